Source: an optimization exercise on an open RTL-to-GDS flow (aim: small area, a short achievable clock period and few clock cycles). Production flows keep margins and buffers that such runs may drop.
Function was checked by simulation only, so behaviour that the tests miss may differ from the original.
Order is by start time. A run may have started before the one above it ended, and the first run may already hold edits.
Some runs may be left out. An edit can pass the tests and still lose a function that they never use.
No activity file was given, so power comes from the tool's default toggle rates.

[flow/config.mk]
export PLATFORM = sky130hd
export DESIGN_NAME = akarin_riscv
export DESIGN_NICKNAME = akarin_riscv
export VERILOG_FILES = /design/flow/design.v
export SDC_FILE = /design/flow/constraint.sdc
export NUM_CORES = 4
export LEC_CHECK = 0
export CAP_MARGIN = 20
export CORE_MARGIN = 2
export CORE_UTILIZATION = 40
export PLACE_DENSITY = 0.6
export SLEW_MARGIN = 20
[flow/constraint.sdc]
create_clock -name core_clock -period 9.0 [get_ports {clk}]
set_input_delay 1.8000 -clock core_clock [delete_from_list [all_inputs] [get_ports {clk}]]
set_output_delay 1.8000 -clock core_clock [all_outputs]
set_load 0.01 [all_outputs]
[flow/design.v]
module RegFile(
    input  logic        clk,
    input  logic [4:0]  ra1_i, ra2_i,
    output logic [31:0] rd1_o, rd2_o,
    input  logic        we_i,
    input  logic [4:0]  wa_i,
    input  logic [31:0] wd_i
);
    logic [31:0] rf [1:31];
    genvar k;
    generate
        for (k = 1; k < 32; k++) begin : g_row
            always_ff @(posedge clk) begin
                if (we_i && wa_i == k) rf[k] <= wd_i;
            end
        end
    endgenerate
    always_comb begin
        rd1_o = 32'h0;
        rd2_o = 32'h0;
        for (int i = 1; i < 32; i++) begin
            rd1_o = rd1_o | ({32{ra1_i == i}} & rf[i]);
            rd2_o = rd2_o | ({32{ra2_i == i}} & rf[i]);
        end
    end
endmodule
module ALU(
    input  logic [31:0] a_i, b_i,
    input  logic [2:0]  f3_i,
    input  logic        sub_i,
    input  logic        sra_i,
    output logic [31:0] res_o
);
    logic [32:0] sum;
    logic        lt, ltu;
    logic [31:0] shin, shr, shl;
    logic        left;
    assign sum = {1'b0, a_i} + {1'b0, b_i ^ {32{sub_i}}} + {32'h0, sub_i};
    assign ltu = ~sum[32];
    assign lt  = (a_i[31] ^ b_i[31]) ? a_i[31] : sum[31];
    assign left = ~f3_i[2];
    always_comb begin
        for (int i = 0; i < 32; i++) shin[i] = left ? a_i[31 - i] : a_i[i];
    end
    logic [32:0] shr33;
    assign shr33 = $signed({sra_i & a_i[31] & ~left, shin}) >>> b_i[4:0];
    assign shr   = shr33[31:0];
    always_comb begin
        for (int i = 0; i < 32; i++) shl[i] = shr[31 - i];
    end
    always_comb begin
        case (f3_i)
            3'b000: res_o = sum[31:0];
            3'b001: res_o = shl;
            3'b010: res_o = {31'h0, lt};
            3'b011: res_o = {31'h0, ltu};
            3'b100: res_o = a_i ^ b_i;
            3'b101: res_o = shr;
            3'b110: res_o = a_i | b_i;
            default: res_o = a_i & b_i;
        endcase
    end
endmodule
module akarin_riscv(
   input  logic        clk, rst,
   output logic [31:2] ibus_addr,
   output logic [31:0] ibus_dataD,
   input  logic [31:0] ibus_dataQ,
   output logic        ibus_read, ibus_write,
   input  logic        ibus_ready,
   output logic [3:0]  ibus_byteSel,
   output logic        wb_valid,
   output logic [31:2] wb_pc,
   output logic [4:0]  wb_rd,
   output logic [31:0] wb_data
 );
   logic [31:2] fa;
   logic        outst;
   assign ibus_read    = ibus_ready | ~outst;
   assign ibus_addr    = fa;
   assign ibus_write   = 1'b0;
   assign ibus_dataD   = 32'h0;
   assign ibus_byteSel = 4'b1111;
   always_ff @(posedge clk) begin
      if (!rst) begin
         fa    <= 30'h0;
         outst <= 1'b0;
      end else begin
         outst <= 1'b1;
         if (ibus_read) fa <= fa + 30'h1;
      end
   end
   logic [31:0] q;
   logic        isOp, isImm, okOp, okImm, f7ok;
   assign q     = ibus_dataQ;
   assign isOp  = q[6:0] == 7'b0110011;
   assign isImm = q[6:0] == 7'b0010011;
   assign f7ok  = q[31:25] == 7'h00 || q[31:25] == 7'h20;
   assign okOp  = isOp  && (f7ok || (q[14:12] != 3'b000 && q[14:12] != 3'b101));
   assign okImm = isImm && (f7ok || q[14:12] != 3'b101);
   logic        v1, w1, imm1;    
   logic [4:0]  rd1, rs1_1;
   logic [2:0]  f3_1;
   logic [11:0] hi1;             
   always_ff @(posedge clk) begin
      v1    <= rst & ibus_ready;
      w1    <= rst & ibus_ready & (okOp | okImm) & (q[11:7] != 5'h0);
      imm1  <= ~q[5];
      rd1   <= q[11:7];
      rs1_1 <= q[19:15];
      f3_1  <= q[14:12];
      hi1   <= q[31:20];
   end
   logic [31:0] rfa, rfb;
   logic        v2, w2, fwa2, fwb2, sub2, sra2;
   logic [4:0]  rd2;
   logic [2:0]  f3_2;
   logic [31:0] a2, b2, res;
   RegFile rfu (
      .clk,
      .ra1_i (rs1_1),
      .ra2_i (hi1[4:0]),
      .rd1_o (rfa),
      .rd2_o (rfb),
      .we_i  (w2),
      .wa_i  (rd2),
      .wd_i  (res)
   );
   always_ff @(posedge clk) begin
      v2   <= rst & v1;
      w2   <= rst & w1;
      rd2  <= rd1;
      f3_2 <= f3_1;
      sub2 <= (f3_1 == 3'b000) ? (~imm1 & hi1[10]) : (f3_1[2:1] == 2'b01);
      sra2 <= hi1[10];
      fwa2 <= w2 && rd2 == rs1_1;
      fwb2 <= ~imm1 && w2 && rd2 == hi1[4:0];
      a2   <= rfa;
      b2   <= imm1 ? {{20{hi1[11]}}, hi1} : rfb;
   end
   logic [31:0] opa, opb;
   assign opa = fwa2 ? wb_data : a2;
   assign opb = fwb2 ? wb_data : b2;
   ALU exu (
      .a_i   (opa),
      .b_i   (opb),
      .f3_i  (f3_2),
      .sub_i (sub2),
      .sra_i (sra2),
      .res_o (res)
   );
   always_ff @(posedge clk) begin
      wb_valid <= rst & w2;
      wb_rd    <= rd2;
      wb_data  <= res;
   end
   assign wb_pc = fa - 30'd2 - {29'h0, v1} - {29'h0, v2};
 endmodule
[flow/run.sh]
#!/bin/bash
# synth_recipe.tcl (not shown) runs the flow's synth.tcl, then flattens the netlist and writes it again
# the make line also repeats each setting of config.mk as NAME=value (left out here)
make -C /OpenROAD-flow-scripts/flow DESIGN_CONFIG=/design/flow/config.mk WORK_HOME=/design/flow/orfs CLKGATE_MAP_FILE= SYNTH_SCRIPT=/design/flow/synth_recipe.tcl finish
==> summary.txt, run 1 <==
Setup path
  • Slowest-stage cell, CP: clkdlybuf4s50_1
  • Startpoint types: flip-flop
  • CP most frequent cell: inv_1
  • WP data required: 7.20 ns
  • CP max stage delay: 0.55 ns
  • Critical Path Sink Type: output port
  • Crit path from: fa[2]
  • Worst EP arrival: 4.60 ns
  • Reg2Reg Launch Point: fwb2
  • CP Class: reg2out
  • Crit path max fanout: 4
  • Critical path cell sequence: inv_1, fa_1, inv_1, ha_1, inv_1, ha_1, nand2b_1, nor4_1, nand2_1, or3_1, nor4_2, nand2_1, nor4_1, xor2_1, clkdlybuf4s50_1

Timing
  • Setup ws final: 2.60 ns
  • Final hold violation count: 0
  • RSZ-0062 raised after global routing: no
  • Total negative slack: 0 ns
  • F_max: 156 MHz
  • Final Cycle Share: 0.711
  • Final Critical Period: 6.40 ns
  • WHS: 0.328 ns
  • Pin slew with the least headroom to its limit: 1.27 ns
  • Final setup viols: 0
  • Skew final: 0.0434 ns
  • Slew HR: 0.151
  • Slew Viols, Final: 0

Floorplan
  • Initial Utilization: 0.403
  • Placeable core region: 0.133 mm²
  • FP Rows: 134
  • Die W: 371 µm
  • DIE HEIGHT: 371 µm
  • Die area: 0.138 mm²
  • Io pins: 171

Clock tree
  • CTS tree: done
  • Clock-pin slew on the worst setup and hold paths: 0.07 ns
  • Maximum buffer depth of the clock tree: 3
  • Hold-fix buffers, CTS: 0
  • Max H-tree Level: 3
  • CTS Buf Count: 113
  • Setup bufs post-CTS: 0
  • Resized Gates After CTS: 0
  • Clock latency (worst-skew pair): 0.77 ns
  • CTS root buffer: clkbuf_16
  • Clk sinks: 1,167

Global routing
  • Number of global-route vias before repair: 42,300
  • Largest net degree at the start of global routing: 44
  • Total track usage: 0.370
  • Initial antenna violation count: 15
  • Gr ovfl total: 0
  • First-pass GRT wire length: 350,000 µm

Cells and area
  • Fin cells: 6,078
  • Most frequent cells in the layout: 992 x edfxtp_1, 465 x a22oi_1, 238 x a221oi_1
  • Ratio of cells with drive above 1 in the final layout: 0.127
  • Filler instances: 11,800
  • Total area of sequential cells: 0.0333 mm²
  • Commonest non-fill, non-tap cell in the layout: edfxtp_1
  • Area Growth Syn to Fin: 15.0%
  • Post-route cell area: 0.0619 mm²
  • Multi-input gate area: 0.0198 mm²
  • Layout Nets: 4,334

Synth
  • Number of synthesized flops with an enable pin: 992
  • Mapped Area: 0.0538 mm²
  • Seq/Total Area, Yosys: 0.618
  • Seq cells post-synth: 1,167
  • Mean Syn Cell Area: 13.1 µm²
  • Mapped Cells: 4,106
  • Ys flop type: edfxtp_1
  • YS warnings: 4
  • FFs w/ async S/R, synth: 0
  • Synth cell types: 87

Drt
  • Post-Route WL: 262,000 µm
  • 1st-iter DRT viols: 10,800
  • Drt drc: 0
  • First-pass DRT Iterations: 10
  • Via/cell ratio: 7.57
  • Detail Route Antenna Nets: 0
  • Average wire per standard cell: 43.1 µm
  • Total number of vias: 46,000

Power
  • PD cells: 216 mW/mm²
  • Seq pwr share: 0.474
  • Int Power: 9.63 mW
  • Leakage power figure: 20.4 nW
  • Sw power: 3.75 mW
  • Max VDD drop: 0.161 mV
  • Switching portion of total power: 0.280
  • Comb power frac: 0.154
  • Clock share of power: 0.371

Placement
  • Gpl congestion: 1.01
  • Placed Instances: 5,851
  • Placed Area: 0.0580 mm²
  • DP Wirelength: 146,000 µm
  • Pre-CTS setup slack: 3.03 ns
  • Number of port buffers: 133

Status
  • Status: complete, no violations

Hold path
  • Hold Crit Start: rd1[1]
  • Hold Path Class: reg2reg

Job
  • MaxCap Viol Count: 0
-- layer usage --
| layer | vias up | GRT usage | wire [µm] |
|---|---|---|---|
| met5 | - | 0.00699 | 176 |
| li1 | 16900 | - | - |
| met2 | 5126 | 0.513 | 105000 |
| met4 | 20 | 0.213 | 19400 |
| met3 | 1436 | 0.167 | 44900 |
| met1 | 22500 | 0.475 | 92700 |
-- per-stage QoR --
step           power, mW  utilization
2_1_floorplan       7.55            -
3_3_place_gp        8.44        0.434
3_5_place_dp        8.43        0.434
4_1_cts             13.3        0.463
5_1_grt             13.7        0.464
6_report            13.4        0.464
-- power groups by stage --
stage               combinational [mW]  sequential, mW  clock, mW
detailed placement                1.98            6.46          0
global placement                  1.98            6.46          0
floorplan                         1.17            6.38          0
CTS                               1.98            6.34       4.98
global route                      2.17            6.35       5.17
finish                            2.06            6.35       4.97
-- logic make-up (layout without fill, tap and decap cells) --
| group | count (synthesis) | in the layout | share of synthesized area |
|---|---|---|---|
| AO/OA/AOI/OAI | 1297 | 1297 | 0.186 |
| XOR/XNOR | 116 | 116 | 0.0189 |
| adder cells (fa/ha/maj) | 100 | 100 | 0.0235 |
| buffers and inverters | 423 | 580 | 0.0330 |
| flip-flops | 1167 | 1167 | 0.618 |
| multiplexers | 185 | 185 | 0.0440 |
| other | 2 | 49 | 0.000139 |
| AND/OR/NAND/NOR | 816 | 816 | 0.0762 |
-- worst max-delay path: cells and delay by family, from the launching register on --
family                     cells  cell delay (ns)
DFF                            1             0.33
and+or+nand+nor                7             2.01
adders and majority gates      3             0.56
xor gates and xnor gates       1             0.18
buffers and inverters          4             0.78
-- state kept, by name, indices dropped and copies added, names as in the netlist, 3 cells and up --
name / flops
wb_rd: 5
wb_data: 32
rs1_1: 5
hi1: 12
f3_1: 3
rfu.rf: 992
fa: 30
rd1: 5
f3_2: 3
b2: 32
rd2: 5
a2: 32
-- synth_stat cells, drive strengths merged, types with 8 or more instances --
cell,instances,area share
or4,29,0.0040
and3,14,0.0016
xor2,34,0.0055
o22ai,15,0.0017
a211oi,18,0.0025
dfxtp,175,0.065
a22o,235,0.038
nor2b,11,0.0013
clkbuf,245,0.017
a221oi,238,0.039
o221ai,8,0.0013
o21ai,59,0.0055
buf,82,0.0092
nor3,53,0.0049
a222oi,32,0.0059
mux2,33,0.0070
edfxtp,992,0.55
o211ai,15,0.0023
and2,37,0.0043
a21o,11,0.0015
nand3,146,0.014
a22oi,465,0.065
a21oi,134,0.013
a31oi,14,0.0017
mux2i,116,0.022
nand2,120,0.0084
xnor2,82,0.013
nand2b,16,0.0019
inv,94,0.0066
or3,17,0.0020
ha,98,0.023
mux4,36,0.015
nor2,217,0.015
nand4,121,0.014
nor4,11,0.0014
-- final timing paths --
path	to	cells after the start	slack, ns
worst max-delay path	wb_pc[31]	15	2.60
worst min-delay path	rd2[1]	0	0.33
worst max register to register	rfu.rf[11][0]	15	3.26
worst min register to register	rd2[1]	0	0.33
-- cell type report --
class                   instances  area share
inverters                      96     0.00586
clock buffers                 139      0.0496
multi-input cells            2551       0.320
well taps                    1768      0.0357
flip-flops and latches       1167       0.538
clock inverters                75      0.0124
repair buffers                270      0.0381
diodes                         12    0.000485
Testbench counts, summed over its fixed seeds: cycles 42,063.
==> run 2: changes to the inputs <==
--- a/flow/design.v
+++ b/flow/design.v
@@ -98,19 +98,6 @@
    assign f7ok  = q[31:25] == 7'h00 || q[31:25] == 7'h20;
    assign okOp  = isOp  && (f7ok || (q[14:12] != 3'b000 && q[14:12] != 3'b101));
    assign okImm = isImm && (f7ok || q[14:12] != 3'b101);
-   logic        v1, w1, imm1;    
-   logic [4:0]  rd1, rs1_1;
-   logic [2:0]  f3_1;
-   logic [11:0] hi1;             
-   always_ff @(posedge clk) begin
-      v1    <= rst & ibus_ready;
-      w1    <= rst & ibus_ready & (okOp | okImm) & (q[11:7] != 5'h0);
-      imm1  <= ~q[5];
-      rd1   <= q[11:7];
-      rs1_1 <= q[19:15];
-      f3_1  <= q[14:12];
-      hi1   <= q[31:20];
-   end
    logic [31:0] rfa, rfb;
    logic        v2, w2, fwa2, fwb2, sub2, sra2;
    logic [4:0]  rd2;
@@ -118,8 +105,8 @@
    logic [31:0] a2, b2, res;
    RegFile rfu (
       .clk,
-      .ra1_i (rs1_1),
-      .ra2_i (hi1[4:0]),
+      .ra1_i (q[19:15]),
+      .ra2_i (q[24:20]),
       .rd1_o (rfa),
       .rd2_o (rfb),
       .we_i  (w2),
@@ -127,16 +114,16 @@
       .wd_i  (res)
    );
    always_ff @(posedge clk) begin
-      v2   <= rst & v1;
-      w2   <= rst & w1;
-      rd2  <= rd1;
-      f3_2 <= f3_1;
-      sub2 <= (f3_1 == 3'b000) ? (~imm1 & hi1[10]) : (f3_1[2:1] == 2'b01);
-      sra2 <= hi1[10];
-      fwa2 <= w2 && rd2 == rs1_1;
-      fwb2 <= ~imm1 && w2 && rd2 == hi1[4:0];
+      v2   <= rst & ibus_ready;
+      w2   <= rst & ibus_ready & (okOp | okImm) & (q[11:7] != 5'h0);
+      rd2  <= q[11:7];
+      f3_2 <= q[14:12];
+      sub2 <= (q[14:12] == 3'b000) ? (q[5] & q[30]) : (q[14:13] == 2'b01);
+      sra2 <= q[30];
+      fwa2 <= w2 && rd2 == q[19:15];
+      fwb2 <= q[5] && w2 && rd2 == q[24:20];
       a2   <= rfa;
-      b2   <= imm1 ? {{20{hi1[11]}}, hi1} : rfb;
+      b2   <= q[5] ? rfb : {{20{q[31]}}, q[31:20]};
    end
    logic [31:0] opa, opb;
    assign opa = fwa2 ? wb_data : a2;
@@ -154,5 +141,5 @@
       wb_rd    <= rd2;
       wb_data  <= res;
    end
-   assign wb_pc = fa - 30'd2 - {29'h0, v1} - {29'h0, v2};
+   assign wb_pc = fa - 30'd2 - {29'h0, v2};
  endmodule
==> run 2 against run 1 <==
Largest cell class unchanged. Still clean. Register-to-register slack better by 0.08 ns. Highest routed layer unchanged. Combinational power about the same. Critical endpoint unchanged. Die area down 0.76%.
==> summary.txt, run 2 <==
Status
  • Status: complete, no violations

Cells and area
  • Layout Nets: 4,283 (-1.2%)
  • Area Growth Syn to Fin: 14.9% (about the same)
  • Most frequent cells in the layout: 992 x edfxtp_1, 386 x a22oi_1, 279 x a221oi_1
  • Commonest non-fill, non-tap cell in the layout: edfxtp_1
  • Biggest register: rfu.rf
  • Filler instances: 11,700 (-1.3%)
  • Post-route cell area: 0.0614 mm² (-0.80%)
  • Max reg flops: 992 (unchanged)
  • Ratio of cells with drive above 1 in the final layout: 0.127 (about the same)

Drt
  • Detail Route Antenna Nets: 0 (unchanged)
  • 1st-iter DRT viols: 9,998 (-7.5%)
  • Drt drc: 0 (unchanged)
  • Average wire per standard cell: 42.7 µm (-0.98%)
  • Post-Route WL: 257,000 µm (-1.9%)
  • First-pass DRT Iterations: 11 (+1)
  • Via/cell ratio: 7.56 (-0.13%)
  • Total number of vias: 45,500 (-1.0%)

Clock tree
  • CTS root buffer: clkbuf_16
  • Hold-fix buffers, CTS: 0 (unchanged)
  • Clock-pin slew on the worst setup and hold paths: 0.06 ns (about the same)
  • Clk sinks: 1,139 (-2.4%)
  • Setup bufs post-CTS: 0 (unchanged)
  • CTS Buf Count: 115 (+1.8%)
  • Resized Gates After CTS: 0 (unchanged)
  • CTS tree: done
  • Clock latency (worst-skew pair): 0.76 ns (about the same)
  • Maximum buffer depth of the clock tree: 3 (unchanged)
  • Max H-tree Level: 3 (unchanged)

Timing
  • Final setup viols: 0 (unchanged)
  • Slew HR: 0.143 (-0.00842)
  • Final Cycle Share: 0.659 (-0.0516)
  • Pin slew with the least headroom to its limit: 1.28 ns (+0.0126 ns)
  • Total negative slack: 0 ns (unchanged)
  • Skew final: 0.0573 ns (+0.0139 ns)
  • Slew Viols, Final: 0 (unchanged)
  • Final Critical Period: 5.93 ns (-0.465 ns)
  • Final hold violation count: 0 (unchanged)
  • RSZ-0062 raised after global routing: no
  • WHS: 0.513 ns (+0.185 ns)
  • F_max: 169 MHz (+7.8%)
  • Setup ws final: 3.07 ns (+0.465 ns)

Synth
  • Most common cell in the synthesized netlist: edfxtp_1
  • FFs w/ async S/R, synth: 0 (unchanged)
  • Seq/Total Area, Yosys: 0.613 (-0.00568)
  • Number of synthesized flops with an enable pin: 992 (unchanged)
  • Mean Syn Cell Area: 13.2 µm² (+0.50%)
  • Synth area leader: edfxtp_1
  • Mapped Area: 0.0534 mm² (-0.77%)
  • Seq cells post-synth: 1,139 (-2.4%)
  • Post-synth top cells: 992 x edfxtp_1, 386 x a22oi_1, 279 x a221oi_1
  • Yosys top cell area share: 0.558 (+0.00430)
  • YS warnings: 4 (unchanged)
  • Synth cell types: 83 (-4.6%)
  • Mapped Cells: 4,054 (-1.3%)
  • Area contributors post-synth: edfxtp_1 56%, dfxtp_1 5.5%, a22oi_1 5.4%, a221oi_1 4.6%, a22o_1 4.5%
  • Ys flop type: edfxtp_1

Power
  • Sw power: 3.73 mW (-0.44%)
  • Seq pwr share: 0.471 (-0.003)
  • PD cells: 216 mW/mm² (-0.16%)
  • Max VDD drop: 0.192 mV (+19%)
  • Leakage power figure: 20.1 nW (-1.5%)
  • Comb power frac: 0.156 (+0.002)
  • Int Power: 9.52 mW (-1.2%)
  • Switching portion of total power: 0.282 (+0.00146)
  • Clock share of power: 0.374 (+0.003)

Setup path
  • Startpoint types: flip-flop
  • Crit path buf inv count: 1 (-3)
  • CP Class: reg2out
  • Critical Path Sink Type: output port
  • CP max stage delay: 0.65 ns (+0.10 ns)
  • Worst EP arrival: 4.13 ns (-0.47 ns)
  • Critical path cell sequence: or4_1, nor4_1, or3b_2, nor3_1, nand3b_1, xnor2_1, clkdlybuf4s50_1
  • Cell family contributing the most delay on the critical path: simple AND/OR/NAND/NOR gates
  • WP data required: 7.20 ns (about the same)
  • Crit path max fanout: 9 (+5)
  • Slowest-stage cell, CP: or4_1

Global routing
  • Total track usage: 0.365 (-0.00549)
  • Number of global-route vias before repair: 42,000 (-0.78%)
  • First-pass GRT wire length: 345,000 µm (-1.3%)
  • Initial antenna violation count: 10 (-5)
  • Largest net degree at the start of global routing: 62 (+41%)
  • Gr ovfl total: 0 (unchanged)

Placement
  • DP Wirelength: 146,000 µm (-0.42%)
  • Number of port buffers: 133 (unchanged)
  • Pre-CTS setup slack: 3.12 ns (+0.0891 ns)
  • Placed Area: 0.0575 mm² (-0.82%)
  • Gpl congestion: 0.983 (-2.9%)

Floorplan
  • Placeable core region: 0.133 mm² (-0.38%)
  • Initial Utilization: 0.402 (-0.00160)
  • Io pins: 171 (unchanged)
  • DIE HEIGHT: 369 µm (-0.38%)
  • Die W: 369 µm (-0.38%)
  • Die area: 0.136 mm² (-0.76%)
  • FP Rows: 134 (unchanged)

Hold path
  • Hold Path Class: reg2reg

Job
  • MaxCap Viol Count: 0 (unchanged)
[run 2: cell families (layout without fill, tap and decap cells)]
family,after synthesis,after routing,synth area share
AOI/OAI and AO/OA,1280,1280,0.189
DFF,1139,1139,0.613
and+or+nand+nor,815,815,0.0761
buffers and inverters,415,576,0.0329
muxes,187,187,0.0465
xor gates and xnor gates,116,116,0.0190
adders and majority gates,100,100,0.0236
other,2,42,0.000141
[run 2: path summary, 6_finish.rpt]
kind	startpoint	cells after the start	to	slack (ns)
worst max-delay path	fa[13]	7	wb_pc[31]	3.07
worst min-delay path	rd2[0]	0	wb_rd[0]	0.51
worst max register to register	fwb2	13	rfu.rf[16][21]	3.34
worst min register to register	rd2[0]	0	wb_rd[0]	0.51
[run 2: power groups by stage]
stage	clock, mW	sequential (mW)	combinational [mW]
floorplan	0	6.24	1.18
global placement	0	6.34	1.96
detailed placement	0	6.34	1.97
CTS	4.94	6.23	1.98
global route	5.15	6.24	2.16
finish	4.95	6.24	2.06
[run 2: final cells by class]
class                   count  area, µm²  area share
diodes                      5       12.5    0.000204
clock buffers             156       3170      0.0517
clock inverters            63        689      0.0112
inverters                  84        315     0.00513
multi-input cells        2535      19900       0.324
flip-flops and latches   1139      32700       0.533
well taps                1768       2210      0.0360
repair buffers            273       2380      0.0387
[run 2: through the flow]
stage               instances  power [mW]  utilization
finish                   6023        13.3        0.462
global route             6018        13.5        0.462
CTS                      6018        13.1        0.462
detailed placement       5799        8.31        0.433
global placement         5799        8.31        0.433
floorplan                4089        7.41            -
[run 2: routing by layer]
layer  share of wire  global-route usage  vias to the layer above  wire length (µm)
met2            0.40               0.516                     5266            103000
met1            0.34               0.454                    21900             86300
met5         0.00088             0.00605                        -               227
li1                -                   -                    16800                 -
met3            0.17               0.152                     1522             44700
met4           0.089               0.240                       12             22800
Testbench counts for the RTL of run 2, summed over its fixed seeds: cycles 42,055.
==> run 3: changes to the inputs <==
--- a/flow/config.mk
+++ b/flow/config.mk
@@ -8,5 +8,7 @@
 export CAP_MARGIN = 20
 export CORE_MARGIN = 2
 export CORE_UTILIZATION = 40
+export CTS_BUF_LIST = sky130_fd_sc_hd__clkbuf_8
 export PLACE_DENSITY = 0.6
+export SETUP_SLACK_MARGIN = 4.7
 export SLEW_MARGIN = 20
==> run 3 against run 2 <==
Synthesized cell count is the same. Hold slack gained 0.053 ns. Largest cell class unchanged. Critical path depth grew 1. Critical path type unchanged.
==> summary.txt, run 3 <==
Drt
  • Met3 WL: 49,800 µm (+12%)
  • Wl on met1: 88,300 µm (+2.4%)
  • Top layer in use: met5
  • First-pass DRT Iterations: 15 (+4)
  • Post-Route WL: 269,000 µm (+4.7%)
  • Total number of vias: 47,300 (+4.0%)
  • WL met2: 106,000 µm (+3.0%)
  • 1st-iter DRT viols: 12,300 (+23%)
  • Drt drc: 0 (unchanged)
  • Via/cell ratio: 7.56 (about the same)
  • Average wire per standard cell: 43.0 µm (+0.68%)
  • Detail Route Antenna Nets: 0 (unchanged)

Timing
  • Slew HR: 0.205 (+0.0620)
  • Pin slew with the least headroom to its limit: 1.19 ns (-0.0899 ns)
  • F_max: 200 MHz (+18%)
  • Final setup viols: 0 (unchanged)
  • Skew final: 0.0434 ns (-0.0140 ns)
  • RSZ-0062 raised after global routing: yes
  • Final hold violation count: 0 (unchanged)
  • Final Cycle Share: 0.557 (-0.102)
  • Slew Viols, Final: 0 (unchanged)
  • Total negative slack: 0 ns (unchanged)
  • Final Critical Period: 5.01 ns (-0.922 ns)

Job
  • MaxCap Viol Count: 0 (unchanged)

Floorplan
  • Die W: 369 µm (unchanged)
  • Initial Utilization: 0.402 (unchanged)
  • Io pins: 171 (unchanged)
  • DIE HEIGHT: 369 µm (unchanged)
  • Die area: 0.136 mm² (unchanged)
  • Placeable core region: 0.133 mm² (unchanged)
  • FP Rows: 134 (unchanged)

Synth
  • Synth area leader: edfxtp_1
  • FFs w/ async S/R, synth: 0 (unchanged)
  • Post-synth top cells: 992 x edfxtp_1, 386 x a22oi_1, 279 x a221oi_1
  • Mapped Area: 0.0534 mm² (unchanged)
  • Seq/Total Area, Yosys: 0.613 (unchanged)
  • Ys flop type: edfxtp_1
  • Number of synthesized flops with an enable pin: 992 (unchanged)
  • Mean Syn Cell Area: 13.2 µm² (unchanged)
  • YS warnings: 4 (unchanged)
  • Yosys top cell area share: 0.558 (unchanged)
  • Synth cell types: 83 (unchanged)
  • Seq cells post-synth: 1,139 (unchanged)
  • Area contributors post-synth: edfxtp_1 56%, dfxtp_1 5.5%, a22oi_1 5.4%, a221oi_1 4.6%, a22o_1 4.5%
  • Mapped Cells: 4,054 (unchanged)
  • Most common cell in the synthesized netlist: edfxtp_1

Cells and area
  • Area Growth Syn to Fin: 19.5%
  • Biggest register: rfu.rf
  • Commonest non-fill, non-tap cell in the layout: edfxtp_1
  • Final core occ: 0.480 (+0.0184)
  • Most frequent cells in the layout: 992 x edfxtp_1, 386 x a22oi_1, 278 x a221oi_1
  • Layout Nets: 4,460 (+4.1%)
  • Post-route cell area: 0.0639 mm² (+4.0%)
  • Filler instances: 11,600 (-0.51%)
  • Max reg flops: 992 (unchanged)
  • Ratio of cells with drive above 1 in the final layout: 0.198 (+0.0704)

Clock tree
  • Clk sinks: 1,139 (unchanged)
  • CTS Buf Count: 182 (+58%)
  • Hold-fix buffers, CTS: 0 (unchanged)
  • CTS root buffer: clkbuf_8
  • Max H-tree Level: 4 (+1)
  • Maximum buffer depth of the clock tree: 3 (unchanged)
  • Clock-pin slew on the worst setup and hold paths: 0.06 ns (about the same)
  • Clock latency (worst-skew pair): 0.91 ns (+0.15 ns)
  • CTS tree: done

Power
  • PD cells: 212 mW/mm² (-1.6%)
  • Leakage power figure: 21.4 nW (+6.4%)
  • Max VDD drop: 0.142 mV (-26%)

Global routing
  • Gr ovfl total: 0 (unchanged)
  • Number of global-route vias before repair: 43,500 (+3.6%)
  • Total track usage: 0.378 (+0.0131)
  • First-pass GRT wire length: 355,000 µm (+2.9%)
  • Initial antenna violation count: 18 (+8)
  • Largest net degree at the start of global routing: 48 (-23%)

Placement
  • DP Wirelength: 142,000 µm (-2.5%)
  • Number of port buffers: 133 (unchanged)
  • Placed Area: 0.0575 mm² (about the same)
  • Gpl congestion: 1.03 (+5.0%)

Setup path
  • Critical Path Sink Type: output port
  • CP most frequent cell: nor4_4
  • Slowest-stage cell, CP: or4_4
  • Startpoint types: flip-flop
  • Crit path max fanout: 4 (-5)
  • Worst EP arrival: 3.21 ns (-0.92 ns)
  • Critical path cell sequence: or4_4, nor4_4, or3b_4, buf_4, buf_6, nor4_4, xor2_1, buf_2
  • WP data required: 7.20 ns (about the same)
  • CP Class: reg2out
  • CP max stage delay: 0.55 ns (-0.10 ns)

Status
  • Status: complete, no violations

Hold path
  • Hold Path Class: reg2reg
run 3: cell count changes in the layout (fill, tap and decap cells not counted), sizes merged, moves of 2 or more:
| cell | delta |
|---|---|
| clkinv | +6 |
| dlygate4sd2 | +3 |
| o32a | +3 |
| diode | +7 |
| a21oi | +2 |
| clkdlybuf4s50 | -30 |
| buf | +122 |
| inv | +52 |
| clkbuf | +57 |
| bufinv | +9 |
| bufbuf | +3 |
run 3: power breakdown:
group / internal [mW] / switching, mW / leakage, nW / total (mW)
combinational: 0.871 / 1.56 / 8.94 / 2.43
clock: 2.69 / 2.18 / 2.22 / 4.86
sequential: 6.05 / 0.217 / 10.2 / 6.27
run 3: routing by layer:
layer  up-vias  track usage
met5         -       0.0167
met4        24        0.245
met3      1751        0.188
met2      5579        0.524
met1     22700        0.460
li1      17200            -
run 3: kinds of logic (layout without fill, tap and decap cells):
logic type	Yosys count	count (layout)	synth area share
AO/OA/AOI/OAI	1280	1289	0.189
flip-flops	1139	1139	0.613
buffers and inverters	415	799	0.0329
XOR/XNOR	116	116	0.0190
adder cells (fa/ha/maj)	100	100	0.0236
AND/OR/NAND/NOR	815	815	0.0761
multiplexers	187	187	0.0465
other	2	49	0.000141
run 3: worst max-delay path, delay by kind of cell, from the launching register on:
kind / cells / cell delay (ns)
AND/OR/NAND/NOR: 4 / 1.35
buffers and inverters: 3 / 0.43
flip-flops: 1 / 0.35
XOR/XNOR: 1 / 0.16
run 3: worst paths after layout:
kind | end | start | slack, ns | cells after the start
worst max-delay path | wb_pc[27] | fa[14] | 3.99 | 8
worst min register to register | fa[31] | fa[31] | 0.57 | 2
worst max register to register | rfu.rf[28][0] | a2[6] | 4.67 | 14
worst min-delay path | fa[31] | fa[31] | 0.57 | 2
run 3: layout make-up:
cell class	instances	area (µm²)	share of cell area
inverters	84	324	0.00508
flip-flops and latches	1139	32800	0.513
multi-input cells	2544	21000	0.329
diodes	12	30.0	0.000470
repair buffers	374	3550	0.0557
well taps	1768	2210	0.0346
clock inverters	130	1060	0.0166
clock buffers	211	2900	0.0455
run 3: repair_timing:
item	4_1_cts	5_1_grt
gates cloned	10	4
gates resized for setup	297	72
buffers inserted	58	46
endpoints found under the setup margin	1053	774
pin swaps	36	43
run 3: through the flow:
stage	setup WS [ns]	hold WS, ns	instances	power, mW
after floorplan	4.69	0.329	4089	7.42
after global placement	3.52	0.519	5791	8.32
after detailed placement	3.41	0.544	5791	8.32
after CTS	3.94	0.554	6200	13.3
after global routing	3.85	0.569	6253	13.8
final	3.99	0.566	6262	13.6
==> run 4: changes to the inputs <==
--- a/flow/design.v
+++ b/flow/design.v
@@ -98,11 +98,11 @@
    assign f7ok  = q[31:25] == 7'h00 || q[31:25] == 7'h20;
    assign okOp  = isOp  && (f7ok || (q[14:12] != 3'b000 && q[14:12] != 3'b101));
    assign okImm = isImm && (f7ok || q[14:12] != 3'b101);
-   logic [31:0] rfa, rfb;
-   logic        v2, w2, fwa2, fwb2, sub2, sra2;
+   logic [31:0] rfa, rfb, res;
+   logic        v2, w2, sub2, sra2, fwa, fwb;
    logic [4:0]  rd2;
    logic [2:0]  f3_2;
-   logic [31:0] a2, b2, res;
+   logic [31:0] a2, b2;
    RegFile rfu (
       .clk,
       .ra1_i (q[19:15]),
@@ -113,6 +113,8 @@
       .wa_i  (rd2),
       .wd_i  (res)
    );
+   assign fwa = w2 && rd2 == q[19:15];
+   assign fwb = q[5] && w2 && rd2 == q[24:20];
    always_ff @(posedge clk) begin
       v2   <= rst & ibus_ready;
       w2   <= rst & ibus_ready & (okOp | okImm) & (q[11:7] != 5'h0);
@@ -120,17 +122,12 @@
       f3_2 <= q[14:12];
       sub2 <= (q[14:12] == 3'b000) ? (q[5] & q[30]) : (q[14:13] == 2'b01);
       sra2 <= q[30];
-      fwa2 <= w2 && rd2 == q[19:15];
-      fwb2 <= q[5] && w2 && rd2 == q[24:20];
-      a2   <= rfa;
-      b2   <= q[5] ? rfb : {{20{q[31]}}, q[31:20]};
+      a2   <= fwa ? res : rfa;
+      b2   <= fwb ? res : q[5] ? rfb : {{20{q[31]}}, q[31:20]};
    end
-   logic [31:0] opa, opb;
-   assign opa = fwa2 ? wb_data : a2;
-   assign opb = fwb2 ? wb_data : b2;
    ALU exu (
-      .a_i   (opa),
-      .b_i   (opb),
+      .a_i   (a2),
+      .b_i   (b2),
       .f3_i  (f3_2),
       .sub_i (sub2),
       .sra_i (sra2),
@@ -140,6 +137,6 @@
       wb_valid <= rst & w2;
       wb_rd    <= rd2;
       wb_data  <= res;
+      wb_pc    <= fa - 30'd2;
    end
-   assign wb_pc = fa - 30'd2 - {29'h0, v2};
  endmodule
==> run 4 against run 3 <==
Die area grew 3.6%. Synthesized area increased by 3.6%. First-iteration DRC count is 4.7% lower. Via count up 5.4%. Highest routed layer unchanged. Sequential power increased by 2%. Critical endpoint is now b2[30]. Non-clock buffer count rose by 4. Critical path type is now in2reg. Routed wire length is 4.0% higher. Combinational power about the same.
==> summary.txt, run 4 <==
Job
  • MaxCap Viol Count: 0 (unchanged)

Clock tree
  • Max H-tree Level: 4 (unchanged)
  • Maximum buffer depth of the clock tree: 3 (unchanged)
  • CTS Buf Count: 190 (+4.4%)
  • Clk sinks: 1,166 (+2.4%)
  • Clock latency (worst-skew pair): 0.99 ns (+0.08 ns)
  • CTS root buffer: clkbuf_8
  • Clock-pin slew on the worst setup and hold paths: 0.07 ns (about the same)
  • CTS tree: done

Setup path
  • Startpoint types: primary input
  • WP data required: 9.88 ns (+2.68 ns)
  • Worst R2R Path Depth: 10 (-4)
  • Crit path max fanout: 23 (+19)
  • Worst EP arrival: 5.50 ns (+2.29 ns)
  • CP Class: in2reg
  • Critical Path Sink Type: flip-flop

Drt
  • Average wire per standard cell: 41.3 µm (-4.0%)
  • Detail Route Antenna Nets: 0 (unchanged)
  • First-pass DRT Iterations: 13 (-2)
  • 1st-iter DRT viols: 11,700 (-4.7%)
  • Total number of vias: 49,900 (+5.4%)
  • Via/cell ratio: 7.36 (-2.7%)
  • Drt drc: 0 (unchanged)
  • Post-Route WL: 280,000 µm (+4.0%)

Floorplan
  • DIE HEIGHT: 376 µm (+1.8%)
  • Io pins: 171 (unchanged)
  • Placeable core region: 0.137 mm² (+3.4%)
  • Initial Utilization: 0.403 (+0.000902)
  • Die area: 0.141 mm² (+3.6%)
  • Die W: 376 µm (+1.8%)
  • FP Rows: 136 (+1.5%)

Global routing
  • First-pass GRT wire length: 375,000 µm (+5.5%)
  • Gr ovfl total: 0 (unchanged)
  • Total track usage: 0.383 (+0.00536)
  • Initial antenna violation count: 15 (-3)
  • Largest net degree at the start of global routing: 50 (+4.2%)
  • Number of global-route vias before repair: 46,200 (+6.2%)

Synth
  • Yosys top cell area share: 0.538 (-0.0196)
  • Seq/Total Area, Yosys: 0.601 (-0.0118)
  • YS warnings: 4 (unchanged)
  • Synth area leader: edfxtp_1
  • Mapped Cells: 4,556 (+12%)
  • Mapped Area: 0.0554 mm² (+3.6%)
  • Area contributors post-synth: edfxtp_1 54%, a22oi_1 12%, dfxtp_1 6.3%, nand2_1 3.0%, mux4_2 2.4%
  • Ys flop type: edfxtp_1
  • Seq cells post-synth: 1,166 (+2.4%)
  • Post-synth top cells: 992 x edfxtp_1, 903 x a22oi_1, 440 x nand2_1
  • Synth cell types: 78 (-6.0%)
  • FFs w/ async S/R, synth: 0 (unchanged)
  • Mean Syn Cell Area: 12.2 µm² (-7.8%)
  • Number of synthesized flops with an enable pin: 992 (unchanged)
  • Most common cell in the synthesized netlist: edfxtp_1

Timing
  • Pin slew with the least headroom to its limit: 1.20 ns (+0.00473 ns)
  • Skew final: 0.0655 ns (+0.0221 ns)
  • Final hold violation count: 0 (unchanged)
  • WHS: 0.458 ns (-0.108 ns)
  • Total negative slack: 0 ns (unchanged)
  • Final setup viols: 0 (unchanged)
  • Setup ws final: 4.38 ns (+0.391 ns)
  • F_max: 217 MHz (+8.5%)
  • Slew HR: 0.201 (-0.00403)
  • Final Cycle Share: 0.513 (-0.0435)
  • RSZ-0062 raised after global routing: yes
  • Final Critical Period: 4.62 ns (-0.391 ns)
  • Slew Viols, Final: 0 (unchanged)

Status
  • Status: complete, no violations

Cells and area
  • Max reg flops: 992 (unchanged)
  • Multi-input gate area: 0.0213 mm² (+1.2%)
  • Ratio of cells with drive above 1 in the final layout: 0.162 (-0.0353)
  • Area Growth Syn to Fin: 16.7%
  • Layout Nets: 4,952 (+11%)
  • Biggest register: rfu.rf
  • Most frequent cells in the layout: 992 x edfxtp_1, 902 x a22oi_1, 438 x nand2_1
  • Total area of sequential cells: 0.0333 mm² (+1.6%)
  • Final core occ: 0.470 (-0.0102)
  • Commonest non-fill, non-tap cell in the layout: edfxtp_1
  • Filler instances: 12,300 (+5.6%)

Placement
  • DP Wirelength: 161,000 µm (+13%)
  • Gpl congestion: 0.997 (-3.4%)
  • Number of port buffers: 133 (unchanged)
  • Pre-CTS setup slack: 3.59 ns (+0.178 ns)

Hold path
  • WHS Path Cells: 0 (-2)
  • Hold Path Class: reg2reg

Power
  • Max VDD drop: 0.131 mV (-7.7%)
  • PD cells: 212 mW/mm² (about the same)
  • Leakage power figure: 22.7 nW (+6.0%)
run 4: layout make-up:
| class | count | area share |
|---|---|---|
| repair inverters | 15 | 0.00174 |
| diodes | 10 | 0.000387 |
| inverters | 101 | 0.00662 |
| clock buffers | 207 | 0.0441 |
| multi-input cells | 2966 | 0.329 |
| clock inverters | 144 | 0.0170 |
| well taps | 1794 | 0.0347 |
| repair buffers | 378 | 0.0512 |
| flip-flops and latches | 1166 | 0.515 |
run 4: worst paths after layout:
| kind | start | endpoint | slack [ns] |
|---|---|---|---|
| setup reg to reg | a2[11] | rfu.rf[12][25] | 4.72 |
| setup / recovery | ibus_dataQ[21] | b2[30] | 4.38 |
| hold / removal | fa[2] | wb_pc[2] | 0.46 |
| hold reg to reg | fa[2] | wb_pc[2] | 0.46 |
run 4: logic make-up (layout without fill, tap and decap cells):
group           Yosys count  count (layout)  share of synthesized area
simple gates           1161            1161                     0.0983
xor+xnor                 99              99                     0.0157
flops                  1166            1166                      0.601
other cells               2              47                   0.000136
mux                     148             148                     0.0422
fa+ha+maj                99              99                     0.0225
compound gates         1422            1422                      0.186
buf+inv                 459             845                     0.0344
run 4: routing by layer:
layer	global-route usage	routed length, µm
met2	0.541	113000
met3	0.199	50600
met4	0.254	25500
met1	0.452	91000
met5	0.0106	233
run 4: repair_timing:
item / in CTS / in global routing
endpoints found under the setup margin: 815 / 531
gates resized for setup: 59 / 37
cloned: 8 / 7
setup buffers: 29 / 18
hold buffers: 0 / 0
pin swaps: 10 / 8
run 4: power by group:
group	switching, mW	total, mW	internal (mW)
clock network	2.33	4.90	2.57
logic	1.62	2.43	0.812
registers	0.188	6.39	6.20
total	4.14	13.7	9.59
run 4: critical path, stage by stage:
cell             delay [ns]
clkdlybuf4s50_1        0.66
or2_2                  0.58
nor2_4                 0.62
buf_4                  0.71
a22oi_1                0.20
nand2_1                0.11
nor3_1                 0.05
a21oi_1                0.47
nand2_1                0.14
o21ai_0                0.09
run 4: per-stage QoR:
| stage | area, µm² | std cells | total power, mW |
|---|---|---|---|
| 4_1_cts | 64200 | 6744 | 13.6 |
| 5_1_grt | 64600 | 6773 | 14.1 |
| 3_3_place_gp | 59800 | 6356 | 8.68 |
| 2_1_floorplan | 55500 | 4591 | 7.69 |
| 6_report | 64600 | 6781 | 13.7 |
| 3_5_place_dp | 59800 | 6356 | 8.69 |
Testbench counts for the RTL of run 4, summed over its fixed seeds: cycles 42,055.
==> run 5: changes to the inputs <==
--- a/flow/design.v
+++ b/flow/design.v
@@ -31,35 +31,41 @@
     input  logic        sra_i,
     output logic [31:0] res_o
 );
-    logic [32:0] sum;
-    logic        lt, ltu;
+    logic [31:0] bx, p, g, sum;
+    logic [32:0] s33;
+    logic        lt, ltu, left;
     logic [31:0] shin, shr, shl;
-    logic        left;
-    assign sum = {1'b0, a_i} + {1'b0, b_i ^ {32{sub_i}}} + {32'h0, sub_i};
-    assign ltu = ~sum[32];
+    logic [32:0] shr33;
+    logic        selP, selG, selS, selL, selR, selLt, selLtu;
+    assign bx  = b_i ^ {32{sub_i}};
+    assign p   = a_i ^ bx;
+    assign g   = a_i & bx;
+    assign s33 = {1'b0, a_i} + {1'b0, bx} + {32'h0, sub_i};
+    assign sum = s33[31:0];
+    assign ltu = ~s33[32];
     assign lt  = (a_i[31] ^ b_i[31]) ? a_i[31] : sum[31];
     assign left = ~f3_i[2];
     always_comb begin
         for (int i = 0; i < 32; i++) shin[i] = left ? a_i[31 - i] : a_i[i];
     end
-    logic [32:0] shr33;
     assign shr33 = $signed({sra_i & a_i[31] & ~left, shin}) >>> b_i[4:0];
     assign shr   = shr33[31:0];
     always_comb begin
         for (int i = 0; i < 32; i++) shl[i] = shr[31 - i];
     end
-    always_comb begin
-        case (f3_i)
-            3'b000: res_o = sum[31:0];
-            3'b001: res_o = shl;
-            3'b010: res_o = {31'h0, lt};
-            3'b011: res_o = {31'h0, ltu};
-            3'b100: res_o = a_i ^ b_i;
-            3'b101: res_o = shr;
-            3'b110: res_o = a_i | b_i;
-            default: res_o = a_i & b_i;
-        endcase
-    end
+    assign selP   = f3_i == 3'b100 || f3_i == 3'b110;
+    assign selG   = f3_i == 3'b111 || f3_i == 3'b110;
+    assign selS   = f3_i == 3'b000;
+    assign selL   = f3_i == 3'b001;
+    assign selR   = f3_i == 3'b101;
+    assign selLt  = f3_i == 3'b010;
+    assign selLtu = f3_i == 3'b011;
+    assign res_o = ({32{selP}} & p)
+                 | ({32{selG}} & g)
+                 | ({32{selS}} & sum)
+                 | ({32{selL}} & shl)
+                 | ({32{selR}} & shr)
+                 | {31'h0, (selLt & lt) | (selLtu & ltu)};
 endmodule
 module akarin_riscv(
    input  logic        clk, rst,
==> flow/flow/run.sh (new file) <==
#!/bin/bash
# Standard ORFS flow (standard.sh, unchanged synthesis) with two
# resizer settings changed:
#  - ports are buffered with buf_2 instead of the default pick (a delay cell)
#  - the resizer may swap cells of different widths
set -euo pipefail
bash standard.sh MATCH_CELL_FOOTPRINT=0 "BUFFER_PORTS_ARGS=-buffer_cell sky130_fd_sc_hd__buf_2" finish > flow.log 2>&1
==> flow/standard.sh (new file) <==
#!/bin/bash
# synth_recipe.tcl (not shown) runs the flow's synth.tcl, then flattens the netlist and writes it again
# the make line also repeats each setting of config.mk as NAME=value (left out here)
make -C /OpenROAD-flow-scripts/flow DESIGN_CONFIG=/design/flow/config.mk WORK_HOME=/design/flow/orfs CLKGATE_MAP_FILE= SYNTH_SCRIPT=/design/flow/synth_recipe.tcl "${@:-finish}"
--- a/flow/config.mk
+++ b/flow/config.mk
@@ -8,7 +8,8 @@
 export CAP_MARGIN = 20
 export CORE_MARGIN = 2
 export CORE_UTILIZATION = 40
-export CTS_BUF_LIST = sky130_fd_sc_hd__clkbuf_8
+export CTS_CLUSTER_DIAMETER = 120
+export CTS_CLUSTER_SIZE = 24
 export PLACE_DENSITY = 0.6
-export SETUP_SLACK_MARGIN = 4.7
+export SETUP_SLACK_MARGIN = 5
 export SLEW_MARGIN = 20
removed: flow/run.sh
==> run 5 against run 4 <==
Still clean. Power fell by 13%. Sequential share of layout area rose by 3.4 points. Hold slack got worse by 0.015 ns. Critical path depth did not move. Global-route usage fell by 0.67 points. First-iteration DRC count rose by 0.62%. Via count fell by 4.2%. Die area fell by 1.2%. Synthesized cell count fell by 3.2%. Non-clock buffer count fell by 43. Critical endpoint is now b2[5].
==> summary.txt, run 5 <==
Status
  • Status: complete, no violations

Cells and area
  • Post-route cell area: 0.0606 mm² (-6.3%)
  • Area Growth Syn to Fin: 10.8%
  • Biggest register: rfu.rf
  • Layout Nets: 4,546 (-8.2%)
  • Max reg flops: 992 (unchanged)
  • Commonest non-fill, non-tap cell in the layout: edfxtp_1
  • Ratio of cells with drive above 1 in the final layout: 0.157 (-0.00515)
  • Most frequent cells in the layout: 992 x edfxtp_1, 834 x a22oi_1, 382 x nand2_1

Synth
  • YS warnings: 4 (unchanged)
  • Area contributors post-synth: edfxtp_1 54%, a22oi_1 11%, dfxtp_1 6.4%, nand2_1 2.7%, mux4_2 2.7%
  • Mapped Area: 0.0547 mm² (-1.2%)
  • Synth area leader: edfxtp_1
  • Number of synthesized flops with an enable pin: 992 (unchanged)
  • FFs w/ async S/R, synth: 0 (unchanged)
  • Ys flop type: edfxtp_1
  • Mean Syn Cell Area: 12.4 µm² (+2.0%)
  • Mapped Cells: 4,411 (-3.2%)
  • Seq/Total Area, Yosys: 0.608 (+0.00751)
  • Yosys top cell area share: 0.545 (+0.00672)
  • Synth cell types: 90 (+15%)
  • Post-synth top cells: 992 x edfxtp_1, 835 x a22oi_1, 391 x nand2_1
  • Seq cells post-synth: 1,166 (unchanged)
  • Most common cell in the synthesized netlist: edfxtp_1

Timing
  • Pin slew with the least headroom to its limit: 1.20 ns (+0.00575 ns)
  • F_max: 239 MHz (+10%)
  • Slew HR: 0.198 (-0.00295)
  • Final Cycle Share: 0.465 (-0.0483)
  • Slew Viols, Final: 0 (unchanged)
  • RSZ-0062 raised after global routing: yes
  • Final Critical Period: 4.18 ns (-0.435 ns)
  • Total negative slack: 0 ns (unchanged)
  • Final hold violation count: 0 (unchanged)
  • Skew final: 0.0597 ns (-0.00581 ns)
  • Final setup viols: 0 (unchanged)

Floorplan
  • Initial Utilization: 0.403 (+0.000472)
  • DIE HEIGHT: 374 µm (-0.61%)
  • Die area: 0.140 mm² (-1.2%)
  • Placeable core region: 0.136 mm² (-1.3%)
  • FP Rows: 135 (-0.74%)
  • Io pins: 171 (unchanged)
  • Die W: 374 µm (-0.61%)

Power
  • Leakage power figure: 20.7 nW (-8.7%)
  • PD cells: 197 mW/mm² (-7.2%)
  • Max VDD drop: 0.136 mV (+3.7%)

Drt
  • 1st-iter DRT viols: 11,800 (+0.62%)
  • Post-Route WL: 274,000 µm (-2.2%)
  • Drt drc: 0 (unchanged)
  • First-pass DRT Iterations: 12 (-1)
  • Total number of vias: 47,800 (-4.2%)
  • Via/cell ratio: 7.57 (+2.9%)
  • Average wire per standard cell: 43.4 µm (+5.1%)
  • Detail Route Antenna Nets: 0 (unchanged)

Hold path
  • Hold Path Class: reg2reg
  • Hold Crit Start: fa[2]

Global routing
  • Total track usage: 0.376 (-0.00669)
  • Number of global-route vias before repair: 44,400 (-3.9%)
  • Gr ovfl total: 0 (unchanged)
  • Initial antenna violation count: 22 (+7)
  • First-pass GRT wire length: 367,000 µm (-1.9%)
  • Largest net degree at the start of global routing: 60 (+20%)

Clock tree
  • CTS tree: done
  • CTS Buf Count: 56 (-71%)
  • Clock latency (worst-skew pair): 0.76 ns (-0.23 ns)
  • Hold-fix buffers, CTS: 0 (unchanged)
  • CTS root buffer: clkbuf_16
  • Clk sinks: 1,166 (unchanged)
  • Clock-pin slew on the worst setup and hold paths: 0.11 ns (+0.04 ns)
  • Maximum buffer depth of the clock tree: 3 (unchanged)
  • Max H-tree Level: 2 (-2)

Setup path
  • WP data required: 9.64 ns (-0.24 ns)
  • CP most frequent cell: buf_4
  • Reg2Reg Launch Point: a2[27]
  • CP max stage delay: 0.63 ns (-0.08 ns)
  • Crit path from: ibus_dataQ[22]
  • Worst EP arrival: 4.82 ns (-0.68 ns)
  • Cell family contributing the most delay on the critical path: buffers and inverters
  • Crit path buf inv count: 3 (+1)
  • Slowest-stage cell, CP: buf_4
  • CP Class: in2reg
  • Crit path max fanout: 24 (+4.3%)
  • Critical path cell sequence: buf_2, nor3b_4, buf_4, and2_2, buf_4, a22oi_1, nand2_1, nor4_1, a21oi_1, mux2_2
  • Critical Path Sink Type: flip-flop
  • Startpoint types: primary input

Job
  • MaxCap Viol Count: 0 (unchanged)

Placement
  • Gpl congestion: 1.02 (+2.3%)
  • Placed Area: 0.0580 mm² (-3.1%)
  • Number of port buffers: 133 (unchanged)
  • DP Wirelength: 155,000 µm (-3.7%)
==> run 5: kinds of logic (layout without fill, tap and decap cells) <==
| family | Yosys count | in the layout | share of synthesized area |
|---|---|---|---|
| AO/OA/AOI/OAI | 1350 | 1350 | 0.183 |
| XOR/XNOR | 99 | 99 | 0.0159 |
| adder cells (fa/ha/maj) | 37 | 37 | 0.00856 |
| buffers and inverters | 410 | 487 | 0.0317 |
| flip-flops | 1166 | 1166 | 0.608 |
| multiplexers | 151 | 151 | 0.0436 |
| other | 2 | 40 | 0.000137 |
| AND/OR/NAND/NOR | 1196 | 1196 | 0.108 |
==> run 5: report_power, final <==
part	internal (mW)	switching [mW]
Combinational	0.749	1.69
Sequential	6.29	0.173
Clock	1.21	1.82
==> run 5: final timing paths <==
path | cells past startpoint | slack, ns | end
max reg2reg | 7 | 5.04 | rfu.rf[19][9]
min reg2reg | 0 | 0.44 | wb_pc[2]
max | 10 | 4.82 | b2[5]
min | 0 | 0.44 | wb_pc[2]
==> run 5: layout make-up <==
class | count | area [µm²]
fill | 12300 | 75100
sequential | 1166 | 33300
multi-input combinational | 2870 | 20800
timing repair buffer | 335 | 2390
tap | 1781 | 2230
clock buffer | 98 | 1560
inverter | 37 | 169
clock inverter | 8 | 116
timing repair inverter | 9 | 67.6
antenna | 3 | 7.51
==> run 5: what timing repair did <==
item / 4_1_cts / 5_1_grt
resized for setup: 81 / 59
pin swaps: 3 / 11
setup endpoints to repair: 790 / 593
cloned: 6 / 3
setup buffers: 16 / 25
==> run 5: through the flow <==
| stage | std cells | hold WS, ns | power (mW) | setup WS [ns] | utilization |
|---|---|---|---|---|---|
| 5_1_grt | 6304 | 0.463 | 12.2 | 4.99 | 0.447 |
| 4_1_cts | 6275 | 0.443 | 11.8 | 5.00 | 0.443 |
| 3_3_place_gp | 6147 | 0.424 | 8.77 | 3.36 | 0.427 |
| 3_5_place_dp | 6147 | 0.424 | 8.77 | 3.37 | 0.427 |
| 6_report | 6307 | 0.443 | 11.9 | 4.82 | 0.447 |
| 2_1_floorplan | 4446 | 0.329 | 7.82 | 5.00 | - |
==> run 5: per-layer routing <==
metal,vias up,GRT usage,wire length [µm]
met4,18,0.244,23100
met3,1522,0.171,49100
met1,23100,0.473,93000
li1,17800,-,-
met2,5362,0.520,108000
met5,-,0,200
Testbench counts for the RTL of run 5, summed over its fixed seeds: cycles 42,055.
==> run 6: changes to the inputs <==
--- a/flow/design.v
+++ b/flow/design.v
@@ -104,6 +104,19 @@
    assign f7ok  = q[31:25] == 7'h00 || q[31:25] == 7'h20;
    assign okOp  = isOp  && (f7ok || (q[14:12] != 3'b000 && q[14:12] != 3'b101));
    assign okImm = isImm && (f7ok || q[14:12] != 3'b101);
+   logic        v1, w1, op1;     
+   logic [4:0]  rd1, rs1_1;
+   logic [2:0]  f3_1;
+   logic [11:0] hi1;             
+   always_ff @(posedge clk) begin
+      v1    <= rst & ibus_ready;
+      w1    <= rst & ibus_ready & (okOp | okImm) & (q[11:7] != 5'h0);
+      op1   <= q[5];
+      rd1   <= q[11:7];
+      rs1_1 <= q[19:15];
+      f3_1  <= q[14:12];
+      hi1   <= q[31:20];
+   end
    logic [31:0] rfa, rfb, res;
    logic        v2, w2, sub2, sra2, fwa, fwb;
    logic [4:0]  rd2;
@@ -111,25 +124,25 @@
    logic [31:0] a2, b2;
    RegFile rfu (
       .clk,
-      .ra1_i (q[19:15]),
-      .ra2_i (q[24:20]),
+      .ra1_i (rs1_1),
+      .ra2_i (hi1[4:0]),
       .rd1_o (rfa),
       .rd2_o (rfb),
       .we_i  (w2),
       .wa_i  (rd2),
       .wd_i  (res)
    );
-   assign fwa = w2 && rd2 == q[19:15];
-   assign fwb = q[5] && w2 && rd2 == q[24:20];
+   assign fwa = w2 && rd2 == rs1_1;
+   assign fwb = op1 && w2 && rd2 == hi1[4:0];
    always_ff @(posedge clk) begin
-      v2   <= rst & ibus_ready;
-      w2   <= rst & ibus_ready & (okOp | okImm) & (q[11:7] != 5'h0);
-      rd2  <= q[11:7];
-      f3_2 <= q[14:12];
-      sub2 <= (q[14:12] == 3'b000) ? (q[5] & q[30]) : (q[14:13] == 2'b01);
-      sra2 <= q[30];
+      v2   <= rst & v1;
+      w2   <= rst & w1;
+      rd2  <= rd1;
+      f3_2 <= f3_1;
+      sub2 <= (f3_1 == 3'b000) ? (op1 & hi1[10]) : (f3_1[2:1] == 2'b01);
+      sra2 <= hi1[10];
       a2   <= fwa ? res : rfa;
-      b2   <= fwb ? res : q[5] ? rfb : {{20{q[31]}}, q[31:20]};
+      b2   <= fwb ? res : op1 ? rfb : {{20{hi1[11]}}, hi1};
    end
    ALU exu (
       .a_i   (a2),
@@ -143,6 +156,6 @@
       wb_valid <= rst & w2;
       wb_rd    <= rd2;
       wb_data  <= res;
-      wb_pc    <= fa - 30'd2;
+      wb_pc    <= fa - 30'd2 - {29'h0, v1};
    end
  endmodule
==> flow/flow/run.sh (replaced) <==
#!/bin/bash
# Standard ORFS flow (standard.sh, unchanged synthesis) with some
# tool settings changed:
#  - ports are buffered with buf_2 instead of the default pick (a delay cell)
#  - the resizer may swap cells of different widths
#  - clock tree: larger sink clusters, no dummy loads
set -euo pipefail
bash standard.sh MATCH_CELL_FOOTPRINT=0 \
  "BUFFER_PORTS_ARGS=-buffer_cell sky130_fd_sc_hd__buf_2" \
  "CTS_ARGS=-sink_clustering_enable -repair_clock_nets -sink_clustering_size 20 -sink_clustering_max_diameter 100 -dont_use_dummy_load" \
  finish > flow.log 2>&1
--- a/flow/config.mk
+++ b/flow/config.mk
@@ -8,8 +8,6 @@
 export CAP_MARGIN = 20
 export CORE_MARGIN = 2
 export CORE_UTILIZATION = 40
-export CTS_CLUSTER_DIAMETER = 120
-export CTS_CLUSTER_SIZE = 24
 export PLACE_DENSITY = 0.6
 export SETUP_SLACK_MARGIN = 5
 export SLEW_MARGIN = 20
==> run 6 against run 5 <==
Final cell count fell by 2.4%. Combinational power barely moved. Hold slack worse by 0.11 ns. Sequential power grew 2%. Register-to-register slack lost 0.31 ns. Critical endpoint is now b2[2]. Highest routed layer unchanged.
==> summary.txt, run 6 <==
Synth
  • Synth area leader: edfxtp_1
  • YS warnings: 4 (unchanged)
  • Compound-Gate Fraction of Synth Area: 0.184 (+0.000983)
  • Largest family of logic cells by synthesized area: compound AO/OA/AOI/OAI gates
  • Synth Area in Simple Gates: 0.0928 (-0.0156)
  • Multiplexer share of the synthesized area: 0.0417 (-0.00193)
  • Mapped Area: 0.0541 mm² (-1.0%)
  • Seq cells post-synth: 1,194 (+2.4%)
  • Seq/Total Area, Yosys: 0.625 (+0.0167)
  • Post-synth top cells: 992 x edfxtp_1, 690 x a22oi_1, 398 x nand2_1
  • Mapped Cells: 4,251 (-3.6%)
  • Synth cell types: 89 (-1.1%)
  • FFs w/ async S/R, synth: 0 (unchanged)
  • Mean Syn Cell Area: 12.7 µm² (+2.7%)
  • Number of synthesized flops with an enable pin: 992 (unchanged)
  • Area contributors post-synth: edfxtp_1 55%, a22oi_1 9.6%, dfxtp_1 7.5%, nand2_1 2.8%, a221oi_1 2.2%
  • Ys flop type: edfxtp_1
  • Post-synthesis xor/xnor area fraction: 0.0170 (+0.00114)
  • Most common cell in the synthesized netlist: edfxtp_1
  • Synth Area in Adders: 0.00869 (+0.000135)
  • Yosys top cell area share: 0.550 (+0.00567)

Power
  • Leakage power figure: 20.5 nW (-1.1%)
  • PD cells: 204 mW/mm² (+3.3%)
  • Max VDD drop: 0.127 mV (-6.3%)

Timing
  • Final Critical Period: 4.27 ns (+0.0838 ns)
  • F_max: 234 MHz (-2.0%)
  • Slew HR: 0.136 (-0.0617)
  • Skew final: 0.129 ns (+0.0697 ns)
  • Final Cycle Share: 0.474 (+0.00931)
  • RSZ-0062 raised after global routing: no
  • Total negative slack: 0 ns (unchanged)
  • Pin slew with the least headroom to its limit: 1.29 ns (+0.0894 ns)
  • Final setup viols: 0 (unchanged)
  • Final hold violation count: 0 (unchanged)
  • Slew Viols, Final: 0 (unchanged)
  • WHS: 0.331 ns (-0.112 ns)

Global routing
  • Largest net degree at the start of global routing: 55 (-8.3%)
  • First-pass GRT wire length: 359,000 µm (-2.2%)
  • Gr ovfl total: 0 (unchanged)
  • Initial antenna violation count: 17 (-23%)
  • Total track usage: 0.379 (+0.00230)
  • Number of global-route vias before repair: 42,900 (-3.4%)

Cells and area
  • Area Growth Syn to Fin: 11.6%
  • Max reg flops: 992 (unchanged)
  • Commonest non-fill, non-tap cell in the layout: edfxtp_1
  • Layout Nets: 4,449 (-2.1%)
  • Most frequent cells in the layout: 992 x edfxtp_1, 690 x a22oi_1, 397 x nand2_1
  • Biggest register: rfu.rf
  • Ratio of cells with drive above 1 in the final layout: 0.160 (+0.00257)

Drt
  • Post-Route WL: 269,000 µm (-1.6%)
  • First-pass DRT Iterations: 10 (-2)
  • Drt drc: 0 (unchanged)
  • Total number of vias: 46,800 (-1.9%)
  • Via/cell ratio: 7.61 (+0.45%)
  • Detail Route Antenna Nets: 0 (unchanged)
  • Average wire per standard cell: 43.7 µm (+0.80%)
  • 1st-iter DRT viols: 10,700 (-8.9%)

Clock tree
  • Hold-fix buffers, CTS: 0 (unchanged)
  • Clk sinks: 1,194 (+2.4%)
  • Max H-tree Level: 3 (+1)
  • CTS tree: done
  • Clock-pin slew on the worst setup and hold paths: 0.08 ns (-0.03 ns)
  • Clock latency (worst-skew pair): 0.75 ns (about the same)
  • Maximum buffer depth of the clock tree: 3 (unchanged)
  • CTS root buffer: clkbuf_16
  • CTS Buf Count: 72 (+29%)

Status
  • Status: complete, no violations

Floorplan
  • Io pins: 171 (unchanged)
  • Die W: 372 µm (-0.51%)
  • FP Rows: 134 (-0.74%)
  • Die area: 0.138 mm² (-1.0%)
  • Placeable core region: 0.134 mm² (-1.4%)
  • DIE HEIGHT: 372 µm (-0.51%)
  • Initial Utilization: 0.405 (+0.00135)

Placement
  • Number of port buffers: 133 (unchanged)
  • Gpl congestion: 1.01 (-0.52%)
  • DP Wirelength: 149,000 µm (-3.6%)

Setup path
  • CP Class: reg2reg
  • Critical Path Sink Type: flip-flop
  • Startpoint types: flip-flop
  • Crit path max fanout: 17 (-29%)
  • Worst EP arrival: 4.72 ns (-0.10 ns)
  • WP data required: 9.46 ns (-0.18 ns)

Job
  • MaxCap Viol Count: 0 (unchanged)

Hold path
  • Hold Path Class: reg2reg
## run 6: cell types whose count changed after synthesis, moves of 20 or more
cell       previous run  this run
and3_1               97        17
a221oi_1             37       134
nand3_1             138       108
o21ai_1               4        29
nor3_1               82        60
dfxtp_1             174       202
a2111oi_0            24         1
nor2_1              170       199
o21ai_0              60        40
a22o_1               41       129
clkbuf_1            292       262
a22oi_1             835       690
and2_1               61        34
## run 6: layer usage
metal | GRT usage | wire length (µm) | share of wire
met5 | 0 | 358 | 0.0013
met4 | 0.258 | 25400 | 0.094
met3 | 0.168 | 47200 | 0.18
met2 | 0.530 | 108000 | 0.40
met1 | 0.468 | 88800 | 0.33
## run 6: logic make-up (layout without fill, tap and decap cells)
| kind of cell | Yosys count | in the layout |
|---|---|---|
| flip-flops | 1194 | 1194 |
| AND/OR/NAND/NOR | 1062 | 1062 |
| other | 2 | 51 |
| adder cells (fa/ha/maj) | 37 | 37 |
| XOR/XNOR | 105 | 105 |
| AO/OA/AOI/OAI | 1313 | 1313 |
| buffers and inverters | 381 | 470 |
| multiplexers | 157 | 157 |
## run 6: power by group
part           leakage (nW)  switching [mW]  internal, mW  total, mW
Combinational          8.87            1.69         0.758       2.44
Clock                 0.887            1.83          1.42       3.25
Sequential             10.7           0.174          6.43       6.60
Total                  20.5            3.69          8.61       12.3
## run 6: cell type report
| class | count | area [µm²] |
|---|---|---|
| inverters | 44 | 235 |
| repair buffers | 333 | 2340 |
| well taps | 1768 | 2210 |
| multi-input cells | 2711 | 19800 |
| diodes | 14 | 35.0 |
| repair inverters | 21 | 153 |
| flip-flops and latches | 1194 | 33800 |
| fillers | 12100 | 73400 |
| clock buffers | 72 | 1800 |
## run 6: what timing repair did
action	in CTS	in global routing
gates resized for setup	69	29
endpoints found under the setup margin	875	566
cloned	17	5
pin swaps	5	9
buffers inserted	20	18
## run 6: final timing paths
path               start  cells past startpoint  slack [ns]      to
setup / recovery  hi1[2]                      9        4.73   b2[2]
hold / removal    rd1[0]                      0        0.33  rd2[0]
setup reg to reg  hi1[2]                      9        4.73   b2[2]
hold reg to reg   rd1[0]                      0        0.33  rd2[0]
## run 6: per-stage QoR
stage	power (mW)	cells	setup WS, ns	instance area, µm²	util
after floorplan	7.90	4286	5.00	54300	-
after global placement	8.82	6010	3.77	57600	0.431
after detailed placement	8.81	6010	3.73	57700	0.431
after CTS	12.1	6119	4.98	60100	0.449
after global routing	12.5	6143	5.00	60400	0.451
final	12.3	6157	4.73	60400	0.452
## run 6: worst max-delay path: stages (launching register included)
cell and delay (ns):
dfxtp_1 0.77, nand3b_1 0.47, nor2_4 0.97, buf_4 0.60, a22oi_1 0.17, nand3_1 0.14
nor4_1 0.05, nand2_1 0.30, o211ai_1 0.14, o21ai_1 0.38
Testbench counts for the RTL of run 6, summed over its fixed seeds: cycles 42,063.
==> run 7: changes to the inputs <==
--- a/flow/design.v
+++ b/flow/design.v
@@ -2,7 +2,7 @@
     input  logic        clk,
     input  logic [4:0]  ra1_i, ra2_i,
     output logic [31:0] rd1_o, rd2_o,
-    input  logic        we_i,
+    input  logic        we_i, wen_i,
     input  logic [4:0]  wa_i,
     input  logic [31:0] wd_i
 );
@@ -10,8 +10,11 @@
     genvar k;
     generate
         for (k = 1; k < 32; k++) begin : g_row
+            logic wr, hold;
+            assign wr   = we_i && wa_i == k;
+            assign hold = wen_i || wa_i != k;
             always_ff @(posedge clk) begin
-                if (we_i && wa_i == k) rf[k] <= wd_i;
+                rf[k] <= (rf[k] & {32{hold}}) | (wd_i & {32{wr}});
             end
         end
     endgenerate
@@ -118,7 +121,7 @@
       hi1   <= q[31:20];
    end
    logic [31:0] rfa, rfb, res;
-   logic        v2, w2, sub2, sra2, fwa, fwb;
+   logic        w2, wn2, sub2, sra2, fwa, fwb;
    logic [4:0]  rd2;
    logic [2:0]  f3_2;
    logic [31:0] a2, b2;
@@ -129,14 +132,15 @@
       .rd1_o (rfa),
       .rd2_o (rfb),
       .we_i  (w2),
+      .wen_i (wn2),
       .wa_i  (rd2),
       .wd_i  (res)
    );
    assign fwa = w2 && rd2 == rs1_1;
    assign fwb = op1 && w2 && rd2 == hi1[4:0];
    always_ff @(posedge clk) begin
-      v2   <= rst & v1;
       w2   <= rst & w1;
+      wn2  <= ~(rst & w1);
       rd2  <= rd1;
       f3_2 <= f3_1;
       sub2 <= (f3_1 == 3'b000) ? (op1 & hi1[10]) : (f3_1[2:1] == 2'b01);
==> flow/flow/run.sh (replaced) <==
#!/bin/bash
# Standard ORFS flow (standard.sh, unchanged synthesis) with some
# tool settings changed:
#  - ports are buffered with buf_1 instead of the default pick (a delay cell)
#  - the resizer may swap cells of different widths
#  - clock tree: larger sink clusters, no dummy loads
set -euo pipefail
bash standard.sh MATCH_CELL_FOOTPRINT=0 \
  "BUFFER_PORTS_ARGS=-buffer_cell sky130_fd_sc_hd__buf_1" \
  "CTS_ARGS=-sink_clustering_enable -repair_clock_nets -sink_clustering_size 20 -sink_clustering_max_diameter 100 -dont_use_dummy_load" \
  finish > flow.log 2>&1
==> run 7 against run 6 <==
Largest cell class is now multi-input combinational cells. Core utilization shrank 1.5 points. Critical path type unchanged. Synthesized cell count increased by 45%. Global-route usage is 8.5 points higher. Largest power group unchanged. Combinational power is 61% lower. Setup slack gained 0.053 ns. Flip-flop and latch count is 1 higher. Register-to-register slack better by 0.05 ns. Final cell count rose by 27%.
==> summary.txt, run 7 <==
Status
  • Status: complete, no violations

Hold path
  • WHS Path Cells: 0 (unchanged)
  • Hold Path Class: reg2reg
  • Hold Path End: rd2[2]
  • Hold Crit Start: rd1[2]

Synth
  • Seq/Total Area, Yosys: 0.435 (-0.190)
  • Ys flop type: dfxtp_1
  • YS warnings: 4 (unchanged)
  • Post-synth top cells: 1,195 x dfxtp_1, 892 x nand2_1, 825 x a22oi_1
  • Synth area leader: dfxtp_1
  • FFs w/ async S/R, synth: 0 (unchanged)
  • Number of synthesized flops with an enable pin: 0 (-100%)
  • Most common cell in the synthesized netlist: dfxtp_1
  • Yosys top cell area share: 0.435 (-0.115)
  • Synth cell types: 90 (+1.1%)
  • Seq cells post-synth: 1,195 (+0.084%)
  • Area contributors post-synth: dfxtp_1 44%, a22oi_1 11%, a22o_1 10%, nand2_1 6.1%, o21ai_0 4.4%
  • Mapped Area: 0.0550 mm² (+1.6%)
  • Mapped Cells: 6,171 (+45%)
  • Mean Syn Cell Area: 8.91 µm² (-30%)

Timing
  • Skew final: 0.137 ns (+0.00744 ns)
  • Slew HR: 0.112 (-0.0236)
  • Final setup viols: 0 (unchanged)
  • F_max: 237 MHz (+1.3%)
  • WHS: 0.332 ns (+0.00168 ns)
  • Pin slew with the least headroom to its limit: 1.33 ns (+0.0352 ns)
  • Slew Viols, Final: 0 (unchanged)
  • Final Cycle Share: 0.468 (-0.00591)
  • Final Critical Period: 4.21 ns (-0.0532 ns)
  • Final hold violation count: 0 (unchanged)
  • RSZ-0062 raised after global routing: yes
  • Total negative slack: 0 ns (unchanged)

Drt
  • Average wire per standard cell: 43.9 µm (+0.41%)
  • Drt drc: 0 (unchanged)
  • Post-Route WL: 344,000 µm (+28%)
  • Total number of vias: 61,700 (+32%)
  • Detail Route Antenna Nets: 0 (unchanged)
  • 1st-iter DRT viols: 15,300 (+43%)
  • Via/cell ratio: 7.89 (+3.7%)
  • First-pass DRT Iterations: 16 (+6)

Setup path
  • Crit path max fanout: 23 (+6)
  • Flop2flop setup slack: 4.79 ns (+0.05 ns)
  • CP most frequent cell: nor2_1
  • Critical path cell sequence: or3b_2, nor2_4, buf_4, a22oi_1, nand2_1, nor4_1, a21oi_1, nor2_1, nor2_1
  • Reg2Reg Launch Point: hi1[2]
  • Slowest-stage cell, CP: buf_4
  • Worst EP arrival: 4.81 ns (+0.09 ns)
  • Cell family contributing the most delay on the critical path: simple AND/OR/NAND/NOR gates
  • Startpoint types: flip-flop
  • Reg2reg end: b2[12]
  • WP data required: 9.59 ns (+0.13 ns)
  • CP Class: reg2reg
  • Crit path buf inv count: 1 (unchanged)
  • Critical Path Sink Type: flip-flop
  • Worst R2R Path Depth: 9 (unchanged)
  • CP max stage delay: 0.78 ns (-0.19 ns)

Global routing
  • Initial antenna violation count: 35 (+18)
  • Largest net degree at the start of global routing: 64 (+16%)
  • Number of global-route vias before repair: 54,700 (+27%)
  • Gr ovfl total: 0 (unchanged)
  • First-pass GRT wire length: 457,000 µm (+27%)
  • Total track usage: 0.464 (+0.0854)

Job
  • MaxCap Viol Count: 0 (unchanged)

Placement
  • DP Wirelength: 183,000 µm (+22%)
  • Gpl congestion: 1.06 (+4.1%)
  • Number of port buffers: 133 (unchanged)
  • Placed Area: 0.0574 mm² (-0.53%)

Cells and area
  • Post-route cell area: 0.0599 mm² (-0.93%)
  • Most frequent cells in the layout: 1,189 x dfxtp_1, 858 x nand2_1, 824 x a22oi_1
  • Commonest non-fill, non-tap cell in the layout: dfxtp_1
  • Filler instances: 13,300 (+10%)
  • Biggest register: rfu.rf
  • Ratio of cells with drive above 1 in the final layout: 0.0934 (-0.0664)
  • Layout Nets: 6,071 (+36%)
  • Max reg flops: 992 (unchanged)
  • Area Growth Syn to Fin: 8.89%

Power
  • Switching portion of total power: 0.280 (-0.0203)
  • Leakage power figure: 22.1 nW (+7.7%)
  • Max VDD drop: 0.122 mV (-3.6%)
  • Comb power frac: 0.098 (-0.101)
  • Int Power: 7.01 mW (-19%)
  • PD cells: 163 mW/mm² (-20%)
  • Sw power: 2.72 mW (-26%)
  • Seq pwr share: 0.555 (+0.018)
  • Clock share of power: 0.347 (+0.082)
  • Total Power: 9.73 mW (-21%)

Floorplan
  • Initial Utilization: 0.401 (-0.00321)
  • DIE HEIGHT: 375 µm (+0.77%)
  • Io pins: 171 (unchanged)
  • FP Rows: 136 (+1.5%)
  • Die area: 0.140 mm² (+1.6%)
  • Placeable core region: 0.137 mm² (+2.4%)
  • Die W: 375 µm (+0.77%)

Clock tree
  • CTS Buf Count: 73 (+1.4%)
  • Max H-tree Level: 3 (unchanged)
  • Clk sinks: 1,195 (+0.084%)
  • Hold-fix buffers, CTS: 0 (unchanged)
  • CTS tree: done
  • Clock latency (worst-skew pair): 0.75 ns (about the same)
  • Clock-pin slew on the worst setup and hold paths: 0.08 ns (about the same)
  • Maximum buffer depth of the clock tree: 3 (unchanged)
  • CTS root buffer: clkbuf_16
run 7: cell types whose count changed after synthesis, sizes merged, moves of 47 or more:
cell,previous run,this run
edfxtp,992,0
a221oi,134,87
dfxtp,202,1195
a22o,129,643
a22oi,690,825
o21ai,69,516
nand2,398,892
clkbuf,263,510
run 7: what timing repair did:
item                                    in CTS  in global routing
pin swaps                                    4                  7
endpoints found under the setup margin     705                619
cloned                                       2                  2
resized for setup                           33                 33
buffers inserted                             2                 14
run 7: cell type report:
class                   instances  area, µm²  area share
repair buffers                338       2210      0.0369
multi-input cells            4338      29400       0.490
flip-flops and latches       1195      23900       0.400
clock buffers                  73       1830      0.0305
diodes                         32       80.1     0.00134
well taps                    1794       2240      0.0375
inverters                      52        201     0.00337
repair inverters                1       7.51    0.000125
run 7: how the worst max path moves through the flow:
stage / start / endpoint / slack [ns] / cells after the start
finish: hi1[2] / b2[12] / 4.79 / 9
global route: f3_2[2] / b2[9] / 5.00 / 9
detailed placement: b2[0] / b2[8] / 4.39 / 9
global placement: b2[0] / rfu.rf[27][8] / 4.38 / 9
floorplan: ibus_ready / ibus_read / 5.12 / 2
CTS: f3_2[2] / b2[2] / 4.90 / 9
run 7: power groups by stage:
stage	combinational [mW]	clock [mW]	sequential, mW
after floorplan	0.491	0	5.52
after detailed placement	0.849	0	5.52
after global placement	0.852	0	5.52
after CTS	0.864	3.31	5.40
final	0.953	3.37	5.40
after global routing	0.950	3.50	5.41
run 7: metal layers:
metal | GRT usage | part of all wire | wire (µm) | up-vias
met2 | 0.619 | 0.37 | 127000 | 7239
met3 | 0.259 | 0.19 | 64100 | 2401
met4 | 0.306 | 0.099 | 34000 | 34
li1 | - | - | - | 22900
met5 | 0.0271 | 0.0025 | 851 | -
met1 | 0.562 | 0.34 | 118000 | 29100
run 7: worst register-to-register path: stages, from the launching register on:
cell	delay [ns]
dfxtp_1	0.77
or3b_2	0.65
nor2_4	0.69
buf_4	0.79
a22oi_1	0.19
nand2_1	0.12
nor4_1	0.07
a21oi_1	0.62
nor2_1	0.10
nor2_1	0.11
run 7: cell families (layout without fill, tap and decap cells):
kind of cell / after synthesis / in the layout / share of synthesized area
DFF: 1195 / 1195 / 0.435
and+or+nand+nor: 1612 / 1612 / 0.130
muxes: 136 / 136 / 0.0339
other: 2 / 69 / 0.000137
buffers and inverters: 676 / 464 / 0.0549
AOI/OAI and AO/OA: 2413 / 2416 / 0.321
adders and majority gates: 37 / 37 / 0.00856
xor gates and xnor gates: 100 / 100 / 0.0159
run 7: through the flow:
stage	setup slack [ns]	std cells	util
floorplan	5.12	6206	-
global placement	4.38	7693	0.418
detailed placement	4.39	7696	0.419
CTS	4.90	7773	0.433
global route	5.00	7796	0.436
finish	4.79	7823	0.437
Testbench counts for the RTL of run 7, summed over its fixed seeds: cycles 42,063.
==> run 8: changes to the inputs <==
--- a/flow/design.v
+++ b/flow/design.v
@@ -1,7 +1,8 @@
 module RegFile(
     input  logic        clk,
-    input  logic [4:0]  ra1_i, ra2_i,
-    output logic [31:0] rd1_o, rd2_o,
+    input  logic [3:0]  ralo_i, rblo_i,    
+    input  logic [7:0]  rahi_i, rbhi_i,    
+    output logic [31:0] rda_o, rdb_o,
     input  logic        we_i, wen_i,
     input  logic [4:0]  wa_i,
     input  logic [31:0] wd_i
@@ -19,11 +20,11 @@
         end
     endgenerate
     always_comb begin
-        rd1_o = 32'h0;
-        rd2_o = 32'h0;
+        rda_o = 32'h0;
+        rdb_o = 32'h0;
         for (int i = 1; i < 32; i++) begin
-            rd1_o = rd1_o | ({32{ra1_i == i}} & rf[i]);
-            rd2_o = rd2_o | ({32{ra2_i == i}} & rf[i]);
+            rda_o = rda_o | ({32{ralo_i[i % 4] & rahi_i[i / 4]}} & rf[i]);
+            rdb_o = rdb_o | ({32{rblo_i[i % 4] & rbhi_i[i / 4]}} & rf[i]);
         end
     end
 endmodule
@@ -108,36 +109,48 @@
    assign okOp  = isOp  && (f7ok || (q[14:12] != 3'b000 && q[14:12] != 3'b101));
    assign okImm = isImm && (f7ok || q[14:12] != 3'b101);
    logic        v1, w1, op1;     
-   logic [4:0]  rd1, rs1_1;
+   logic [4:0]  rd1;
    logic [2:0]  f3_1;
    logic [11:0] hi1;             
+   logic [3:0]  ralo1, rblo1;    
+   logic [7:0]  rahi1, rbhi1;    
+   logic        fwa1, fwb1;      
    always_ff @(posedge clk) begin
       v1    <= rst & ibus_ready;
       w1    <= rst & ibus_ready & (okOp | okImm) & (q[11:7] != 5'h0);
       op1   <= q[5];
       rd1   <= q[11:7];
-      rs1_1 <= q[19:15];
       f3_1  <= q[14:12];
       hi1   <= q[31:20];
+      for (int i = 0; i < 4; i++) begin
+         ralo1[i] <= q[16:15] == i;
+         rblo1[i] <= q[21:20] == i;
+      end
+      for (int i = 0; i < 8; i++) begin
+         rahi1[i] <= q[19:17] == i;
+         rbhi1[i] <= q[24:22] == i;
+      end
+      fwa1  <= w1 && rd1 == q[19:15];
+      fwb1  <= q[5] && w1 && rd1 == q[24:20];
    end
    logic [31:0] rfa, rfb, res;
-   logic        w2, wn2, sub2, sra2, fwa, fwb;
+   logic        w2, wn2, sub2, sra2;
    logic [4:0]  rd2;
    logic [2:0]  f3_2;
    logic [31:0] a2, b2;
    RegFile rfu (
       .clk,
-      .ra1_i (rs1_1),
-      .ra2_i (hi1[4:0]),
-      .rd1_o (rfa),
-      .rd2_o (rfb),
+      .ralo_i (ralo1),
+      .rahi_i (rahi1),
+      .rblo_i (rblo1),
+      .rbhi_i (rbhi1),
+      .rda_o (rfa),
+      .rdb_o (rfb),
       .we_i  (w2),
       .wen_i (wn2),
       .wa_i  (rd2),
       .wd_i  (res)
    );
-   assign fwa = w2 && rd2 == rs1_1;
-   assign fwb = op1 && w2 && rd2 == hi1[4:0];
    always_ff @(posedge clk) begin
       w2   <= rst & w1;
       wn2  <= ~(rst & w1);
@@ -145,8 +158,8 @@
       f3_2 <= f3_1;
       sub2 <= (f3_1 == 3'b000) ? (op1 & hi1[10]) : (f3_1[2:1] == 2'b01);
       sra2 <= hi1[10];
-      a2   <= fwa ? res : rfa;
-      b2   <= fwb ? res : op1 ? rfb : {{20{hi1[11]}}, hi1};
+      a2   <= fwa1 ? res : rfa;
+      b2   <= fwb1 ? res : op1 ? rfb : {{20{hi1[11]}}, hi1};
    end
    ALU exu (
       .a_i   (a2),
==> run 8 against run 7 <==
Synthesized area is 0.79% higher. Largest cell class unchanged. Critical path type unchanged. Highest routed layer unchanged. Combinational power barely moved. Critical path depth increased by 1. Routed wire length decreased by 3.4%. Still clean.
==> summary.txt, run 8 <==
Status
  • Status: complete, no violations

Clock tree
  • CTS root buffer: clkbuf_16
  • CTS Buf Count: 76 (+4.1%)
  • Max H-tree Level: 3 (unchanged)
  • Clk sinks: 1,216 (+1.8%)
  • Maximum buffer depth of the clock tree: 3 (unchanged)
  • Clock-pin slew on the worst setup and hold paths: 0.09 ns (about the same)
  • Clock latency (worst-skew pair): 0.75 ns (about the same)
  • CTS tree: done

Floorplan
  • Die W: 376 µm (+0.39%)
  • Die area: 0.142 mm² (+0.79%)
  • DIE HEIGHT: 376 µm (+0.39%)
  • Io pins: 171 (unchanged)
  • FP Rows: 136 (unchanged)
  • Placeable core region: 0.137 mm² (+0.37%)
  • Initial Utilization: 0.403 (+0.00169)

Power
  • Leakage power figure: 21.4 nW (-3.0%)
  • Max VDD drop: 0.130 mV (+5.9%)
  • PD cells: 165 mW/mm² (+1.8%)

Cells and area
  • Layout Nets: 5,985 (-1.4%)
  • Most frequent cells in the layout: 1,207 x dfxtp_1, 756 x nand2_1, 740 x a22o_1
  • Area Growth Syn to Fin: 7.91%
  • Max reg flops: 992 (unchanged)
  • Ratio of cells with drive above 1 in the final layout: 0.0944 (+0.00102)
  • Biggest register: rfu.rf
  • Commonest non-fill, non-tap cell in the layout: dfxtp_1

Drt
  • Post-Route WL: 332,000 µm (-3.4%)
  • WL met2: 120,000 µm (-4.9%)
  • Total number of vias: 61,900 (+0.40%)
  • Top layer in use: met5
  • Met3 WL: 63,700 µm (-0.66%)
  • Average wire per standard cell: 42.7 µm (-2.8%)
  • First-pass DRT Iterations: 14 (-2)
  • Detail Route Antenna Nets: 0 (unchanged)
  • Via/cell ratio: 7.97 (+1.0%)
  • Drt drc: 0 (unchanged)
  • 1st-iter DRT viols: 15,500 (+1.2%)
  • Wl on met1: 112,000 µm (-5.1%)

Setup path
  • Reg2Reg Launch Point: f3_2[2]
  • Crit path from: f3_2[2]
  • Worst R2R Path Depth: 10 (+1)
  • Worst EP arrival: 4.60 ns (-0.21 ns)
  • Crit path to: a2[3]
  • Reg2reg end: a2[3]
  • Critical Path Sink Type: flip-flop
  • Startpoint types: flip-flop
  • WP data required: 9.50 ns (-0.09 ns)
  • Crit path max fanout: 60 (+160%)
  • CP Class: reg2reg
  • Flop2flop setup slack: 4.89 ns (+0.11 ns)

Synth
  • Mapped Cells: 6,145 (-0.42%)
  • Area contributors post-synth: dfxtp_1 44%, a22o_1 12%, nand2_1 5.4%, a22oi_1 5.2%, a221oi_1 4.9%
  • Seq/Total Area, Yosys: 0.439 (+0.00416)
  • Yosys top cell area share: 0.439 (+0.00416)
  • FFs w/ async S/R, synth: 0 (unchanged)
  • Seq cells post-synth: 1,216 (+1.8%)
  • Ys flop type: dfxtp_1
  • Mapped Area: 0.0554 mm² (+0.79%)
  • Post-synth top cells: 1,216 x dfxtp_1, 801 x nand2_1, 740 x a22o_1
  • Synth area leader: dfxtp_1
  • Mean Syn Cell Area: 9.02 µm² (+1.2%)
  • YS warnings: 4 (unchanged)
  • Most common cell in the synthesized netlist: dfxtp_1
  • Number of synthesized flops with an enable pin: 0 (unchanged)
  • Synth cell types: 93 (+3.3%)

Placement
  • Pre-CTS setup slack: 4.21 ns (-0.174 ns)
  • Number of port buffers: 133 (unchanged)
  • Gpl congestion: 1.04 (-1.7%)
  • DP Wirelength: 180,000 µm (-1.4%)

Timing
  • WHS: 0.401 ns (+0.0687 ns)
  • Pin slew with the least headroom to its limit: 1.36 ns (+0.0332 ns)
  • Final setup viols: 0 (unchanged)
  • Setup ws final: 4.89 ns (+0.106 ns)
  • Total negative slack: 0 ns (unchanged)
  • Slew Viols, Final: 0 (unchanged)
  • Final Cycle Share: 0.456 (-0.0118)
  • Final Critical Period: 4.11 ns (-0.106 ns)
  • Final hold violation count: 0 (unchanged)
  • RSZ-0062 raised after global routing: yes
  • F_max: 243 MHz (+2.6%)
  • Skew final: 0.115 ns (-0.0215 ns)
  • Slew HR: 0.0828 (-0.0296)

Global routing
  • Total track usage: 0.446 (-0.0181)
  • First-pass GRT wire length: 444,000 µm (-2.9%)
  • Initial antenna violation count: 34 (-2.9%)
  • Number of global-route vias before repair: 54,500 (-0.32%)
  • Largest net degree at the start of global routing: 61 (-4.7%)
  • Gr ovfl total: 0 (unchanged)

Hold path
  • Hold Path Class: reg2reg

Job
  • MaxCap Viol Count: 0 (unchanged)
[run 8: worst min path at each step]
| stage | start | endpoint | slack, ns | cells after the start |
|---|---|---|---|---|
| after CTS | rd1[3] | rd2[3] | 0.41 | 0 |
| final | f3_1[0] | f3_2[0] | 0.40 | 0 |
| after global routing | f3_1[2] | f3_2[2] | 0.41 | 0 |
| after global placement | rd1[3] | rd2[3] | 0.40 | 0 |
| after floorplan | f3_1[0] | f3_2[0] | 0.33 | 0 |
| after detailed placement | rd1[2] | rd2[2] | 0.40 | 0 |
[run 8: cell type report]
| class | instances | area [µm²] |
|---|---|---|
| multi-input combinational | 4251 | 28800 |
| fill | 13500 | 77700 |
| sequential | 1216 | 24400 |
| timing repair buffer | 321 | 2110 |
| inverter | 47 | 180 |
| tap | 1794 | 2240 |
| antenna | 68 | 170 |
| clock buffer | 76 | 1900 |
[run 8: worst max-delay path, cell delays in order (launching register included)]
cell,delay (ns)
dfxtp_4,0.44
buf_12,0.23
inv_1,0.11
buf_4,0.41
nor2_1,0.33
a22o_1,0.26
a21oi_1,0.58
o21ai_0,0.38
nor3_4,0.26
buf_4,0.42
a21oi_1,0.35
[run 8: report_power, final]
part,total (mW),switching (mW),internal (mW)
logic,0.951,0.723,0.227
registers,5.50,0.0596,5.44
clock network,3.44,1.94,1.50
[run 8: kinds of logic (layout without fill, tap and decap cells)]
family                     count (synthesis)  count (layout)  synth area share
xor gates and xnor gates                 107             107            0.0169
other                                      2             105          0.000136
muxes                                    120             120            0.0324
adders and majority gates                 37              37           0.00849
buffers and inverters                    716             444            0.0547
and+or+nand+nor                         1580            1580             0.132
AOI/OAI and AO/OA                       2367            2370             0.316
DFF                                     1216            1216             0.439
[run 8: routing by layer]
layer  vias up  GRT usage
met3      2621      0.274
met5         -     0.0340
met1     29000      0.528
met4        20      0.337
met2      7610      0.569
li1      22700          -
[run 8: repair_timing]
| item | CTS | global route |
|---|---|---|
| pin swaps | 4 | 3 |
| hold buffers | 0 | 0 |
| resized for setup | 25 | 27 |
| gates cloned | 2 | 1 |
| setup buffers | 14 | 2 |
| endpoints found under the setup margin | 881 | 569 |
| hold endpoints to repair | 0 | 0 |
[run 8: metrics by stage]
| step | std cells | power (mW) | area, µm² | util |
|---|---|---|---|---|
| after floorplan | 6180 | 6.11 | 55500 | - |
| after global placement | 7606 | 6.44 | 57200 | 0.416 |
| after detailed placement | 7610 | 6.45 | 57300 | 0.417 |
| after CTS | 7702 | 9.75 | 59500 | 0.432 |
| after global routing | 7714 | 10.0 | 59600 | 0.434 |
| final | 7773 | 9.89 | 59800 | 0.435 |
Testbench counts for the RTL of run 8, summed over its fixed seeds: cycles 42,063.
==> run 9: changes to the inputs <==
==> flow/flow/run.sh (replaced) <==
#!/bin/bash
# Standard ORFS flow (standard.sh, unchanged synthesis) with some
# tool settings changed:
#  - ports are buffered with buf_1 instead of the default pick (a delay cell)
#  - the resizer may swap cells of different widths
#  - clock tree: clkbuf_8 buffers, sink clusters of 16, no dummy loads
set -euo pipefail
bash standard.sh MATCH_CELL_FOOTPRINT=0 \
  "BUFFER_PORTS_ARGS=-buffer_cell sky130_fd_sc_hd__buf_1" \
  "CTS_ARGS=-sink_clustering_enable -repair_clock_nets -sink_clustering_size 16 -sink_clustering_max_diameter 80 -dont_use_dummy_load -buf_list sky130_fd_sc_hd__clkbuf_8" \
  finish > flow.log 2>&1
==> run 9 against run 8 <==
The layout now fails its checks (max-capacitance violations, max-slew violations). Final cell count decreased by 0.13%. Fmax increased by 2.7%. Synthesized cell count unchanged. Power decreased by 6.1%. Register-to-register slack improved by 0.11 ns. Clock skew decreased by 0.015 ns. Largest power group unchanged. Clock power decreased by 18%.
==> summary.txt, run 9 <==
Clock tree
  • Max H-tree Level: 3 (unchanged)
  • Maximum buffer depth of the clock tree: 3 (unchanged)
  • Clock-pin slew on the worst setup and hold paths: 0.11 ns (+0.02 ns)
  • Hold-fix buffers, CTS: 0 (unchanged)
  • Clk sinks: 1,216 (unchanged)
  • Clock latency (worst-skew pair): 0.94 ns (+0.19 ns)
  • CTS Buf Count: 92 (+21%)
  • CTS tree: done
  • CTS root buffer: clkbuf_8

Setup path
  • Startpoint types: flip-flop
  • Crit path max fanout: 60 (unchanged)
  • Reg2Reg Launch Point: f3_2[2]
  • Flop2flop setup slack: 5.00 ns (+0.11 ns)
  • Worst R2R Path Depth: 9 (-1)
  • Critical path cell sequence: buf_12, xor2_1, mux2_2, a211oi_2, mux2i_1, a221o_1, a211oi_4, buf_4, mux2i_1
  • CP max stage delay: 0.52 ns (-0.06 ns)
  • Slowest-stage cell, CP: dfxtp_4
  • CP Class: reg2reg
  • Cell family contributing the most delay on the critical path: compound AO/OA/AOI/OAI gates
  • WP data required: 9.66 ns (+0.16 ns)
  • Reg2reg end: b2[1]
  • CP most frequent cell: mux2i_1
  • Worst EP arrival: 4.66 ns (+0.06 ns)
  • Critical Path Sink Type: flip-flop
  • Crit path buf inv count: 2 (-2)

Hold path
  • Hold Path End: rd2[2]
  • Hold Path Class: reg2reg
  • Hold Crit Start: rd1[2]
  • WHS Path Cells: 0 (unchanged)

Placement
  • Gpl congestion: 1.04 (unchanged)
  • Pre-CTS setup slack: 4.21 ns (unchanged)
  • DP Wirelength: 180,000 µm (unchanged)
  • Placed Instances: 7,610 (unchanged)
  • Placed Area: 0.0573 mm² (unchanged)
  • Number of port buffers: 133 (unchanged)

Drt
  • Drt drc: 0 (unchanged)
  • Total number of vias: 61,800 (-0.21%)
  • 1st-iter DRT viols: 15,600 (+0.91%)
  • Post-Route WL: 335,000 µm (+0.95%)
  • Detail Route Antenna Nets: 0 (unchanged)
  • Average wire per standard cell: 43.2 µm (+1.1%)
  • Via/cell ratio: 7.96 (about the same)
  • First-pass DRT Iterations: 14 (unchanged)

Synth
  • Most common cell in the synthesized netlist: dfxtp_1
  • Mean Syn Cell Area: 9.02 µm² (unchanged)
  • Mapped Cells: 6,145 (unchanged)
  • Post-synthesis xor/xnor area fraction: 0.0169 (unchanged)
  • Synth Area in Simple Gates: 0.132 (unchanged)
  • Largest family of logic cells by synthesized area: compound AO/OA/AOI/OAI gates
  • Mapped Area: 0.0554 mm² (unchanged)
  • Synth area leader: dfxtp_1
  • Seq/Total Area, Yosys: 0.439 (unchanged)
  • Ys flop type: dfxtp_1
  • Synth Area in Adders: 0.00849 (unchanged)
  • Multiplexer share of the synthesized area: 0.0324 (unchanged)
  • Compound-Gate Fraction of Synth Area: 0.316 (unchanged)
  • Synth cell types: 93 (unchanged)
  • Area contributors post-synth: dfxtp_1 44%, a22o_1 12%, nand2_1 5.4%, a22oi_1 5.2%, a221oi_1 4.9%
  • Post-synth top cells: 1,216 x dfxtp_1, 801 x nand2_1, 740 x a22o_1
  • Seq cells post-synth: 1,216 (unchanged)
  • YS warnings: 4 (unchanged)
  • FFs w/ async S/R, synth: 0 (unchanged)
  • Yosys top cell area share: 0.439 (unchanged)
  • Number of synthesized flops with an enable pin: 0 (unchanged)

Timing
  • Pin slew with the least headroom to its limit: 1.56 ns (+0.195 ns)
  • RSZ-0062 raised after global routing: yes
  • Slew Viols, Final: 3 (+3)
  • Final setup viols: 0 (unchanged)
  • WHS: 0.403 ns (+0.00193 ns)
  • Final Cycle Share: 0.444 (-0.0120)
  • Setup ws final: 5.00 ns (+0.108 ns)
  • Slew HR: -0.0488 (-0.132)
  • Skew final: 0.100 ns (-0.0149 ns)
  • Final hold violation count: 0 (unchanged)
  • F_max: 250 MHz (+2.7%)
  • Total negative slack: 0 ns (unchanged)
  • Final Critical Period: 4.00 ns (-0.108 ns)

Global routing
  • Gr ovfl total: 0 (unchanged)
  • Largest net degree at the start of global routing: 61 (unchanged)
  • First-pass GRT wire length: 445,000 µm (+0.26%)
  • Number of global-route vias before repair: 54,700 (+0.34%)
  • Initial antenna violation count: 42 (+24%)
  • Total track usage: 0.448 (+0.00161)

Cells and area
  • Total area of sequential cells: 0.0244 mm² (unchanged)
  • Commonest non-fill, non-tap cell in the layout: dfxtp_1
  • Biggest register: rfu.rf
  • Most frequent cells in the layout: 1,207 x dfxtp_1, 756 x nand2_1, 740 x a22o_1
  • Post-route cell area: 0.0592 mm² (-1.1%)
  • Final core occ: 0.430 (-0.00460)
  • Ratio of cells with drive above 1 in the final layout: 0.0984 (+0.00403)
  • Layout Nets: 6,007 (+0.37%)
  • Area Growth Syn to Fin: 6.77%
  • Max reg flops: 992 (unchanged)
  • Multi-input gate area: 0.0289 mm² (+0.15%)
  • Filler instances: 13,500 (+0.61%)
  • Fin cells: 7,763 (-0.13%)

Floorplan
  • Die W: 376 µm (unchanged)
  • Io pins: 171 (unchanged)
  • DIE HEIGHT: 376 µm (unchanged)
  • Placeable core region: 0.137 mm² (unchanged)
  • Die area: 0.142 mm² (unchanged)
  • Initial Utilization: 0.403 (unchanged)
  • FP Rows: 136 (unchanged)

Power
  • Max VDD drop: 0.106 mV (-18%)
  • PD cells: 157 mW/mm² (-5.0%)
  • Total Power: 9.29 mW (-6.1%)
  • Leakage power figure: 21.2 nW (-1.1%)

Job
  • MaxCap Viol Count: 1 (+1)

Status
  • Checks failing in the layout checks: max-capacitance violations, max-slew violations
  • Status: failed layout checks
run 9: changes by cell type in the layout (fill, tap and decap cells not counted), sizes merged:
cell	delta
diode	-32
buf	+5
clkbuf	+16
and4bb	+1
run 9: cell families after synthesis:
logic type	after synthesis
multiplexers	120
flip-flops	1216
buffers and inverters	716
adder cells (fa/ha/maj)	37
XOR/XNOR	107
AO/OA/AOI/OAI	2367
AND/OR/NAND/NOR	1580
other	2
run 9: layout make-up:
class	instances	area share
diodes	36	0.00152
inverters	47	0.00305
flip-flops and latches	1216	0.412
clock buffers	92	0.0214
well taps	1794	0.0379
multi-input cells	4252	0.488
repair buffers	326	0.0363
run 9: per-layer routing:
layer	vias to the layer above	track usage	part of all wire
met2	7500	0.569	0.36
met3	2612	0.270	0.20
met1	28900	0.530	0.34
li1	22700	-	-
met4	51	0.347	0.11
met5	-	0.0515	0.0031
run 9: power by group:
group          leakage, nW  switching, mW  internal (mW)
logic                 10.7          0.731          0.230
clock network        0.662           1.91          0.912
registers             9.84         0.0605           5.45
total                 21.2           2.70           6.59
run 9: worst max-delay path by stage:
| stage | from | end | slack (ns) | depth (start not counted) |
|---|---|---|---|---|
| after floorplan | b2[2] | rfu.rf[10][28] | 5.05 | 15 |
| after global placement | b2[0] | rfu.rf[27][12] | 4.01 | 12 |
| after detailed placement | b2[0] | rfu.rf[10][8] | 4.21 | 12 |
| after CTS | f3_2[2] | rfu.rf[26][2] | 4.97 | 10 |
| after global routing | sub2 | rfu.rf[4][22] | 4.97 | 12 |
| final | f3_2[2] | b2[1] | 5.00 | 9 |
run 9: timing repair:
action | in CTS | in global routing
pin swaps | 4 | 3
buffers inserted | 13 | 8
endpoints found under the setup margin | 751 | 683
resized for setup | 27 | 31
cloned | 2 | 2
==> run 10: changes to the inputs <==
--- a/flow/design.v
+++ b/flow/design.v
@@ -30,17 +30,16 @@
 endmodule
 module ALU(
     input  logic [31:0] a_i, b_i,
-    input  logic [2:0]  f3_i,
+    input  logic [6:0]  sel_i,
     input  logic        sub_i,
     input  logic        sra_i,
     output logic [31:0] res_o
 );
     logic [31:0] bx, p, g, sum;
     logic [32:0] s33;
-    logic        lt, ltu, left;
+    logic        lt, ltu;
     logic [31:0] shin, shr, shl;
     logic [32:0] shr33;
-    logic        selP, selG, selS, selL, selR, selLt, selLtu;
     assign bx  = b_i ^ {32{sub_i}};
     assign p   = a_i ^ bx;
     assign g   = a_i & bx;
@@ -48,28 +47,20 @@
     assign sum = s33[31:0];
     assign ltu = ~s33[32];
     assign lt  = (a_i[31] ^ b_i[31]) ? a_i[31] : sum[31];
-    assign left = ~f3_i[2];
     always_comb begin
-        for (int i = 0; i < 32; i++) shin[i] = left ? a_i[31 - i] : a_i[i];
+        for (int i = 0; i < 32; i++) shin[i] = sel_i[3] ? a_i[31 - i] : a_i[i];
     end
-    assign shr33 = $signed({sra_i & a_i[31] & ~left, shin}) >>> b_i[4:0];
+    assign shr33 = $signed({sra_i & a_i[31], shin}) >>> b_i[4:0];
     assign shr   = shr33[31:0];
     always_comb begin
         for (int i = 0; i < 32; i++) shl[i] = shr[31 - i];
     end
-    assign selP   = f3_i == 3'b100 || f3_i == 3'b110;
-    assign selG   = f3_i == 3'b111 || f3_i == 3'b110;
-    assign selS   = f3_i == 3'b000;
-    assign selL   = f3_i == 3'b001;
-    assign selR   = f3_i == 3'b101;
-    assign selLt  = f3_i == 3'b010;
-    assign selLtu = f3_i == 3'b011;
-    assign res_o = ({32{selP}} & p)
-                 | ({32{selG}} & g)
-                 | ({32{selS}} & sum)
-                 | ({32{selL}} & shl)
-                 | ({32{selR}} & shr)
-                 | {31'h0, (selLt & lt) | (selLtu & ltu)};
+    assign res_o = ({32{sel_i[0]}} & p)
+                 | ({32{sel_i[1]}} & g)
+                 | ({32{sel_i[2]}} & sum)
+                 | ({32{sel_i[3]}} & shl)
+                 | ({32{sel_i[4]}} & shr)
+                 | {31'h0, (sel_i[5] & lt) | (sel_i[6] & ltu)};
 endmodule
 module akarin_riscv(
    input  logic        clk, rst,
@@ -136,7 +127,7 @@
    logic [31:0] rfa, rfb, res;
    logic        w2, wn2, sub2, sra2;
    logic [4:0]  rd2;
-   logic [2:0]  f3_2;
+   logic [6:0]  sel2;
    logic [31:0] a2, b2;
    RegFile rfu (
       .clk,
@@ -155,16 +146,18 @@
       w2   <= rst & w1;
       wn2  <= ~(rst & w1);
       rd2  <= rd1;
-      f3_2 <= f3_1;
+      sel2 <= {f3_1 == 3'b011, f3_1 == 3'b010, f3_1 == 3'b101, f3_1 == 3'b001,
+               f3_1 == 3'b000, f3_1 == 3'b111 || f3_1 == 3'b110,
+               f3_1 == 3'b100 || f3_1 == 3'b110};
       sub2 <= (f3_1 == 3'b000) ? (op1 & hi1[10]) : (f3_1[2:1] == 2'b01);
-      sra2 <= hi1[10];
+      sra2 <= hi1[10] & (f3_1 == 3'b101);
       a2   <= fwa1 ? res : rfa;
       b2   <= fwb1 ? res : op1 ? rfb : {{20{hi1[11]}}, hi1};
    end
    ALU exu (
       .a_i   (a2),
       .b_i   (b2),
-      .f3_i  (f3_2),
+      .sel_i (sel2),
       .sub_i (sub2),
       .sra_i (sra2),
       .res_o (res)
==> flow/flow/run.sh (replaced) <==
#!/bin/bash
# Standard ORFS flow (standard.sh, unchanged synthesis) with some
# tool settings changed:
#  - ports are buffered with buf_1 instead of the default pick (a delay cell)
#  - the resizer may swap cells of different widths
#  - clock tree: larger sink clusters, no dummy loads
set -euo pipefail
bash standard.sh MATCH_CELL_FOOTPRINT=0 \
  "BUFFER_PORTS_ARGS=-buffer_cell sky130_fd_sc_hd__buf_1" \
  "CTS_ARGS=-sink_clustering_enable -repair_clock_nets -sink_clustering_size 24 -sink_clustering_max_diameter 120 -dont_use_dummy_load" \
  finish > flow.log 2>&1
==> run 10 against run 9 <==
Now clean on timing, DRC and antenna. Clock power grew 7.8%. Non-clock buffer count shrank 1. Synthesized area shrank 1.8%. Global-route usage shrank 0.65 points. Critical path type is now in2out. Critical endpoint is now ibus_read. Highest routed layer unchanged.
==> summary.txt, run 10 <==
Setup path
  • Worst EP arrival: 2.18 ns (-2.48 ns)
  • Crit path max fanout: 2 (-97%)
  • WP data required: 7.20 ns (-2.46 ns)
  • Worst R2R Path Depth: 7 (-2)
  • CP Class: in2out
  • Critical Path Sink Type: output port
  • Startpoint types: primary input

Cells and area
  • Max reg flops: 992 (unchanged)
  • Biggest register: rfu.rf
  • Post-route cell area: 0.0583 mm² (-1.5%)
  • Most frequent cells in the layout: 1,213 x dfxtp_1, 918 x nand2_1, 626 x o21ai_1
  • Layout Nets: 6,070 (+1.0%)
  • Ratio of cells with drive above 1 in the final layout: 0.0871 (-0.0114)
  • Final core occ: 0.431 (+0.000548)
  • Area Growth Syn to Fin: 7.10%
  • Fin cells: 7,804 (+0.53%)
  • Commonest non-fill, non-tap cell in the layout: dfxtp_1

Synth
  • Mapped Cells: 6,241 (+1.6%)
  • FFs w/ async S/R, synth: 0 (unchanged)
  • YS warnings: 4 (unchanged)
  • Seq cells post-synth: 1,220 (+0.33%)
  • Yosys top cell area share: 0.449 (+0.00940)
  • Seq/Total Area, Yosys: 0.449 (+0.00940)
  • Post-synth top cells: 1,220 x dfxtp_1, 980 x nand2_1, 626 x o21ai_1
  • Ys flop type: dfxtp_1
  • Synth cell types: 81 (-13%)
  • Synth area leader: dfxtp_1
  • Area contributors post-synth: dfxtp_1 45%, a22o_1 7.9%, nand2_1 6.8%, a22oi_1 6.4%, o21ai_1 5.8%
  • Number of synthesized flops with an enable pin: 0 (unchanged)
  • Mean Syn Cell Area: 8.72 µm² (-3.3%)
  • Most common cell in the synthesized netlist: dfxtp_1
  • Mapped Area: 0.0544 mm² (-1.8%)

Power
  • Comb power frac: 0.086 (-0.017)
  • Total Power: 9.36 mW (+0.77%)
  • Sw power: 2.58 mW (-4.7%)
  • PD cells: 161 mW/mm² (+2.3%)
  • Max VDD drop: 0.158 mV (+49%)
  • Clock share of power: 0.324 (+0.020)
  • Switching portion of total power: 0.275 (-0.0157)
  • Seq pwr share: 0.589 (-0.004)
  • Int Power: 6.79 mW (+3.0%)
  • Leakage power figure: 20.2 nW (-4.4%)

Drt
  • First-pass DRT Iterations: 14 (unchanged)
  • Post-Route WL: 324,000 µm (-3.2%)
  • Detail Route Antenna Nets: 0 (unchanged)
  • 1st-iter DRT viols: 14,700 (-5.7%)
  • Average wire per standard cell: 41.5 µm (-3.7%)
  • Drt drc: 0 (unchanged)
  • Total number of vias: 60,000 (-3.0%)
  • Via/cell ratio: 7.69 (-3.5%)

Floorplan
  • Initial Utilization: 0.402 (-0.000726)
  • DIE HEIGHT: 373 µm (-0.88%)
  • Die area: 0.139 mm² (-1.8%)
  • Placeable core region: 0.135 mm² (-1.6%)
  • Io pins: 171 (unchanged)
  • FP Rows: 135 (-0.74%)
  • Die W: 373 µm (-0.88%)

Hold path
  • Hold Path Class: reg2reg
  • WHS Path Cells: 0 (unchanged)

Timing
  • Final setup viols: 0 (unchanged)
  • Total negative slack: 0 ns (unchanged)
  • Final Cycle Share: 0.443 (-0.00159)
  • Pin slew with the least headroom to its limit: 1.34 ns (-0.217 ns)
  • Final hold violation count: 0 (unchanged)
  • Slew Viols, Final: 0 (-3)
  • F_max: 251 MHz (+0.36%)
  • Final Critical Period: 3.98 ns (-0.0143 ns)
  • WHS: 0.393 ns (-0.00985 ns)
  • Slew HR: 0.103 (+0.152)
  • Setup ws final: 5.02 ns (+0.0143 ns)
  • RSZ-0062 raised after global routing: yes
  • Skew final: 0.0573 ns (-0.0430 ns)

Clock tree
  • Clk sinks: 1,220 (+0.33%)
  • CTS Buf Count: 58 (-37%)
  • CTS tree: done
  • Clock-pin slew on the worst setup and hold paths: 0.09 ns (-0.02 ns)
  • Clock latency (worst-skew pair): 0.78 ns (-0.16 ns)
  • Max H-tree Level: 2 (-1)
  • Maximum buffer depth of the clock tree: 3 (unchanged)
  • Hold-fix buffers, CTS: 0 (unchanged)
  • CTS root buffer: clkbuf_16

Global routing
  • Gr ovfl total: 0 (unchanged)
  • Total track usage: 0.441 (-0.00653)
  • Largest net degree at the start of global routing: 59 (-3.3%)
  • First-pass GRT wire length: 434,000 µm (-2.5%)
  • Number of global-route vias before repair: 53,100 (-2.9%)
  • Initial antenna violation count: 31 (-26%)

Placement
  • Number of port buffers: 133 (unchanged)
  • Placed Area: 0.0564 mm² (-1.5%)
  • Pre-CTS setup slack: 4.44 ns (+0.222 ns)
  • Gpl congestion: 1.01 (-3.2%)
  • Placed Instances: 7,700 (+1.2%)
  • DP Wirelength: 174,000 µm (-3.1%)

Job
  • MaxCap Viol Count: 0 (-1)

Status
  • Status: complete, no violations
[run 10: changes by cell type in the layout (fill, tap and decap cells not counted), moves of 30 or more]
cell | previous run | this run
clkbuf_8 | 92 | 0
o21ai_0 | 541 | 175
o21ai_1 | 57 | 626
clkbuf_16 | 0 | 58
o211ai_1 | 15 | 45
a22oi_1 | 382 | 462
nor2_1 | 134 | 174
nand2_1 | 756 | 918
a22o_1 | 740 | 492
a221oi_1 | 310 | 276
[run 10: final timing paths]
check | startpoint | endpoint | slack [ns]
setup / recovery | ibus_ready | ibus_read | 5.02
hold / removal | rd1[4] | rd2[4] | 0.39
setup reg to reg | a2[12] | rfu.rf[28][25] | 5.03
hold reg to reg | rd1[4] | rd2[4] | 0.39
[run 10: layout make-up]
cell class / instances / area [µm²]
Antenna cell: 27 / 67.6
Inverter: 54 / 203
Timing Repair Buffer: 325 / 2020
Fill cell: 13300 / 77000
Tap cell: 1781 / 2230
Clock buffer: 58 / 1450
Sequential cell: 1220 / 24400
Multi-Input combinational cell: 4339 / 27900
[run 10: what timing repair did]
item	4_1_cts	5_1_grt
resized for setup	18	13
endpoints found under the setup margin	422	299
buffers inserted	12	4
hold endpoints to repair	0	0
gates cloned	2	0
pin swaps	2	0
[run 10: logic make-up (layout without fill, tap and decap cells)]
family | count (synthesis) | in the layout | synth area share
AOI/OAI and AO/OA | 2342 | 2344 | 0.301
and+or+nand+nor | 1700 | 1700 | 0.139
DFF | 1220 | 1220 | 0.449
buffers and inverters | 719 | 437 | 0.0541
muxes | 112 | 112 | 0.0304
xor gates and xnor gates | 109 | 109 | 0.0175
adders and majority gates | 37 | 37 | 0.00864
other | 2 | 64 | 0.000138
[run 10: worst max-delay path, cell delays in order]
cell,delay (ns)
buf_6,0.10
nor2b_4,0.12
inv_2,0.05
buf_6,0.11
[run 10: per-layer routing]
metal  share of wire  wire length, µm  vias up  GRT usage
met2            0.36           115000     7018      0.558
met5          0.0020              654        -    0.00524
met4            0.11            36500       36      0.354
met3            0.19            62000     2519      0.275
met1            0.34           110000    27800      0.518
li1                -                -    22600          -
[run 10: power by group through the flow]
stage / Combinational (mW) / Clock (mW) / Sequential (mW)
finish: 0.807 / 3.04 / 5.52
CTS: 0.738 / 2.98 / 5.51
detailed placement: 0.715 / 0 / 5.64
global route: 0.804 / 3.17 / 5.52
global placement: 0.716 / 0 / 5.64
floorplan: 0.425 / 0 / 5.62
Testbench counts for the RTL of run 10, summed over its fixed seeds: cycles 42,063.

[afterwards: timing with drivers on the ports]
No port has a modelled driver above. Below, the same layouts with a new extraction and two added sets of constraints. Step 1: set_driving_cell puts a clkbuf_16 on clk and a buf_2 on each other input, an assumption about the parent block. Step 2 times the ports against the registers' clock, not the clock port: input delays grow and output delays shrink by t, the midpoint of the rising clock arrivals with the driver on. Slacks: no drivers / after step 1 / after step 2; pairs: no drivers / after step 1.
| run | t, ns | setup WS [ns] | clock arrival spread, ns | worst data-port slew with drivers (ns) |
|---|---|---|---|---|
| run 1 | 0.820 | 2.604 / 2.528 / 3.264 | 0.045 / 0.046 | 0.07 |
| run 2 | 0.808 | 3.069 / 2.994 / 3.239 | 0.057 / 0.058 | 0.11 |
| run 3 | 0.963 | 3.991 / 3.921 / 3.599 | 0.044 / 0.044 | 0.08 |
| run 4 | 1.030 | 4.382 / 4.424 / 3.395 | 0.072 / 0.073 | 0.14 |
| run 5 | 0.802 | 4.817 / 4.810 / 4.007 | 0.060 / 0.061 | 0.12 |
| run 6 | 0.763 | 4.734 / 4.734 / 4.734 | 0.133 / 0.133 | 0.05 |
| run 7 | 0.778 | 4.787 / 4.787 / 4.651 | 0.142 / 0.142 | 0.05 |
| run 8 | 0.767 | 4.893 / 4.893 / 4.893 | 0.116 / 0.117 | 0.04 |
| run 9 | 0.972 | 5.001 / 5.001 / 5.001 | 0.108 / 0.109 | 0.05 |
| run 10 | 0.824 | 5.015 / 4.977 / 4.496 | 0.058 / 0.058 | 0.05 |
The setup slack of run 4, which loses most, moves by +0.042 ns with the drivers and by -0.987 ns with both steps.
